This design comes from an exercise in tuning for small area on the open sky130 flow, not from production work.
Where RTL was checked, it was by simulation tests only, not by an equivalence proof against the original.
Order is by start time. A run may have started before the one above it ended, and the first run may already hold edits.
Not every run is shown, and edits may drop behaviour that the tests do not exercise.
Only the layout flow was run in run 1; the RTL was not checked for function there.
The flow treats the clock pin as an ideal source, which a real chip does not have.
Power and IR drop assume default switching activity.

**design/flow/design.v**
```verilog
`timescale 1ns / 1ps
module UDP_Packet_Sender(
									clk,rst,
									SRC_PORT,
									DST_PORT,
									DST_MAC,
									Dst_IP,Local_IP,
									StartUDPSend,
									UserDaPacketLen,
									UserDaFifoRd,
									UserDaFifoDout,
									Mac_tx_data,
									Mac_tx_mod,
									Mac_tx_sop,
									Mac_tx_eop,
									Mac_tx_wren,
									Mac_tx_rdy);
input								clk,rst;
input				[15:0]		SRC_PORT,DST_PORT;
input				[47:0]		DST_MAC;
input				[31:0]		Dst_IP,Local_IP;
input								StartUDPSend; 
input				[15:0]		UserDaPacketLen; 
output reg						UserDaFifoRd; 
input				[31:0]		UserDaFifoDout; 
output reg		[31:0]		Mac_tx_data; 
output reg		[1:0]			Mac_tx_mod; 
output reg						Mac_tx_sop; 
output reg						Mac_tx_eop; 
output reg						Mac_tx_wren; 
input								Mac_tx_rdy; 
localparam				INIT				  =	0;
localparam				SP0				  =	1;
localparam				SP1				  =	2;
localparam				SP2				  =	3;
localparam				SP3				  =	4;
localparam				SP4				  =	5;
localparam				SP5				  =	6;
localparam				SP6				  =	7;
localparam				SP7				  =	8;
localparam				SP8				  =	9;
localparam				SP9				  =	10;
localparam				SP10				  =	11;
localparam				SP11				  =	12;
localparam				SPn				  =	13;
localparam [15:0]   UDP_CHECKSUM        = 16'h0000;
reg		[3:0]	 state,next_state;
reg		[15:0]	 ByteCnt;
wire    [15:0]  ip_total_length;
wire    [15:0]  udp_length;
wire    [31:0]  ip_word_0;
wire    [31:0]  ip_word_1;
wire    [31:0]  ip_word_2;
wire    [31:0]  ip_word_3;
wire    [31:0]  ip_word_4;
wire    [31:0]  udp_word_0;
wire    [31:0]  udp_word_1;
reg     [16:0]  ip_header_sum_0;
reg     [16:0]  ip_header_sum_1;
reg     [16:0]  ip_header_sum_2;
reg     [16:0]  ip_header_sum_3;
reg     [16:0]  ip_header_sum_4;
reg     [17:0]  ip_header_sum_a;
reg     [17:0]  ip_header_sum_b;
reg     [18:0]  ip_header_sum_c;
reg     [19:0]  ip_header_sum_d;
reg     [19:0]  ip_header_sum_e;
wire    [15:0]  ip_header_carry_sum;
wire    [15:0]  ip_header_checksum;
wire    [31:0]  packet_word_0;
wire    [31:0]  packet_word_1;
wire    [31:0]  packet_word_2;
wire    [31:0]  packet_word_3;
wire    [31:0]  packet_word_4;
wire    [31:0]  packet_word_5;
wire    [31:0]  packet_word_6;
wire    [31:0]  packet_word_7;
wire    [31:0]  packet_word_8;
wire    [31:0]  packet_word_9;
wire    [31:0]  packet_word_10;
wire	  [47:0]	 Dst_MAC,Src_MAC;
reg	  [1:0]	 UserFifoDaRdyNum;
reg	  [15:0]	 LastByteLen;	
reg				 FifoRdStoped;
reg		[15:0]	IP_IDENTIFICATION;
assign udp_length           = UserDaPacketLen + 16'd8;
assign ip_total_length      = udp_length + 16'd20; 
assign ip_header_carry_sum  = (ip_header_sum_e[15:0]) + ({{12{1'b0}}, ip_header_sum_e[19:16]});
assign ip_header_checksum   = ~ip_header_carry_sum;
assign		Dst_MAC=DST_MAC;
assign		Src_MAC=48'h5c_63_bf_41_6c_6a;
assign ip_word_0    = {4'h4, 4'h5, 8'h0, ip_total_length};
assign ip_word_1    = {IP_IDENTIFICATION, 3'h2, 13'h0};
assign ip_word_2    = {8'h80, 8'h11, ip_header_checksum};
assign ip_word_3    = Local_IP;
assign ip_word_4    = Dst_IP;
assign udp_word_0   = {SRC_PORT, DST_PORT};
assign udp_word_1   = {udp_length, UDP_CHECKSUM};
assign packet_word_0    = {16'h0000,Dst_MAC[47:32]};
assign packet_word_1    = Dst_MAC[31:0];
assign packet_word_2    = Src_MAC[47:16];
assign packet_word_3    = {Src_MAC[15:0],16'h0800};
assign packet_word_4    = ip_word_0;
assign packet_word_5    = ip_word_1;
assign packet_word_6    = ip_word_2;
assign packet_word_7    = ip_word_3;
assign packet_word_8    = ip_word_4;
assign packet_word_9    = udp_word_0;
assign packet_word_10   = udp_word_1;
always @ (posedge clk or posedge rst)
begin
    if(rst) begin
        ip_header_sum_0 <= 0;
        ip_header_sum_1 <= 0;
        ip_header_sum_2 <= 0;
        ip_header_sum_3 <= 0;
        ip_header_sum_4 <= 0;
        ip_header_sum_a <= 0;
        ip_header_sum_b <= 0;
        ip_header_sum_c <= 0;
        ip_header_sum_d <= 0;
    end
    else begin
        ip_header_sum_0 <= ip_word_0[31:16] + ip_word_0[15:0];
        ip_header_sum_1 <= ip_word_1[31:16] + ip_word_1[15:0];
        ip_header_sum_2 <= ip_word_2[31:16] + 17'h0;
        ip_header_sum_3 <= ip_word_3[31:16] + ip_word_3[15:0];
        ip_header_sum_4 <= ip_word_4[31:16] + ip_word_4[15:0];
        ip_header_sum_a <= ip_header_sum_0 + ip_header_sum_1;
        ip_header_sum_b <= ip_header_sum_3 + ip_header_sum_4;
        ip_header_sum_c <= ip_header_sum_a + ip_header_sum_b;
        ip_header_sum_d <= ip_header_sum_2 + ip_header_sum_c;
		  ip_header_sum_e<=(ip_header_sum_d[15:0]) + ip_header_sum_d[19:16];
    end
end
always@(*)begin
	next_state=state;
	case(state)
		INIT:
			if(StartUDPSend && Mac_tx_rdy) 
				next_state=SP1;
		SP1:
			if(Mac_tx_rdy)
				next_state=SP2;
		SP2:
			if(Mac_tx_rdy)
				next_state=SP3;
		SP3:
			if(Mac_tx_rdy)
				next_state=SP4;
		SP4:
			if(Mac_tx_rdy)
				next_state=SP5;
		SP5:
			if(Mac_tx_rdy)
				next_state=SP6;
		SP6:
			if(Mac_tx_rdy)
				next_state=SP7;
		SP7:if(Mac_tx_rdy)
				next_state=SP8;
		SP8:if(Mac_tx_rdy)
				next_state=SP9;
		SP9:
			if(Mac_tx_rdy)
				next_state=SP10;
		SP10:
			if(Mac_tx_rdy && UserFifoDaRdyNum==2'b00)
				next_state=INIT;
			else if(Mac_tx_rdy)
				next_state=SPn;
		SPn:
			if(Mac_tx_rdy && UserFifoDaRdyNum==2'b01)
				next_state=INIT;
	endcase
end
always@(posedge clk or posedge rst)
	if(rst)
		state<=INIT;
	else 
		state<=next_state;
always@(posedge clk or posedge rst)
	if(rst)begin
		UserDaFifoRd<=1'b0;
		Mac_tx_data<=32'h0;
		Mac_tx_mod<=2'b00;
		Mac_tx_sop<=1'b0;
		Mac_tx_eop<=1'b0;
		Mac_tx_wren<=1'b0;
		FifoRdStoped<=1'b0;
		UserFifoDaRdyNum<=2'b00;
		IP_IDENTIFICATION<=16'h0;
	end
	else case(state)
		INIT:
			if(StartUDPSend && Mac_tx_rdy)begin
				Mac_tx_data<=packet_word_0;
				IP_IDENTIFICATION<=IP_IDENTIFICATION+1'b1;
				ByteCnt<=UserDaPacketLen; 
				Mac_tx_mod<=2'b00;
				Mac_tx_sop<=1'b1;
				Mac_tx_eop<=1'b0;
				Mac_tx_wren<=1'b1;
				LastByteLen<=16'h0;
			end
			else begin
				Mac_tx_data<=32'h0;
				Mac_tx_mod<=2'b00;
				Mac_tx_sop<=1'b0;
				Mac_tx_eop<=1'b0;
				Mac_tx_wren<=1'b0;
			end
		SP1:
			if( Mac_tx_rdy)begin
				Mac_tx_data<=packet_word_1;
				Mac_tx_mod<=2'b00;
				Mac_tx_sop<=1'b0;
				Mac_tx_eop<=1'b0;
				Mac_tx_wren<=1'b1;
			end
			else begin
				Mac_tx_data<=32'h0;
				Mac_tx_mod<=2'b00;
				Mac_tx_sop<=1'b0;
				Mac_tx_eop<=1'b0;
				Mac_tx_wren<=1'b0;
			end
		SP2:
			if( Mac_tx_rdy)begin
				Mac_tx_data<=packet_word_2;
				Mac_tx_mod<=2'b00;
				Mac_tx_sop<=1'b0;
				Mac_tx_eop<=1'b0;
				Mac_tx_wren<=1'b1;
			end
			else begin
				Mac_tx_data<=32'h0;
				Mac_tx_mod<=2'b00;
				Mac_tx_sop<=1'b0;
				Mac_tx_eop<=1'b0;
				Mac_tx_wren<=1'b0;
			end
		SP3:
			if( Mac_tx_rdy)begin
				Mac_tx_data<=packet_word_3;
				Mac_tx_mod<=2'b00;
				Mac_tx_sop<=1'b0;
				Mac_tx_eop<=1'b0;
				Mac_tx_wren<=1'b1;
			end
			else begin
				Mac_tx_data<=32'h0;
				Mac_tx_mod<=2'b00;
				Mac_tx_sop<=1'b0;
				Mac_tx_eop<=1'b0;
				Mac_tx_wren<=1'b0;
			end
		SP4:
			if( Mac_tx_rdy)begin
				Mac_tx_data<=packet_word_4;
				Mac_tx_mod<=2'b00;
				Mac_tx_sop<=1'b0;
				Mac_tx_eop<=1'b0;
				Mac_tx_wren<=1'b1;
			end
			else begin
				Mac_tx_data<=32'h0;
				Mac_tx_mod<=2'b00;
				Mac_tx_sop<=1'b0;
				Mac_tx_eop<=1'b0;
				Mac_tx_wren<=1'b0;
			end
		SP5:
			if( Mac_tx_rdy)begin
				Mac_tx_data<=packet_word_5;
				Mac_tx_mod<=2'b00;
				Mac_tx_sop<=1'b0;
				Mac_tx_eop<=1'b0;
				Mac_tx_wren<=1'b1;
			end
			else begin
				Mac_tx_data<=32'h0;
				Mac_tx_mod<=2'b00;
				Mac_tx_sop<=1'b0;
				Mac_tx_eop<=1'b0;
				Mac_tx_wren<=1'b0;
			end
		SP6:
			if( Mac_tx_rdy)begin
				Mac_tx_data<=packet_word_6;
				Mac_tx_mod<=2'b00;
				Mac_tx_sop<=1'b0;
				Mac_tx_eop<=1'b0;
				Mac_tx_wren<=1'b1;
			end
			else begin
				Mac_tx_data<=32'h0;
				Mac_tx_mod<=2'b00;
				Mac_tx_sop<=1'b0;
				Mac_tx_eop<=1'b0;
				Mac_tx_wren<=1'b0;
			end
		SP7:
			if( Mac_tx_rdy)begin
				Mac_tx_data<=packet_word_7;
				Mac_tx_mod<=2'b00;
				Mac_tx_sop<=1'b0;
				Mac_tx_eop<=1'b0;
				Mac_tx_wren<=1'b1;
			end
			else begin
				Mac_tx_data<=32'h0;
				Mac_tx_mod<=2'b00;
				Mac_tx_sop<=1'b0;
				Mac_tx_eop<=1'b0;
				Mac_tx_wren<=1'b0;
			end
		SP8:
			if( Mac_tx_rdy)begin
				Mac_tx_data<=packet_word_8;
				Mac_tx_mod<=2'b00;
				Mac_tx_sop<=1'b0;
				Mac_tx_eop<=1'b0;
				Mac_tx_wren<=1'b1;
			end
			else begin
				Mac_tx_data<=32'h0;
				Mac_tx_mod<=2'b00;
				Mac_tx_sop<=1'b0;
				Mac_tx_eop<=1'b0;
				Mac_tx_wren<=1'b0;
			end
		SP9:begin
			if( Mac_tx_rdy)begin
				Mac_tx_data<=packet_word_9;
				Mac_tx_mod<=2'b00;
				Mac_tx_sop<=1'b0;
				Mac_tx_eop<=1'b0;
				Mac_tx_wren<=1'b1;
			end
			else begin
				Mac_tx_data<=32'h0;
				Mac_tx_mod<=2'b00;
				Mac_tx_sop<=1'b0;
				Mac_tx_eop<=1'b0;
				Mac_tx_wren<=1'b0;
			end
			if(Mac_tx_rdy && ByteCnt>16'h0)begin
				UserDaFifoRd<=1'b1;
				UserFifoDaRdyNum<=2'b01;
			end
			else 
				UserFifoDaRdyNum<=2'b00;
			if(ByteCnt>16'h3 && Mac_tx_rdy)
				ByteCnt<=ByteCnt-16'h4;
			else if(Mac_tx_rdy)
				ByteCnt<=16'h0;
			if(Mac_tx_rdy && ByteCnt>16'h0)
				LastByteLen<=ByteCnt;
		end
		SP10:begin
			if( Mac_tx_rdy && UserFifoDaRdyNum==2'b00)begin
				Mac_tx_data<=packet_word_10;
				Mac_tx_mod<=2'b00;
				Mac_tx_sop<=1'b0;
				Mac_tx_eop<=1'b1;
				Mac_tx_wren<=1'b1;
			end
			else if(Mac_tx_rdy)begin
				Mac_tx_data<=packet_word_10;
				Mac_tx_mod<=2'b00;
				Mac_tx_sop<=1'b0;
				Mac_tx_eop<=1'b0;
				Mac_tx_wren<=1'b1;
			end
			else begin
				Mac_tx_data<=32'h0;
				Mac_tx_mod<=2'b00;
				Mac_tx_sop<=1'b0;
				Mac_tx_eop<=1'b0;
				Mac_tx_wren<=1'b0;
			end
			if(Mac_tx_rdy && ByteCnt>16'h0)begin
				UserDaFifoRd<=1'b1;
				UserFifoDaRdyNum<=2'b10;
			end
			else begin
				UserDaFifoRd<=1'b0;
				UserFifoDaRdyNum<=2'b01;
			end
			if(ByteCnt>16'h3 && Mac_tx_rdy)
				ByteCnt<=ByteCnt-16'h4;
			else if(Mac_tx_rdy)
				ByteCnt<=16'h0;
			if(Mac_tx_rdy && ByteCnt>16'h0)
				LastByteLen<=ByteCnt;
		end
		SPn:begin
			if(Mac_tx_rdy && UserFifoDaRdyNum==2'b01)begin
				Mac_tx_data<=FifoRdStoped ? Mac_tx_data : UserDaFifoDout;
				Mac_tx_sop<=1'b0;
				Mac_tx_eop<=1'b1;
				Mac_tx_wren<=1'b1;
				if(LastByteLen==16'h3)
					Mac_tx_mod<=2'b01;
				else if(LastByteLen==16'h2)
					Mac_tx_mod<=2'b10;
				else if(LastByteLen==16'h1)
					Mac_tx_mod<=2'b11;
				else
					Mac_tx_mod<=2'b00;
			end
			else if(Mac_tx_rdy)begin
				Mac_tx_data<= FifoRdStoped ? Mac_tx_data : UserDaFifoDout;
				Mac_tx_mod<=2'b00;
				Mac_tx_sop<=1'b0;
				Mac_tx_eop<=1'b0;
				Mac_tx_wren<=1'b1;
			end
			else if(FifoRdStoped==1'b0) begin
				Mac_tx_data<=UserDaFifoDout;
				Mac_tx_mod<=2'b00;
				Mac_tx_sop<=1'b0;
				Mac_tx_eop<=1'b0;
				Mac_tx_wren<=1'b0;
			end
			if(Mac_tx_rdy && ByteCnt>16'h0)begin
				UserDaFifoRd<=1'b1;
				FifoRdStoped<=1'b0;
				UserFifoDaRdyNum<=2'b10;
			end
			else if(Mac_tx_rdy)begin
				UserDaFifoRd<=1'b0;
				FifoRdStoped<=1'b0;
				UserFifoDaRdyNum<=UserFifoDaRdyNum-1'b1;
			end
			else begin
				UserDaFifoRd<=1'b0;
				FifoRdStoped<=1'b1;
			end
			if(ByteCnt>16'h3 && Mac_tx_rdy)
				ByteCnt<=ByteCnt-16'h4;
			else if(Mac_tx_rdy)
				ByteCnt<=16'h0;
			if(Mac_tx_rdy && ByteCnt>16'h0)
				LastByteLen<=ByteCnt;
		end
	endcase
endmodule	
```
**design/flow/run.sh**
```bash
#!/bin/bash
# synth_recipe.tcl (not shown) runs the flow's synth.tcl, then flattens the netlist and writes it again
# the make line also repeats each setting of config.mk as NAME=value (left out here)
make -C /OpenROAD-flow-scripts/flow DESIGN_CONFIG=/design/flow/config.mk WORK_HOME=/design/flow/orfs CLKGATE_MAP_FILE= SYNTH_SCRIPT=/design/flow/synth_recipe.tcl finish
```
**design/flow/config.mk**
```make
export PLATFORM = sky130hd
export DESIGN_NAME = UDP_Packet_Sender
export DESIGN_NICKNAME = UDP_Packet_Sender
export VERILOG_FILES = /design/flow/design.v
export SDC_FILE = /design/flow/constraint.sdc
export NUM_CORES = 4
export LEC_CHECK = 0
export CAP_MARGIN = 20
export CORE_MARGIN = 2
export CORE_UTILIZATION = 40
export PLACE_DENSITY = 0.6
export SLEW_MARGIN = 20
```
**design/flow/constraint.sdc**
```tcl
create_clock -name core_clock -period 6.0 [get_ports {clk}]
set_input_delay 1.2000 -clock core_clock [delete_from_list [all_inputs] [get_ports {clk}]]
set_output_delay 1.2000 -clock core_clock [all_outputs]
set_load 0.01 [all_outputs]
```
==> impl_metrics.ini, run 1 <==
[global_route]
grt_pass1_wl_um = 83100
grt_pass1_vias = 13300
grt_max_degree = 149
grt_use_total_pct = 28.5
antenna_found_initial = 2
grt-ovfl-total = 0

[worst_setup_path]
timing.rr.end = Mac_tx_data[12]$_DFFE_PP0P_
end_kind = flop
rrSetupSlack_ns = 2.34
crit_fanout = 29
crit_required_ns = 6.44
rr_worst_depth = 10
r2r-start = state[3]$_DFFE_PP0P_
cp.arrival_ns = 4.10
crit_type = flop to flop
critPathLaunchType = flop

[yosys]
post_synth.cell_area_avg_um2 = 9.88
ys_async_sr_fraction_pct = 80.7
yosysUniqueCellTypes = 86
synth-edff-count = 49
yosysWarnings = 1
synth_nets = 1859
synth_seq_cells = 254
synth-seq-area-share_pct = 43.2
ys.flop_type = dfrtp_1
syn_area_mm2 = 0.0153
synth_cells = 1548

[pwr]
switching_share_pct = 41.2
power-per-cell-area_mw_per_mm2 = 433
switching_power_mw = 3.41
p_leak_nw = 7.92
internal-power_mw = 4.86
ir_drop_uv = 259
combPwrFrac_pct = 46.6
clkPwrFrac_pct = 20.7
seqPwrFrac_pct = 32.8

[clock_network]
cts_resized = 0
cts.reportedPaths.clkPinSlew_ns = 0.06
clock_path_buffers = 3
clkLatencyLatePin_ns = 0.56
cts.sinks = 254
cts_buffers = 29
clock_tree.root_cell = clkbuf_16
htreeDepth = 1
cts_setup_buffers = 0
tritoncts = done
cts_hold_buf = 0

[min_path]
whs_path_depth = 1
hold_start = ip_header_sum_c[18]$_DFF_PP0_
min_to = ip_header_sum_d[18]$_DFF_PP0_
holdCritPathClass = flop to flop

[routing]
wirelength_um = 56200
drt_iter0_markers = 1338
vias_per_cell = 5.71
wl_per_cell_um = 24.3
vias = 13200
firstDrtPassIters = 8
drc_errors = 0
ant_nets = 0

[finish]
drive_above_1_share_pct = 5.56
final_util_pct = 50.7
fillers = 3542
finalNonFillerCells = 2311
antenna_cells = 0
nets = 2090
design_area_mm2 = 0.0191
multiInputGateArea_mm2 = 0.00818
syn_to_final_growth_pct = 24.8
ff_latch_area_mm2 = 0.00660

[sta]
worstMarginPinSlew_ns = 1.01
fin_tns_setup_ns = 0
period_share_pct = 61.1
maxSlewViolCount = 0
period_minus_slack_ns = 3.66
max_freq_mhz = 273
hold_viol = 0
max_slew_margin_pct = 32.8
rsz0062_at_grt = false
hold_ws_ns = 0.455
setup_viol = 0
fin_skew_ns = 0.00997

[place]
dp_hpwl_um = 44600
io_buffers = 233
gp_congestion = 0.966
placedCellCount = 2258
dpl_cell_area_mm2 = 0.0182

[run]
maxCapViolCount = 0

[floorplan]
die_y_um = 200
fp.dieW_um = 200
rows = 71
io_pins = 234
start_util_pct = 40.6
core_area_mm2 = 0.0377
dieArea_mm2 = 0.0398

[outcome]
status = no timing/DRC/antenna violations
worst max-delay path by stage:
stage / startpoint / endpoint / slack [ns] / cells after the start
finish: state[3]$_DFFE_PP0P_ / Mac_tx_data[12]$_DFFE_PP0P_ / 2.34 / 10
global route: state[3]$_DFFE_PP0P_ / Mac_tx_data[13]$_DFFE_PP0P_ / 2.06 / 10
CTS: state[3]$_DFFE_PP0P_ / Mac_tx_data[12]$_DFFE_PP0P_ / 2.43 / 10
detailed placement: UserDaPacketLen[3] / ip_header_sum_0[14]$_DFF_PP0_ / 1.84 / 12
global placement: UserDaPacketLen[3] / ip_header_sum_0[12]$_DFF_PP0_ / 1.94 / 12
floorplan: rst / ip_header_sum_e[0]$_DFFE_PN_ / 0.79 / 1
layer usage:
layer	vias up	GRT usage (%)	wire length [um]
li1	6081	-	-
met3	124	4.66	4030
met2	563	46.0	25700
met4	2	13.8	2980
met1	6419	37.2	23400
met5	-	0	11
power by group through the flow:
stage,combinational [mW],sequential (mW),clock (mW)
after floorplan,2.39,2.64,0
after global placement,3.75,2.72,0
after detailed placement,3.78,2.73,0
after CTS,3.80,2.71,1.74
after global routing,4.18,2.76,1.81
final,3.85,2.71,1.71
registers in the layout (all words and copies together) (netlist names), 2 cells and up:
register and flops:
ip_header_sum_b 18, ip_header_sum_0 17, ByteCnt 16, ip_header_sum_4 17, ip_header_sum_1 17, ip_header_sum_e 17, ip_header_sum_a 18, IP_IDENTIFICATION 16
Mac_tx_data 32, Mac_tx_mod 2, UserFifoDaRdyNum 2, state 4, LastByteLen 16, ip_header_sum_c 19, ip_header_sum_d 20, ip_header_sum_3 17
area by class of cell:
class                           count  share of cell area (%)
Clock buffer                       39                    4.10
Clock inverter                     13                   0.596
Inverter                           72                    1.44
Multi-Input combinational cell   1169                    42.9
Sequential cell                   254                    34.6
Tap cell                          511                    3.35
Timing Repair Buffer              253                    13.1
logic make-up (layout without fill, tap and decap cells):
logic type | count (synthesis) | in the layout | synth area share, %
AOI/OAI and AO/OA | 427 | 427 | 18.2
and+or+nand+nor | 440 | 440 | 14.4
other | 1 | 1 | 0.0245
DFF | 254 | 254 | 43.2
adders and majority gates | 115 | 115 | 9.70
muxes | 18 | 18 | 1.37
xor gates and xnor gates | 168 | 168 | 9.72
buffers and inverters | 125 | 377 | 3.40
cells in the mapped netlist, types with 12 or more instances:
cell type,n,share of area [%]
nor2b_1,16,0.65
a21o_1,15,0.74
and2_1,18,0.74
buf_2,13,0.43
nand4_1,14,0.57
a22o_1,17,0.97
nand3_1,49,1.6
mux2i_1,12,0.79
and3_1,26,1.1
xor2_1,48,2.7
nor2_1,103,2.5
clkbuf_1,30,0.74
o22ai_1,15,0.61
nand2_1,122,3.0
nor3_1,22,0.72
o21bai_1,12,0.59
nand2b_1,22,0.90
ha_1,109,8.9
inv_1,72,1.8
a21oi_1,110,3.6
dfrtp_1,205,34
o21a_1,12,0.59
a31oi_1,16,0.65
edfxtp_1,49,9.6
xnor2_1,118,6.8
a22oi_1,30,1.5
o21ai_0,99,3.2
a221oi_1,14,0.80
cells in the final DEF, fill, tap and decap left out, types with 6 or more instances in the layout:
cell               n
nand3_1           49
clkinv_2           6
a31oi_1           16
xor2_1            48
a21oi_1          110
o21ai_0           98
nor2b_1           15
nand2b_1          22
nand4_1           14
dfrtp_1          204
and2_1            18
and3_1            26
buf_4             19
a21boi_0           6
o22ai_1           15
mux2i_1           12
nor3_1            21
a22oi_1           30
ha_1             109
nor2_1           103
clkbuf_1           8
a21o_1            15
a211oi_1           6
a222oi_1          11
a22o_1            17
a221oi_1          14
o21bai_1          12
inv_1             71
fa_1               6
nand2_1          122
nor4_1             7
o211ai_1          11
clkdlybuf4s50_1  233
o21a_1            12
xnor2_1          118
clkbuf_16         29
and4_1             6
edfxtp_1          49
worst max-delay path: stages (launching register included):
cell	delay (ns)
dfrtp_1	0.43
inv_1	0.12
ha_1	0.67
inv_1	0.21
o21ai_0	0.69
o21ai_2	0.08
buf_4	0.28
a21oi_1	0.48
nand3_1	0.19
a221oi_1	0.32
nor2_1	0.08
stage by stage:
stage	setup slack, ns	total power, mW
CTS	2.43	8.25
global route	2.06	8.75
global placement	1.94	6.48
finish	2.34	8.27
detailed placement	1.84	6.51
floorplan	0.787	5.02
==> run 2: changes to the inputs <==
==> design/flow/design.v (replaced) <==
`timescale 1ns / 1ps
module UDP_Packet_Sender(
    clk,rst,
    SRC_PORT,
    DST_PORT,
    DST_MAC,
    Dst_IP,Local_IP,
    StartUDPSend,
    UserDaPacketLen,
    UserDaFifoRd,
    UserDaFifoDout,
    Mac_tx_data,
    Mac_tx_mod,
    Mac_tx_sop,
    Mac_tx_eop,
    Mac_tx_wren,
    Mac_tx_rdy);
input               clk,rst;
input       [15:0]  SRC_PORT,DST_PORT;
input       [47:0]  DST_MAC;
input       [31:0]  Dst_IP,Local_IP;
input               StartUDPSend;
input       [15:0]  UserDaPacketLen;
output reg          UserDaFifoRd;
input       [31:0]  UserDaFifoDout;
output      [31:0]  Mac_tx_data;
output      [1:0]   Mac_tx_mod;
output              Mac_tx_sop;
output              Mac_tx_eop;
output reg          Mac_tx_wren;
input               Mac_tx_rdy;
localparam [3:0] INIT  = 4'd0;
localparam [3:0] SP1   = 4'd1;
localparam [3:0] SP2   = 4'd2;
localparam [3:0] SP3   = 4'd3;
localparam [3:0] SP4   = 4'd4;
localparam [3:0] SP5   = 4'd5;
localparam [3:0] SP6   = 4'd6;
localparam [3:0] SP7   = 4'd7;
localparam [3:0] SP8   = 4'd8;
localparam [3:0] SP9   = 4'd9;
localparam [3:0] SP10A = 4'd10;   
localparam [3:0] SP10B = 4'd11;   
localparam [3:0] SPN2  = 4'd12;   
localparam [3:0] SPN1  = 4'd13;   
localparam [15:0] CKS_K = 16'h0512;
reg  [3:0]  state;
reg  [15:0] IP_IDENTIFICATION;
reg  [15:0] acc;
reg         acc_c;
reg  [31:0] dreg;
reg         FifoRdStoped;
wire rdy  = Mac_tx_rdy;
wire go   = (state == INIT) & StartUDPSend & rdy;
wire pay  = (state == SP9) | (state == SP10A) | (state == SP10B) | (state == SPN2) | (state == SPN1);
wire inspn = (state == SPN2) | (state == SPN1);
wire more = ~acc[15];            
wire [15:0] udp_length      = UserDaPacketLen + 16'd8;
wire [15:0] ip_total_length = UserDaPacketLen + 16'd28;
reg  [15:0] add_a, add_x;
reg         add_ci;
always @(*) begin
    add_a  = acc;
    add_x  = 16'h0;
    add_ci = acc_c;
    case (state)
        INIT: begin add_a = CKS_K; add_x = ip_total_length; add_ci = 1'b0; end
        SP1:  if (rdy) add_x = IP_IDENTIFICATION;
        SP2:  if (rdy) add_x = Local_IP[31:16];
        SP3:  if (rdy) add_x = Local_IP[15:0];
        SP4:  if (rdy) add_x = Dst_IP[31:16];
        SP5:  if (rdy) add_x = Dst_IP[15:0];
        SP6:  ;
        SP7, SP8: begin
            add_a  = 16'hffff;
            add_x  = {2'b00, UserDaPacketLen[15:2]};
            add_ci = |UserDaPacketLen[1:0];
        end
        default: begin
            add_x  = (pay & rdy) ? 16'hffff : 16'h0;
            add_ci = 1'b0;
        end
    endcase
end
always @(posedge clk)
    {acc_c, acc} <= {1'b0, add_a} + {1'b0, add_x} + {16'h0, add_ci};
reg [3:0] next_state;
always @(*) begin
    next_state = state;
    case (state)
        INIT:  if (go) next_state = SP1;
        SP1:   if (rdy) next_state = SP2;
        SP2:   if (rdy) next_state = SP3;
        SP3:   if (rdy) next_state = SP4;
        SP4:   if (rdy) next_state = SP5;
        SP5:   if (rdy) next_state = SP6;
        SP6:   if (rdy) next_state = SP7;
        SP7:   if (rdy) next_state = SP8;
        SP8:   if (rdy) next_state = SP9;
        SP9:   if (rdy) next_state = more ? SP10B : SP10A;
        SP10A: next_state = rdy ? INIT : SP10B;
        SP10B: if (rdy) next_state = more ? SPN2 : SPN1;
        SPN2:  if (rdy) next_state = more ? SPN2 : SPN1;
        SPN1:  if (rdy) next_state = INIT;
        default: next_state = INIT;
    endcase
end
always @(posedge clk or posedge rst)
    if (rst) begin
        state             <= INIT;
        Mac_tx_wren       <= 1'b0;
        UserDaFifoRd      <= 1'b0;
        IP_IDENTIFICATION <= 16'h0;
    end else begin
        state             <= next_state;
        Mac_tx_wren       <= go | (rdy & (state != INIT));
        UserDaFifoRd      <= pay & rdy & more;
        IP_IDENTIFICATION <= IP_IDENTIFICATION + {15'h0, go};
    end
always @(posedge clk)
    FifoRdStoped <= inspn & ~rdy;
reg [31:0] next_word;
always @(*) begin
    case (state)
        INIT:    next_word = {16'h0000, DST_MAC[47:32]};
        SP1:     next_word = DST_MAC[31:0];
        SP2:     next_word = 48'h5c_63_bf_41_6c_6a >> 16;
        SP3:     next_word = {16'h6c6a, 16'h0800};
        SP4:     next_word = {4'h4, 4'h5, 8'h0, ip_total_length};
        SP5:     next_word = {IP_IDENTIFICATION, 3'h2, 13'h0};
        SP6:     next_word = {8'h80, 8'h11, 16'h0000};
        SP7:     next_word = Local_IP;
        SP8:     next_word = Dst_IP;
        SP9:     next_word = {SRC_PORT, DST_PORT};
        SP10A, SP10B: next_word = {udp_length, 16'h0000};
        default: next_word = UserDaFifoDout;
    endcase
end
always @(posedge clk)
    if (!FifoRdStoped)
        dreg <= next_word;
assign Mac_tx_data = {dreg[31:16], (state == SP7) ? ~acc : dreg[15:0]};
assign Mac_tx_sop  = (state == SP1);
assign Mac_tx_eop  = (state == INIT);
assign Mac_tx_mod  = (state == INIT) ? {UserDaPacketLen[1] ^ UserDaPacketLen[0], UserDaPacketLen[0]} : 2'b00;
endmodule
==> impl_metrics.ini, run 2 <==
[outcome]
status = no timing/DRC/antenna violations

[clock_network]
cts_setup_buffers = 0
cts_hold_buf = 0
clock_tree.root_cell = clkbuf_16
cts_resized = 0
clock_path_buffers = 2
cts_buffers = 9
tritoncts = done
cts.sinks = 72
htreeDepth = 3
clkLatencyLatePin_ns = 0.35
cts.reportedPaths.clkPinSlew_ns = 0.06

[sta]
hold_ws_ns = 0.525
max_freq_mhz = 214
max_slew_margin_pct = 22.6
rsz0062_at_grt = false
setup_viol = 0
fin_skew_ns = 0.0111
worstMarginPinSlew_ns = 1.16
maxSlewViolCount = 0
fin_tns_setup_ns = 0
setup_slack_ns = 1.33
hold_viol = 0
period_share_pct = 77.9
period_minus_slack_ns = 4.67

[place]
pre_cts_slack_ns = 1.20
io_buffers = 233
dp_hpwl_um = 23300
gp_congestion = 0.987
placedCellCount = 1222

[finish]
largest_reg_flops = 32
finalNonFillerCells = 1238
layout_commonest_cell = clkdlybuf4s50_1
final_cell_mix = 233 x clkdlybuf4s50_1, 94 x nand2_1, 79 x nor2_1, 56 x a21oi_1, 54 x a22oi_1
drive_above_1_share_pct = 5.58
syn_to_final_growth_pct = 39.4
nets = 1237
top_register = dreg
antenna_cells = 0

[global_route]
antenna_found_initial = 0
grt_pass1_vias = 7866
grt_max_degree = 52
grt_use_total_pct = 34.8
grt_pass1_wl_um = 46900
grt-ovfl-total = 0

[routing]
wl_met3_um = 3190
vias = 7891
ant_nets = 0
wl_met2_um = 14300
drt_iter0_markers = 822
drc_errors = 0
wl_per_cell_um = 25.0
m1WireLength_um = 12200
firstDrtPassIters = 7
wirelength_um = 31000
vias_per_cell = 6.37
maxUsedRoutingLayer = met4

[yosys]
yosys.area.top_type = edfxtp_1
yosys.cell_count.top_type = nand2_1
ys_async_sr_fraction_pct = 30.6
synth-edff-count = 32
yosysUniqueCellTypes = 67
synth_seq_cells = 72
synthTopCellsByCount = 95 x nand2_1, 79 x nor2_1, 56 x a21oi_1, 54 x a22oi_1, 41 x o21ai_0
synth_nets = 1054
ys.flop_type = edfxtp_1
synth-seq-area-share_pct = 28.3
synth_cells = 834
syn_area_mm2 = 0.00661
post_synth.cell_area_avg_um2 = 7.92
synth_top_area_share_pct = 14.5
ys_top_cells_by_area = edfxtp_1 15%, dfrtp_1 8.3%, a22oi_1 6.1%
yosysWarnings = 1

[worst_setup_path]
path_buf_inv = 3
cp.depth = 16
crit_chain = inv_2 > nor2_4 > nand3_1 > buf_4 > nand2_2 > a221oi_1 > or2_1 > fa_1 > inv_1 > fa_1 > a21o_1 > a221oi_2 > o31ai_1 > nor2b_1 > o22ai_1 > xnor2_1
rrSetupSlack_ns = 1.33
cpMostUsedCell = fa_1
cp.arrival_ns = 4.91
crit_type = flop to flop
crit_path_start = state[2]$_DFFE_PP0P_
crit_path_end = acc[14]$_DFF_P_
cpMaxStageDelayCell = dfrtp_1
r2r-start = state[2]$_DFFE_PP0P_
slowest_delay_ns = 0.74
critPathLaunchType = flop
rr_worst_depth = 16
crit_required_ns = 6.23
end_kind = flop
timing.rr.end = acc[14]$_DFF_P_
crit_fanout = 33
crit_family = simple AND/OR/NAND/NOR gates

[pwr]
seqPwrFrac_pct = 19.9
power-per-cell-area_mw_per_mm2 = 510
combPwrFrac_pct = 69.3
ir_drop_uv = 250
clkPwrFrac_pct = 10.9
switching_share_pct = 48.1
switching_power_mw = 2.26
p_total_mw = 4.70
p_leak_nw = 3.54
internal-power_mw = 2.44

[floorplan]
fp.dieW_um = 133
die_y_um = 133
dieArea_mm2 = 0.0176
io_pins = 234
start_util_pct = 41.3
rows = 46
core_area_mm2 = 0.0160

[min_path]
holdCritPathClass = flop to flop

[run]
maxCapViolCount = 0
## run 2: changes by cell type after synthesis, sizes merged, moves of 18 or more
| cell | before | now |
|---|---|---|
| xnor2 | 120 | 32 |
| a22oi | 30 | 54 |
| xor2 | 48 | 18 |
| inv | 72 | 18 |
| dfrtp | 205 | 22 |
| nor2 | 103 | 83 |
| nand3 | 50 | 22 |
| dfxtp | 0 | 18 |
| buf | 23 | 54 |
| a21oi | 112 | 57 |
| nand2 | 124 | 96 |
| ha | 109 | 22 |
| o21ai | 103 | 65 |
## run 2: worst min path at each step
| stage | depth (start not counted) | end | start |
|---|---|---|---|
| 5_1_grt | 1 | IP_IDENTIFICATION[4]$_DFF_PP0_ | IP_IDENTIFICATION[4]$_DFF_PP0_ |
| 3_5_place_dp | 1 | IP_IDENTIFICATION[15]$_DFF_PP0_ | IP_IDENTIFICATION[15]$_DFF_PP0_ |
| 4_1_cts | 1 | IP_IDENTIFICATION[4]$_DFF_PP0_ | IP_IDENTIFICATION[4]$_DFF_PP0_ |
| 3_3_place_gp | 1 | IP_IDENTIFICATION[15]$_DFF_PP0_ | IP_IDENTIFICATION[15]$_DFF_PP0_ |
| 2_1_floorplan | 1 | IP_IDENTIFICATION[15]$_DFF_PP0_ | IP_IDENTIFICATION[15]$_DFF_PP0_ |
| 6_report | 1 | IP_IDENTIFICATION[15]$_DFF_PP0_ | IP_IDENTIFICATION[15]$_DFF_PP0_ |
## run 2: cell type report
cell class,instances,area (um^2)
Clock buffer,12,236
Clock inverter,4,22.5
Fill cell,1546,6790
Inverter,18,67.6
Multi-Input combinational cell,661,4240
Sequential cell,72,1870
Tap cell,216,270
Timing Repair Buffer,255,2500
## run 2: cell families after synthesis
family          count (synthesis)  synth area share (%)
compound gates                315                  32.9
simple gates                  263                  18.3
buf+inv                       101                  7.65
flops                          72                  28.3
xor+xnor                       50                  6.63
fa+ha+maj                      25                  4.93
mux                             8                  1.23
## run 2: routing by layer
metal	track usage (%)	vias up
met3	7.59	89
li1	-	3502
met5	0	-
met1	44.9	3743
met4	15.1	0
met2	56.3	557
## run 2: per-stage QoR
step,util [%],instance area (um^2)
finish,57.6,9210
global placement,55.9,8950
floorplan,-,6610
detailed placement,55.9,8950
global route,57.6,9210
CTS,57.6,9210
## run 2: power by group through the flow
stage | clock [mW] | sequential, mW | combinational [mW]
2_1_floorplan | 0 | 0.849 | 2.23
3_3_place_gp | 0 | 0.931 | 3.12
3_5_place_dp | 0 | 0.938 | 3.19
4_1_cts | 0.513 | 0.929 | 3.20
5_1_grt | 0.538 | 0.953 | 3.51
6_report | 0.511 | 0.933 | 3.26
==> run 3: changes to the inputs <==
--- a/design/flow/design.v
+++ b/design/flow/design.v
@@ -82,8 +82,11 @@
         end
     endcase
 end
+wire [15:0] add_sum;
+wire        add_co;
+assign {add_co, add_sum} = {1'b0, add_a} + {1'b0, add_x} + {16'h0, add_ci};
 always @(posedge clk)
-    {acc_c, acc} <= {1'b0, add_a} + {1'b0, add_x} + {16'h0, add_ci};
+    {acc_c, acc} <= {add_co, add_sum};
 reg [3:0] next_state;
 always @(*) begin
     next_state = state;
@@ -128,7 +131,7 @@
         SP3:     next_word = {16'h6c6a, 16'h0800};
         SP4:     next_word = {4'h4, 4'h5, 8'h0, ip_total_length};
         SP5:     next_word = {IP_IDENTIFICATION, 3'h2, 13'h0};
-        SP6:     next_word = {8'h80, 8'h11, 16'h0000};
+        SP6:     next_word = {8'h80, 8'h11, ~add_sum};
         SP7:     next_word = Local_IP;
         SP8:     next_word = Dst_IP;
         SP9:     next_word = {SRC_PORT, DST_PORT};
@@ -137,9 +140,8 @@
     endcase
 end
 always @(posedge clk)
-    if (!FifoRdStoped)
-        dreg <= next_word;
-assign Mac_tx_data = {dreg[31:16], (state == SP7) ? ~acc : dreg[15:0]};
+    dreg <= (next_word & {32{~FifoRdStoped}}) | (dreg & {32{FifoRdStoped}});
+assign Mac_tx_data = dreg;
 assign Mac_tx_sop  = (state == SP1);
 assign Mac_tx_eop  = (state == INIT);
 assign Mac_tx_mod  = (state == INIT) ? {UserDaPacketLen[1] ^ UserDaPacketLen[0], UserDaPacketLen[0]} : 2'b00;
==> impl_metrics.ini, run 3 <==
[yosys]
synth_cells = 776
synthAdderAreaFrac_pct = 5.05
ys_top_cells_by_area = edfxtp_1 15%, dfrtp_1 8.8%, a22oi_1 7.0%
yosysUniqueCellTypes = 64
synth_top_family_by_area = compound AO/OA/AOI/OAI gates
post_synth.cell_area_avg_um2 = 8.05
yosys.area.top_type = edfxtp_1
synth_nets = 996
synth-compound-area-share_pct = 31.1
synthMuxAreaShare_pct = 0.801
synth-xor-area-share_pct = 6.73
synth-edff-count = 32
yosys.cell_count.top_type = nand2_1
ys.flop_type = edfxtp_1
syn_area_mm2 = 0.00625
synthSimpleGateAreaFrac_pct = 20.7
synth-seq-area-share_pct = 30.0
synth_top_area_share_pct = 15.4
synthTopCellsByCount = 83 x nand2_1, 78 x nor2_1, 63 x a21oi_1, 58 x a22oi_1, 36 x nand3_1
yosysWarnings = 1
ys_async_sr_fraction_pct = 30.6
synth_seq_cells = 72

[floorplan]
io_pins = 234
core_area_mm2 = 0.0153
fp.dieW_um = 129
dieArea_mm2 = 0.0166
die_y_um = 129
rows = 45
start_util_pct = 41.0

[routing]
drt_iter0_markers = 977
vias_per_cell = 6.32
firstDrtPassIters = 8
wirelength_um = 29600
vias = 7548
drc_errors = 0
wl_per_cell_um = 24.8
ant_nets = 0

[pwr]
combPwrFrac_pct = 72.9
p_total_mw = 5.34
switching_share_pct = 50.1
seqPwrFrac_pct = 17.5
internal-power_mw = 2.66
ir_drop_uv = 550
p_leak_nw = 3.45
clkPwrFrac_pct = 9.5
power-per-cell-area_mw_per_mm2 = 592
switching_power_mw = 2.68

[clock_network]
cts.sinks = 72
cts_buffers = 9
clock_tree.root_cell = clkbuf_16
tritoncts = done
clkLatencyLatePin_ns = 0.35
cts_resized = 0
htreeDepth = 3
cts_hold_buf = 0
clock_path_buffers = 2
cts_setup_buffers = 0
cts.reportedPaths.clkPinSlew_ns = 0.06

[finish]
finalNonFillerCells = 1194
multiInputGateArea_mm2 = 0.00405
antenna_cells = 0
fillers = 1421
syn_to_final_growth_pct = 44.3
ff_latch_area_mm2 = 0.00187
nets = 1198
drive_above_1_share_pct = 5.09
layout_commonest_cell = clkdlybuf4s50_1
design_area_mm2 = 0.00902
final_util_pct = 59.1
final_cell_mix = 233 x clkdlybuf4s50_1, 83 x nand2_1, 78 x nor2_1, 63 x a21oi_1, 58 x a22oi_1

[sta]
rsz0062_at_grt = false
setup_viol = 0
period_share_pct = 85.5
max_slew_margin_pct = 31.0
fin_skew_ns = 0.00741
maxSlewViolCount = 0
hold_ws_ns = 0.531
fin_tns_setup_ns = 0
period_minus_slack_ns = 5.13
hold_viol = 0
max_freq_mhz = 195
setup_slack_ns = 0.868
worstMarginPinSlew_ns = 1.03

[outcome]
status = no timing/DRC/antenna violations

[global_route]
grt_pass1_wl_um = 44500
grt-ovfl-total = 0
antenna_found_initial = 0
grt_max_degree = 36
grt_pass1_vias = 7457
grt_use_total_pct = 35.8

[place]
pre_cts_slack_ns = 0.671
placedCellCount = 1178
dpl_cell_area_mm2 = 0.00875
gp_congestion = 0.955
io_buffers = 233
dp_hpwl_um = 22300

[min_path]
holdCritPathClass = flop to flop

[run]
maxCapViolCount = 0

[worst_setup_path]
crit_family = compound AO/OA/AOI/OAI gates
cpMaxStageDelayCell = a21boi_0
path_buf_inv = 2
cp.arrival_ns = 5.21
end_kind = flop
crit_required_ns = 6.08
crit_type = primary input to flop
crit_chain = clkdlybuf4s50_1 > inv_1 > ha_1 > a21boi_0 > xnor2_1 > a222oi_1 > nor2_1 > ha_1 > o21a_1 > o21a_1 > o21ai_0 > a21oi_1 > o2111ai_1 > o211ai_1
crit_fanout = 7
critPathLaunchType = primary input
slowest_delay_ns = 0.63
-- run 3: final timing paths --
check,start,to,slack (ns),cells past startpoint
max,UserDaPacketLen[4],flop,0.87,14
min,IP_IDENTIFICATION[13]$_DFF_PP0_,IP_IDENTIFICATION[13]$_DFF_PP0_,0.53,1
max reg2reg,state[1]$_DFFE_PP0P_,flop,1.01,15
min reg2reg,IP_IDENTIFICATION[13]$_DFF_PP0_,IP_IDENTIFICATION[13]$_DFF_PP0_,0.53,1
max in group asynchronous,rst,IP_IDENTIFICATION[2]$_DFF_PP0_,4.01,2
min in group asynchronous,rst,Mac_tx_wren$_DFF_PP0_,1.39,2
-- run 3: cell families (layout without fill, tap and decap cells) --
group / count (synthesis) / count (layout)
xor+xnor: 48 / 48
buf+inv: 80 / 287
simple gates: 268 / 268
fa+ha+maj: 24 / 24
mux: 5 / 5
flops: 72 / 72
compound gates: 279 / 279
-- run 3: power groups by stage --
stage | sequential (mW) | clock (mW) | combinational (mW)
6_report | 0.936 | 0.509 | 3.89
2_1_floorplan | 0.939 | 0 | 2.51
5_1_grt | 0.956 | 0.528 | 4.24
3_5_place_dp | 0.945 | 0 | 3.80
4_1_cts | 0.936 | 0.509 | 3.82
3_3_place_gp | 0.935 | 0 | 3.74
-- run 3: worst reg2reg max path: stages, from the launching register on --
cell,delay (ns)
dfrtp_1,0.88
buf_4,0.34
nor4b_4,0.68
a22oi_1,0.19
nand3_1,0.16
a221oi_1,0.09
or2_2,0.33
fa_1,0.43
inv_1,0.09
fa_1,0.21
a21oi_1,0.14
o211ai_1,0.20
o21ai_0,0.24
a21oi_1,0.49
o21a_1,0.17
o211ai_1,0.10
-- run 3: per-layer routing --
layer	share of wire, %	vias up	global-route usage, %
li1	-	3365	-
met1	40	3571	46.1
met2	46	527	58.5
met3	9.4	85	6.24
met4	4.4	0	16.8
met5	0	-	0
-- run 3: area by class of cell --
| class | count | share of cell area (%) |
|---|---|---|
| Clock buffer | 10 | 2.54 |
| Clock inverter | 6 | 0.402 |
| Inverter | 16 | 0.666 |
| Multi-Input combinational cell | 624 | 44.9 |
| Sequential cell | 72 | 20.8 |
| Tap cell | 211 | 2.93 |
| Timing Repair Buffer | 255 | 27.8 |
==> run 4: changes to the inputs <==
==> design/flow/flow/run.sh (new file) <==
#!/bin/bash
set -euo pipefail
export BUFFER_PORTS_ARGS="-buffer_cell sky130_fd_sc_hd__buf_1"
bash standard.sh > standard_make.log 2>&1
==> design/flow/standard.sh (new file) <==
#!/bin/bash
# synth_recipe.tcl (not shown) runs the flow's synth.tcl, then flattens the netlist and writes it again
# the make line also repeats each setting of config.mk as NAME=value (left out here)
make -C /OpenROAD-flow-scripts/flow DESIGN_CONFIG=/design/flow/config.mk WORK_HOME=/design/flow/orfs CLKGATE_MAP_FILE= SYNTH_SCRIPT=/design/flow/synth_recipe.tcl "${@:-finish}"
removed: design/flow/run.sh
==> impl_metrics.ini, run 4 <==
[outcome]
status = no timing/DRC/antenna violations

[clock_network]
cts_resized = 0
cts.reportedPaths.clkPinSlew_ns = 0.06
clock_tree.root_cell = clkbuf_16
tritoncts = done
htreeDepth = 3
cts.sinks = 72
cts_buffers = 9
cts_hold_buf = 0
clock_path_buffers = 2
clkLatencyLatePin_ns = 0.36
cts_setup_buffers = 0

[yosys]
ys_top_cells_by_area = edfxtp_1 15%, dfrtp_1 8.8%, a22oi_1 7.0%
synth-edff-count = 32
ys_async_sr_fraction_pct = 30.6
post_synth.cell_area_avg_um2 = 8.05
yosys.cell_count.top_type = nand2_1
yosysUniqueCellTypes = 64
synth_cells = 776
synth_seq_cells = 72
syn_area_mm2 = 0.00625
synth_top_area_share_pct = 15.4
synthTopCellsByCount = 83 x nand2_1, 78 x nor2_1, 63 x a21oi_1, 58 x a22oi_1, 36 x nand3_1
yosys.area.top_type = edfxtp_1
synth_nets = 996
yosysWarnings = 1
synth-seq-area-share_pct = 30.0
ys.flop_type = edfxtp_1

[place]
dp_hpwl_um = 20500
placedCellCount = 1176
gp_congestion = 0.975
io_buffers = 233
pre_cts_slack_ns = 1.15
dpl_cell_area_mm2 = 0.00727

[floorplan]
io_pins = 234
die_y_um = 129
rows = 45
dieArea_mm2 = 0.0166
fp.dieW_um = 129
start_util_pct = 41.0
core_area_mm2 = 0.0153

[finish]
syn_to_final_growth_pct = 21.2
finalNonFillerCells = 1192
design_area_mm2 = 0.00757
final_util_pct = 49.6
nets = 1196
final_cell_mix = 233 x buf_1, 83 x nand2_1, 78 x nor2_1, 63 x a21oi_1, 58 x a22oi_1
layout_commonest_cell = buf_1
drive_above_1_share_pct = 4.99
antenna_cells = 0

[pwr]
power-per-cell-area_mw_per_mm2 = 672
p_total_mw = 5.09
p_leak_nw = 2.83
ir_drop_uv = 276

[routing]
ant_nets = 0
vias = 7355
wirelength_um = 27400
vias_per_cell = 6.17
firstDrtPassIters = 8
drc_errors = 0
drt_iter0_markers = 827
wl_per_cell_um = 23.0

[worst_setup_path]
critPathLaunchType = flop
crit_fanout = 38
rr_worst_depth = 12
cp.arrival_ns = 4.88
crit_type = flop to flop
crit_required_ns = 6.09
end_kind = flop

[sta]
worstMarginPinSlew_ns = 0.971
fin_skew_ns = 0.00973
setup_slack_ns = 1.20
period_minus_slack_ns = 4.80
period_share_pct = 79.9
maxSlewViolCount = 0
max_slew_margin_pct = 35.2
hold_viol = 0
max_freq_mhz = 209
fin_tns_setup_ns = 0
setup_viol = 0
hold_ws_ns = 0.533
rsz0062_at_grt = false

[global_route]
grt_pass1_wl_um = 39800
grt_pass1_vias = 6891
grt_max_degree = 39
antenna_found_initial = 0
grt-ovfl-total = 0
grt_use_total_pct = 32.2

[min_path]
whs_path_depth = 1
holdCritPathClass = flop to flop

[run]
maxCapViolCount = 0
[run 4: cell counts after synthesis]
No cell type changed its count.
[run 4: where the power goes]
group / internal [mW] / total [mW] / leakage (nW) / switching [mW]
Combinational: 1.34 / 3.59 / 1.88 / 2.26
Sequential: 0.817 / 0.930 / 0.804 / 0.112
Clock: 0.335 / 0.569 / 0.145 / 0.235
[run 4: area by class of cell]
type                       instances  area [um^2]
fill                            1568         7680
tap                              211          264
timing repair buffer             253         1020
inverter                          16         60.1
sequential                        72         1870
clock inverter                     6         67.6
clock buffer                      10          239
multi-input combinational        624         4050
[run 4: kinds of logic (layout without fill, tap and decap cells)]
group	Yosys count	after routing	share of synthesized area [%]
multiplexers	5	5	0.801
AO/OA/AOI/OAI	279	279	31.1
buffers and inverters	80	285	5.65
flip-flops	72	72	30.0
AND/OR/NAND/NOR	268	268	20.7
XOR/XNOR	48	48	6.73
adder cells (fa/ha/maj)	24	24	5.05
[run 4: path summary, 6_finish.rpt]
check / startpoint / endpoint / slack [ns]
worst max-delay path: state[2]$_DFFE_PP0P_ / flop / 1.20
worst min-delay path: IP_IDENTIFICATION[15]$_DFF_PP0_ / IP_IDENTIFICATION[15]$_DFF_PP0_ / 0.53
worst max register to register: state[2]$_DFFE_PP0P_ / flop / 1.20
worst min register to register: IP_IDENTIFICATION[15]$_DFF_PP0_ / IP_IDENTIFICATION[15]$_DFF_PP0_ / 0.53
max in group asynchronous: rst / IP_IDENTIFICATION[5]$_DFF_PP0_ / 4.37
min in group asynchronous: rst / state[3]$_DFFE_PP0P_ / 1.04
[run 4: worst max-delay path, stage by stage (launching register included)]
cell	delay [ns]
dfrtp_1	0.66
nor2_1	0.66
nand2_2	0.35
inv_2	0.72
a222oi_1	0.19
nor2_1	0.15
ha_1	0.29
a211oi_1	0.44
o211ai_1	0.19
o21ai_0	0.22
a21oi_1	0.26
a32oi_1	0.25
o31ai_1	0.10
[run 4: per-layer routing]
metal	up-vias	part of all wire, %	GRT usage (%)
met2	469	45	52.5
met4	0	4.1	13.2
met3	67	9.7	6.86
met5	-	0	0
li1	3352	-	-
met1	3467	41	41.6
==> run 5: changes to the inputs <==
==> design/flow/design.v (replaced) <==
`timescale 1ns / 1ps
module UDP_Packet_Sender(
    clk,rst,
    SRC_PORT,
    DST_PORT,
    DST_MAC,
    Dst_IP,Local_IP,
    StartUDPSend,
    UserDaPacketLen,
    UserDaFifoRd,
    UserDaFifoDout,
    Mac_tx_data,
    Mac_tx_mod,
    Mac_tx_sop,
    Mac_tx_eop,
    Mac_tx_wren,
    Mac_tx_rdy);
input               clk,rst;
input       [15:0]  SRC_PORT,DST_PORT;
input       [47:0]  DST_MAC;
input       [31:0]  Dst_IP,Local_IP;
input               StartUDPSend;
input       [15:0]  UserDaPacketLen;
output              UserDaFifoRd;
input       [31:0]  UserDaFifoDout;
output      [31:0]  Mac_tx_data;
output      [1:0]   Mac_tx_mod;
output              Mac_tx_sop;
output              Mac_tx_eop;
output              Mac_tx_wren;
input               Mac_tx_rdy;
localparam [3:0] INIT  = 4'd0;
localparam [3:0] SP1   = 4'd1;
localparam [3:0] SP2   = 4'd2;
localparam [3:0] SP3   = 4'd3;
localparam [3:0] SP4   = 4'd4;
localparam [3:0] SP5   = 4'd5;
localparam [3:0] SP6   = 4'd6;
localparam [3:0] SP7   = 4'd7;
localparam [3:0] SP8   = 4'd8;
localparam [3:0] SP9   = 4'd9;
localparam [3:0] SP10A = 4'd10;   
localparam [3:0] SP10B = 4'd11;   
localparam [3:0] SPN2  = 4'd12;   
localparam [3:0] SPN1  = 4'd13;   
localparam [3:0] DONE  = 4'd14;   
localparam [15:0] CKS_K = 16'h0512;
reg  [3:0]  state;
reg         rdy_q;               
reg  [15:0] IP_IDENTIFICATION;
reg  [15:0] acc;
reg         acc_c;
reg  [31:0] dreg;
wire rdy   = Mac_tx_rdy;
wire s_idle = (state == INIT) | (state == DONE);
wire s_1    = (state == SP1);
wire s_2    = (state == SP2);
wire s_3    = (state == SP3);
wire s_4    = (state == SP4);
wire s_5    = (state == SP5);
wire s_6    = (state == SP6);
wire s_7    = (state == SP7);
wire s_8    = (state == SP8);
wire s_9    = (state == SP9);
wire s_10   = (state == SP10A) | (state == SP10B);
wire s_n    = (state == SPN2) | (state == SPN1);
wire s_ck   = s_1 | s_2 | s_3 | s_4 | s_5 | s_6;    
wire s_ld   = s_7 | s_8;                           
wire s_pay  = s_9 | s_10 | s_n;                    
wire go     = s_idle & StartUDPSend & rdy;
genvar gi;
wire        len_k = ~s_10;
wire [15:0] len_sum;
wire [16:0] l_c;
assign len_sum[1:0] = UserDaPacketLen[1:0];
assign len_sum[2]   = UserDaPacketLen[2] ^ len_k;
assign l_c[3]       = UserDaPacketLen[2] & len_k;
assign len_sum[3]   = ~(UserDaPacketLen[3] ^ l_c[3]);
assign l_c[4]       = UserDaPacketLen[3] | l_c[3];
assign len_sum[4]   = UserDaPacketLen[4] ^ len_k ^ l_c[4];
assign l_c[5]       = (UserDaPacketLen[4] & len_k) | (l_c[4] & (UserDaPacketLen[4] ^ len_k));
generate
    for (gi = 5; gi < 16; gi = gi + 1) begin : g_len
        assign len_sum[gi] = UserDaPacketLen[gi] ^ l_c[gi];
        assign l_c[gi+1]   = UserDaPacketLen[gi] & l_c[gi];
    end
endgenerate
wire [15:0] udp_length      = len_sum;
wire [15:0] ip_total_length = len_sum;
wire len_wrap = (&UserDaPacketLen[15:5]) & (|UserDaPacketLen[4:2]);    
wire s_dec  = rdy_q & (s_10 | s_n);             
wire [15:0] add_a =
      ({16{s_ck | s_pay}} & acc)
    | ({16{s_idle}}       & 16'h052d)
    | ({16{s_ld}}         & 16'hffff);         
wire [15:0] add_x =
      ({16{s_idle | s_ld}} & UserDaPacketLen)
    | ({16{s_1 & rdy_q}}   & IP_IDENTIFICATION)
    | ({16{s_2 & rdy_q}}   & Local_IP[31:16])
    | ({16{s_3 & rdy_q}}   & Local_IP[15:0])
    | ({16{s_4 & rdy_q}}   & Dst_IP[31:16])
    | ({16{s_5 & rdy_q}}   & Dst_IP[15:0])
    | {{14{s_pay}}, {2{s_pay & ~s_dec}}};
wire        add_ci = (s_ck & acc_c) | (s_pay & ~s_dec) | (s_idle & ~len_wrap);
wire [15:0] add_sum;
wire [15:0] a_g = add_a & add_x;
wire [15:0] a_p = add_a ^ add_x;
wire [16:0] a_c;
wire [3:0]  b_g, b_p;
assign a_c[0] = add_ci;
generate
    for (gi = 0; gi < 4; gi = gi + 1) begin : g_blk
        assign b_g[gi] = a_g[4*gi+3] | (a_p[4*gi+3] & a_g[4*gi+2]) | (a_p[4*gi+3] & a_p[4*gi+2] & a_g[4*gi+1])
                       | (a_p[4*gi+3] & a_p[4*gi+2] & a_p[4*gi+1] & a_g[4*gi]);
        assign b_p[gi] = &a_p[4*gi+3:4*gi];
        assign a_c[4*gi+4] = b_g[gi] | (b_p[gi] & a_c[4*gi]);
        assign a_c[4*gi+1] = a_g[4*gi]   | (a_p[4*gi]   & a_c[4*gi]);
        assign a_c[4*gi+2] = a_g[4*gi+1] | (a_p[4*gi+1] & a_c[4*gi+1]);
        assign a_c[4*gi+3] = a_g[4*gi+2] | (a_p[4*gi+2] & a_c[4*gi+2]);
    end
endgenerate
assign add_sum = a_p ^ a_c[15:0];
wire acc_c_next = a_c[16] ^ s_ld ^ (s_pay & ~acc_c);
wire more       = ~acc_c & (~s_dec | (|acc[15:2]));    
always @(posedge clk)
    {acc_c, acc} <= {acc_c_next, add_sum};
wire [15:0] id_inc;
wire [16:0] i_c;
assign i_c[0] = go;
generate
    for (gi = 0; gi < 16; gi = gi + 1) begin : g_id
        assign id_inc[gi] = IP_IDENTIFICATION[gi] ^ i_c[gi];
        assign i_c[gi+1]  = IP_IDENTIFICATION[gi] & i_c[gi];
    end
endgenerate
reg [3:0] next_state;
always @(*) begin
    next_state = state;
    case (state)
        INIT, DONE: next_state = go ? SP1 : INIT;
        SP1:   if (rdy) next_state = SP2;
        SP2:   if (rdy) next_state = SP3;
        SP3:   if (rdy) next_state = SP4;
        SP4:   if (rdy) next_state = SP5;
        SP5:   if (rdy) next_state = SP6;
        SP6:   if (rdy) next_state = SP7;
        SP7:   if (rdy) next_state = SP8;
        SP8:   if (rdy) next_state = SP9;
        SP9:   if (rdy) next_state = more ? SP10B : SP10A;
        SP10A: next_state = rdy ? DONE : SP10B;
        SP10B: if (rdy) next_state = more ? SPN2 : SPN1;
        SPN2:  if (rdy) next_state = more ? SPN2 : SPN1;
        SPN1:  if (rdy) next_state = DONE;
        default: next_state = INIT;
    endcase
end
always @(posedge clk or posedge rst)
    if (rst) begin
        state             <= INIT;
        IP_IDENTIFICATION <= 16'h0;
    end else begin
        state             <= next_state;
        IP_IDENTIFICATION <= id_inc;
    end
always @(posedge clk)
    rdy_q <= rdy;
wire s_dl = s_n & rdy_q;
wire s_dh = s_n & ~rdy_q;
wire [31:0] next_word =
      ({32{s_idle}} & {16'h0000, DST_MAC[47:32]})
    | ({32{s_1}}    & DST_MAC[31:0])
    | ({32{s_2}}    & (48'h5c_63_bf_41_6c_6a >> 16))
    | ({32{s_3}}    & {16'h6c6a, 16'h0800})
    | ({32{s_4}}    & {4'h4, 4'h5, 8'h0, ip_total_length})
    | ({32{s_5}}    & {IP_IDENTIFICATION, 3'h2, 13'h0})
    | ({32{s_6}}    & {8'h80, 8'h11, 16'h0000})
    | ({32{s_7}}    & Local_IP)
    | ({32{s_8}}    & Dst_IP)
    | ({32{s_9}}    & {SRC_PORT, DST_PORT})
    | ({32{s_10}}   & {udp_length, 16'h0000})
    | ({32{s_dl}}   & UserDaFifoDout)
    | ({32{s_dh}}   & dreg);
always @(posedge clk)
    dreg <= next_word;
assign Mac_tx_data  = {dreg[31:16], s_7 ? ~acc : dreg[15:0]};
assign Mac_tx_wren  = (state == DONE) | (rdy_q & (state != INIT));
assign UserDaFifoRd = rdy_q & ((state == SP10B) | (state == SPN2));
assign Mac_tx_sop   = s_1;
assign Mac_tx_eop   = (state == DONE);
assign Mac_tx_mod   = (state == DONE) ? {UserDaPacketLen[1] ^ UserDaPacketLen[0], UserDaPacketLen[0]} : 2'b00;
endmodule
==> design/flow/flow/run.sh (replaced) <==
#!/bin/bash
# The standard layout (standard.sh), with three changes to how it is made:
#  * synthesis maps logic with an area-oriented ABC script (synth_area.tcl,
#    abc_area.script); everything else in it is the standard synthesis;
#  * every port is still buffered, with the smallest buffer (buf_1);
#  * CTS builds the clock tree from clkbuf_4 without dummy loads.
set -euo pipefail
F=$PWD/flow
export FLOW_ABC_SCRIPT=$F/abc_area.script
export BUFFER_PORTS_ARGS="-buffer_cell sky130_fd_sc_hd__buf_1"
export CTS_ARGS="-sink_clustering_enable -repair_clock_nets -dont_use_dummy_load -buf_list sky130_fd_sc_hd__clkbuf_8"
bash standard.sh SYNTH_SCRIPT=$F/synth_area.tcl finish > standard_make.log 2>&1
==> design/flow/flow/abc_area.script (new file) <==
strash
&get -n
&fraig -x
&put
scorr
dc2
strash
&get -n
&dch -f
&nf -R 1000
&put
==> design/flow/flow/synth_area.tcl (new file) <==
proc synth {args} { yosys synth -nofsm -noshare {*}$args }
# Same as the standard synthesis, except that the technology mapping
# (abc) uses an area-oriented script instead of ORFS's speed script.
proc abc {args} {
  set i [lsearch -exact $args -script]
  if {$i >= 0} { set args [lreplace $args [expr {$i + 1}] [expr {$i + 1}] $::env(FLOW_ABC_SCRIPT)] }
  yosys abc {*}$args
}
source $::env(SCRIPTS_DIR)/synth.tcl
# left out here: clear keep_hierarchy, flatten, clean up, hide names made inside functions, write 1_2_yosys.v
==> impl_metrics.ini, run 5 <==
[worst_setup_path]
cp.arrival_ns = 5.68
crit_required_ns = 6.24
crit_type = flop to flop
r2r-start = state[1]$_DFFE_PP0P_
crit_fanout = 13
slowest_delay_ns = 0.60
crit_path_start = state[1]$_DFFE_PP0P_
crit_family = adder cells
crit_chain = buf_4 > and2_0 > clkinv_1 > o21ai_0 > nand2_1 > a222oi_1 > nand3_1 > ha_1 > a21o_1 > a21oi_1 > nor2b_1 > o21ai_0 > nand2b_1 > a21oi_1 > o21ai_0 > nand3_1 > o211ai_1 > fa_1 > fa_1 > fa_1 > xor2_1
rr_worst_depth = 21
critPathLaunchType = flop
timing.rr.end = acc[15]$_DFF_P_
end_kind = flop
cpMaxStageDelayCell = dfrtp_1
rrSetupSlack_ns = 0.56
path_buf_inv = 2

[global_route]
grt-ovfl-total = 0
grt_max_degree = 35
grt_use_total_pct = 31.9
antenna_found_initial = 0
grt_pass1_vias = 5935
grt_pass1_wl_um = 32300

[sta]
rsz0062_at_grt = false
hold_ws_ns = 0.483
fin_skew_ns = 0.0171
setup_viol = 0
period_minus_slack_ns = 5.44
fin_tns_setup_ns = 0
worstMarginPinSlew_ns = 0.911
period_share_pct = 90.7
max_slew_margin_pct = 39.0
hold_viol = 0
max_freq_mhz = 184
maxSlewViolCount = 0

[pwr]
ir_drop_uv = 218
p_leak_nw = 2.64
power-per-cell-area_mw_per_mm2 = 555

[yosys]
yosys.area.top_type = dfxtp_1
yosys.cell_count.top_type = nand2_1
syn_area_mm2 = 0.00501
synthTopCellsByCount = 75 x nand2_1, 65 x a222oi_1, 50 x dfxtp_1, 49 x nand3_1, 44 x ha_1
synth_cells = 551
yosysUniqueCellTypes = 37
synth_top_area_share_pct = 20.0
ys_async_sr_fraction_pct = 28.6
synth-edff-count = 0
synth_nets = 804
post_synth.cell_area_avg_um2 = 9.09
yosysWarnings = 1
synth-seq-area-share_pct = 30.0
ys.flop_type = dfxtp_1
ys_top_cells_by_area = dfxtp_1 20%, a222oi_1 13%, ha_1 11%
synth_seq_cells = 70

[clock_network]
tritoncts = done
cts.reportedPaths.clkPinSlew_ns = 0.07
clock_tree.root_cell = clkbuf_8
clock_path_buffers = 2
cts.sinks = 70
htreeDepth = 3
clkLatencyLatePin_ns = 0.37
cts_buffers = 9

[finish]
antenna_cells = 0
final_cell_mix = 233 x buf_1, 75 x nand2_1, 65 x a222oi_1, 50 x dfxtp_1, 49 x nand3_1
drive_above_1_share_pct = 4.99
final_util_pct = 52.3
top_register = dreg
largest_reg_flops = 32
nets = 1057
syn_to_final_growth_pct = 26.3
layout_commonest_cell = buf_1
fillers = 1215

[floorplan]
rows = 40
fp.dieW_um = 116
core_area_mm2 = 0.0121
die_y_um = 116
start_util_pct = 41.4
io_pins = 234
dieArea_mm2 = 0.0134

[min_path]
whs_path_depth = 2
holdCritPathClass = flop to flop
hold_start = dreg[12]$_DFF_P_
min_to = dreg[12]$_DFF_P_

[routing]
drt_iter0_markers = 1032
wl_per_cell_um = 22.3
vias_per_cell = 6.38
drc_errors = 0
firstDrtPassIters = 9
ant_nets = 0
vias = 6192
wirelength_um = 21600

[outcome]
status = no timing/DRC/antenna violations

[place]
io_buffers = 233
gp_congestion = 1.03
dp_hpwl_um = 16200

[run]
maxCapViolCount = 0
[run 5: cell count changes after synthesis, sizes merged, moves of 31 or more]
cell / previous run / this run
a21oi: 63 / 21
a222oi: 18 / 65
a22oi: 58 / 23
clkbuf: 31 / 0
dfxtp: 18 / 50
edfxtp: 32 / 0
nor2: 79 / 12
[run 5: worst register-to-register path, stage by stage, from the launching register on]
cell,delay [ns]
dfrtp_1,0.60
buf_4,0.23
and2_0,0.28
clkinv_1,0.20
o21ai_0,0.18
nand2_1,0.20
a222oi_1,0.26
nand3_1,0.18
ha_1,0.33
a21o_1,0.16
a21oi_1,0.14
nor2b_1,0.06
o21ai_0,0.17
nand2b_1,0.12
a21oi_1,0.17
o21ai_0,0.17
nand3_1,0.13
o211ai_1,0.16
fa_1,0.49
fa_1,0.47
fa_1,0.45
xor2_1,0.17
[run 5: repair_timing]
action | 4_1_cts | 5_1_grt
hold buffers | 0 | 0
hold endpoints to repair | 0 | 0
endpoints found under the setup margin | 0 | 1
buffers inserted | 0 | 0
gates resized for setup | 0 | 1
[run 5: how the worst max path moves through the flow]
stage,depth (start not counted),end
after global routing,21,acc[15]$_DFF_P_
after detailed placement,21,acc[15]$_DFF_P_
after global placement,23,acc[15]$_DFF_P_
after floorplan,20,acc[15]$_DFF_P_
final,21,acc[15]$_DFF_P_
after CTS,21,acc[15]$_DFF_P_
[run 5: routing by layer]
layer  up-vias  track usage, %  share of wire, %
li1       2764               -                 -
met1      2919            42.8                40
met2       462            51.8                47
met3        47            7.95                12
met4         0            7.78               1.8
met5         -               0                 0
[run 5: power by group]
group | switching, mW | internal, mW
sequential | 0.164 | 0.697
clock | 0.170 | 0.134
combinational | 1.40 | 0.951
[run 5: kinds of logic after synthesis]
group | count (synthesis) | share of synthesized area, %
multiplexers | 1 | 0.225
XOR/XNOR | 8 | 1.40
adder cells (fa/ha/maj) | 57 | 16.2
buffers and inverters | 38 | 4.05
flip-flops | 70 | 30.0
AND/OR/NAND/NOR | 184 | 17.2
AO/OA/AOI/OAI | 193 | 31.0
[run 5: final cells by class]
type	count	area [um^2]	area share (%)
Timing Repair Buffer	258	1060	16.8
Inverter	22	82.6	1.30
Tap cell	168	210	3.32
Multi-Input combinational cell	443	3350	52.9
Clock buffer	9	124	1.96
Sequential cell	70	1500	23.7
[run 5: through the flow]
step | total power [mW] | setup WS (ns) | instance area (um^2) | std cells
2_1_floorplan | 2.45 | 0.157 | 5020 | 551
3_3_place_gp | 3.12 | 0.705 | 6200 | 961
3_5_place_dp | 3.18 | 0.601 | 6200 | 961
4_1_cts | 3.50 | 0.553 | 6330 | 970
5_1_grt | 3.86 | 0.0460 | 6330 | 970
6_report | 3.52 | 0.559 | 6330 | 970
==> run 6: changes to the inputs <==
--- a/design/flow/flow/run.sh
+++ b/design/flow/flow/run.sh
@@ -8,5 +8,5 @@
 F=$PWD/flow
 export FLOW_ABC_SCRIPT=$F/abc_area.script
 export BUFFER_PORTS_ARGS="-buffer_cell sky130_fd_sc_hd__buf_1"
-export CTS_ARGS="-sink_clustering_enable -repair_clock_nets -dont_use_dummy_load -buf_list sky130_fd_sc_hd__clkbuf_8"
+export CTS_ARGS="-sink_clustering_enable -repair_clock_nets -dont_use_dummy_load -buf_list sky130_fd_sc_hd__clkbuf_4 -sink_clustering_size 8"
 bash standard.sh SYNTH_SCRIPT=$F/synth_area.tcl finish > standard_make.log 2>&1
==> impl_metrics.ini, run 6 <==
[yosys]
yosysUniqueCellTypes = 37
synth_top_area_share_pct = 20.0
synthTopCellsByCount = 75 x nand2_1, 65 x a222oi_1, 50 x dfxtp_1, 49 x nand3_1, 44 x ha_1
yosysWarnings = 1
synth-xor-area-share_pct = 1.40
synth-compound-area-share_pct = 31.0
ys_async_sr_fraction_pct = 28.6
synth-seq-area-share_pct = 30.0
synthAdderAreaFrac_pct = 16.2
yosys.cell_count.top_type = nand2_1
synth_seq_cells = 70
synthMuxAreaShare_pct = 0.225
synth_nets = 804
syn_area_mm2 = 0.00501
synth_top_family_by_area = compound AO/OA/AOI/OAI gates
post_synth.cell_area_avg_um2 = 9.09
ys_top_cells_by_area = dfxtp_1 20%, a222oi_1 13%, ha_1 11%
synthSimpleGateAreaFrac_pct = 17.2
synth-edff-count = 0
synth_cells = 551
yosys.area.top_type = dfxtp_1
ys.flop_type = dfxtp_1

[sta]
period_minus_slack_ns = 5.44
hold_ws_ns = 0.485
setup_viol = 0
fin_skew_ns = 0.0252
period_share_pct = 90.6
worstMarginPinSlew_ns = 0.888
hold_viol = 0
fin_tns_setup_ns = 0
max_freq_mhz = 184
setup_slack_ns = 0.562
rsz0062_at_grt = false
maxSlewViolCount = 0
max_slew_margin_pct = 40.5

[routing]
wl_met3_um = 2590
m1WireLength_um = 8480
wl_per_cell_um = 22.3
drc_errors = 0
vias_per_cell = 6.44
wl_met2_um = 10100
ant_nets = 0
wirelength_um = 21700
vias = 6258
firstDrtPassIters = 10
maxUsedRoutingLayer = met4
drt_iter0_markers = 1060

[worst_setup_path]
path_buf_inv = 2
rrSetupSlack_ns = 0.56
crit_required_ns = 6.34
r2r-start = state[1]$_DFFE_PP0P_
critPathLaunchType = flop
slowest_delay_ns = 0.61
rr_worst_depth = 21
end_kind = flop
crit_chain = buf_4 > and2_0 > clkinv_1 > o21ai_0 > nand2_1 > a222oi_1 > nand3_1 > ha_1 > a21o_1 > a21oi_1 > nor2b_1 > o21ai_0 > nand2b_1 > a21oi_1 > o21ai_0 > nand3_1 > o211ai_1 > fa_1 > fa_1 > fa_1 > xor2_1
crit_type = flop to flop
crit_fanout = 13
cpMaxStageDelayCell = dfrtp_1
crit_family = adder cells
cp.arrival_ns = 5.78
timing.rr.end = acc[15]$_DFF_P_

[floorplan]
start_util_pct = 41.4
fp.dieW_um = 116
core_area_mm2 = 0.0121
dieArea_mm2 = 0.0134
io_pins = 234
rows = 40
die_y_um = 116

[clock_network]
cts_buffers = 9
cts.sinks = 70
htreeDepth = 3
cts_setup_buffers = 0
clkLatencyLatePin_ns = 0.47
clock_path_buffers = 2
cts_hold_buf = 0
tritoncts = done
cts_resized = 0
cts.reportedPaths.clkPinSlew_ns = 0.10
clock_tree.root_cell = clkbuf_4

[place]
pre_cts_slack_ns = 0.601
placedCellCount = 961
gp_congestion = 1.03
io_buffers = 233
dp_hpwl_um = 16200
dpl_cell_area_mm2 = 0.00620

[global_route]
grt-ovfl-total = 0
grt_pass1_vias = 5962
grt_pass1_wl_um = 32200
grt_max_degree = 35
grt_use_total_pct = 31.7
antenna_found_initial = 1

[finish]
finalNonFillerCells = 971
final_util_pct = 51.8
ff_latch_area_mm2 = 0.00150
design_area_mm2 = 0.00628
top_register = dreg
layout_commonest_cell = buf_1
largest_reg_flops = 32
syn_to_final_growth_pct = 25.2
multiInputGateArea_mm2 = 0.00335
drive_above_1_share_pct = 4.99
fillers = 1230
final_cell_mix = 233 x buf_1, 75 x nand2_1, 65 x a222oi_1, 50 x dfxtp_1, 49 x nand3_1
nets = 1057

[min_path]
min_to = dreg[12]$_DFF_P_
holdCritPathClass = flop to flop
whs_path_depth = 2
hold_start = dreg[12]$_DFF_P_

[run]
maxCapViolCount = 0

[pwr]
p_total_mw = 3.45
power-per-cell-area_mw_per_mm2 = 549
p_leak_nw = 2.62
ir_drop_uv = 220

[outcome]
status = no timing/DRC/antenna violations
-- run 6: report_power, final --
group / internal (mW) / leakage [nW] / switching, mW / total (mW)
Sequential: 0.695 / 0.687 / 0.163 / 0.858
Combinational: 0.951 / 1.89 / 1.40 / 2.35
Clock: 0.0694 / 0.0414 / 0.165 / 0.234
-- run 6: final cells by class --
class	instances	share of cell area, %
multi-input combinational	443	53.3
sequential	70	23.9
timing repair buffer	258	16.9
tap	168	3.35
inverter	22	1.32
clock buffer	9	1.08
antenna	1	0.0399
-- run 6: cells by family (layout without fill, tap and decap cells) --
logic type                 after synthesis  in the layout
DFF                                     70             70
xor gates and xnor gates                 8              8
buffers and inverters                   38            289
other                                    0              1
and+or+nand+nor                        184            184
AOI/OAI and AO/OA                      193            193
muxes                                    1              1
adders and majority gates               57             57
-- run 6: worst reg2reg max path, delay by kind of cell (launching register included) --
family / cells / cell delay, ns
xor+xnor: 1 / 0.17
simple gates: 6 / 0.97
compound gates: 8 / 1.41
buf+inv: 2 / 0.43
fa+ha+maj: 4 / 1.74
flops: 1 / 0.61
-- run 6: worst max path at each step --
stage | slack [ns] | cells after the start | startpoint | end
after global routing | 0.03 | 21 | state[1]$_DFFE_PP0P_ | acc[15]$_DFF_P_
after detailed placement | 0.60 | 21 | state[3]$_DFFE_PP0P_ | acc[15]$_DFF_P_
final | 0.56 | 21 | state[1]$_DFFE_PP0P_ | acc[15]$_DFF_P_
after floorplan | 0.16 | 20 | state[2]$_DFFE_PP0P_ | acc[15]$_DFF_P_
after CTS | 0.54 | 21 | state[3]$_DFFE_PP0P_ | acc[15]$_DFF_P_
after global placement | 0.70 | 23 | state[3]$_DFFE_PP0P_ | acc[15]$_DFF_P_
-- run 6: routing by layer --
| metal | track usage [%] | vias up |
|---|---|---|
| li1 | - | 2769 |
| met1 | 42.1 | 2964 |
| met2 | 51.2 | 471 |
| met3 | 8.58 | 54 |
| met4 | 8.89 | 0 |
| met5 | 0 | - |
==> run 7: changes to the inputs <==
==> design/flow/flow/run.sh (replaced) <==
#!/bin/bash
# The standard layout (standard.sh), with three changes to how it is made:
#  * synthesis maps logic with an area-oriented ABC script (synth_area.tcl,
#    abc_area.script); everything else in it is the standard synthesis;
#  * every port is still buffered, with the smallest buffer (buf_1);
#  * CTS builds the clock tree from clkbuf_8 without dummy loads.
set -euo pipefail
F=$PWD/flow
export FLOW_ABC_SCRIPT=$F/abc_area.script
export BUFFER_PORTS_ARGS="-buffer_cell sky130_fd_sc_hd__buf_1"
export CTS_ARGS="-sink_clustering_enable -repair_clock_nets -dont_use_dummy_load -buf_list sky130_fd_sc_hd__clkbuf_8"
bash standard.sh SYNTH_SCRIPT=$F/synth_area.tcl finish > standard_make.log 2>&1
==> impl_metrics.ini, run 7 <==
[run]
maxCapViolCount = 0

[yosys]
synth_nets = 804
ys_top_cells_by_area = dfxtp_1 20%, a222oi_1 13%, ha_1 11%
yosysWarnings = 1
yosys.cell_count.top_type = nand2_1
syn_area_mm2 = 0.00501
synth_top_area_share_pct = 20.0
synthTopCellsByCount = 75 x nand2_1, 65 x a222oi_1, 50 x dfxtp_1, 49 x nand3_1, 44 x ha_1
synth-seq-area-share_pct = 30.0
synth_seq_cells = 70
ys_async_sr_fraction_pct = 28.6
synth_cells = 551
synth-edff-count = 0
yosysUniqueCellTypes = 37
ys.flop_type = dfxtp_1
post_synth.cell_area_avg_um2 = 9.09
yosys.area.top_type = dfxtp_1

[floorplan]
die_y_um = 116
fp.dieW_um = 116
start_util_pct = 41.4
io_pins = 234
core_area_mm2 = 0.0121
rows = 40
dieArea_mm2 = 0.0134

[clock_network]
cts_hold_buf = 0
cts.sinks = 70
clkLatencyLatePin_ns = 0.37
cts.reportedPaths.clkPinSlew_ns = 0.07
cts_setup_buffers = 0
htreeDepth = 3
clock_path_buffers = 2
tritoncts = done
cts_buffers = 9
clock_tree.root_cell = clkbuf_8

[finish]
final_cell_mix = 233 x buf_1, 75 x nand2_1, 65 x a222oi_1, 50 x dfxtp_1, 49 x nand3_1
nets = 1057
top_register = dreg
drive_above_1_share_pct = 4.99
antenna_cells = 0
layout_commonest_cell = buf_1
final_util_pct = 52.3
largest_reg_flops = 32
syn_to_final_growth_pct = 26.3

[min_path]
holdCritPathClass = flop to flop

[sta]
worstMarginPinSlew_ns = 0.911
rsz0062_at_grt = false
fin_tns_setup_ns = 0
fin_skew_ns = 0.0171
hold_viol = 0
max_slew_margin_pct = 39.0
maxSlewViolCount = 0
setup_viol = 0
period_share_pct = 90.7
period_minus_slack_ns = 5.44
max_freq_mhz = 184

[worst_setup_path]
crit_fanout = 13
critPathLaunchType = flop
crit_type = flop to flop
cp.arrival_ns = 5.68
end_kind = flop
crit_chain = buf_4 > and2_0 > clkinv_1 > o21ai_0 > nand2_1 > a222oi_1 > nand3_1 > ha_1 > a21o_1 > a21oi_1 > nor2b_1 > o21ai_0 > nand2b_1 > a21oi_1 > o21ai_0 > nand3_1 > o211ai_1 > fa_1 > fa_1 > fa_1 > xor2_1
slowest_delay_ns = 0.60
cpMaxStageDelayCell = dfrtp_1
rrSetupSlack_ns = 0.56
crit_required_ns = 6.24

[place]
gp_congestion = 1.03
io_buffers = 233
dp_hpwl_um = 16200

[global_route]
grt-ovfl-total = 0
grt_pass1_wl_um = 32300
grt_max_degree = 35
grt_use_total_pct = 31.9
grt_pass1_vias = 5935
antenna_found_initial = 0

[routing]
wirelength_um = 21600
drc_errors = 0
vias = 6192
ant_nets = 0
drt_iter0_markers = 1032
wl_per_cell_um = 22.3
firstDrtPassIters = 9
vias_per_cell = 6.38

[outcome]
status = no timing/DRC/antenna violations

[pwr]
power-per-cell-area_mw_per_mm2 = 555
p_leak_nw = 2.64
ir_drop_uv = 218
[run 7: cell counts after synthesis]
No cell type changed its count.
[run 7: final cells by class]
type / count / area [um^2]
fillers: 1215 / 5780
multi-input cells: 443 / 3350
flip-flops and latches: 70 / 1500
repair buffers: 258 / 1060
well taps: 168 / 210
clock buffers: 9 / 124
inverters: 22 / 82.6
[run 7: worst paths after layout]
check,start,to,cells after the start
max in group asynchronous,rst,state[3]$_DFFE_PP0P_,2
min in group asynchronous,rst,IP_IDENTIFICATION[0]$_DFF_PP0_,2
setup / recovery,state[1]$_DFFE_PP0P_,acc[15]$_DFF_P_,21
hold / removal,dreg[12]$_DFF_P_,dreg[12]$_DFF_P_,2
setup reg to reg,state[1]$_DFFE_PP0P_,acc[15]$_DFF_P_,21
hold reg to reg,dreg[12]$_DFF_P_,dreg[12]$_DFF_P_,2
[run 7: cells by family after synthesis]
family / share of synthesized area [%]
AOI/OAI and AO/OA: 31.0
and+or+nand+nor: 17.2
muxes: 0.225
xor gates and xnor gates: 1.40
adders and majority gates: 16.2
buffers and inverters: 4.05
DFF: 30.0
[run 7: through the flow]
| stage | power (mW) | setup WS (ns) | area (um^2) | cells | hold WS, ns |
|---|---|---|---|---|---|
| after detailed placement | 3.18 | 0.601 | 6200 | 961 | 0.460 |
| after global placement | 3.12 | 0.705 | 6200 | 961 | 0.453 |
| after global routing | 3.86 | 0.0460 | 6330 | 970 | 0.506 |
| final | 3.52 | 0.559 | 6330 | 970 | 0.483 |
| after CTS | 3.50 | 0.553 | 6330 | 970 | 0.476 |
| after floorplan | 2.45 | 0.157 | 5020 | 551 | 0.439 |
[run 7: critical path: cells and delay by family, from the launching register on]
family	cells	cell delay (ns)
AOI/OAI and AO/OA	8	1.41
xor gates and xnor gates	1	0.17
adders and majority gates	4	1.74
buffers and inverters	2	0.43
DFF	1	0.60
and+or+nand+nor	6	0.96
[run 7: what timing repair did]
action,in CTS,in global routing
setup endpoints to repair,0,1
gates resized for setup,0,1
hold endpoints to repair,0,0
[run 7: power by group]
group	switching [mW]	internal (mW)
sequential	0.164	0.697
combinational	1.40	0.951
clock	0.170	0.134
[run 7: metal layers]
layer	wire, um	part of all wire [%]	global-route usage (%)	vias up
met5	0	0	0	-
met4	393	1.8	7.78	0
met2	10100	47	51.8	462
li1	-	-	-	2764
met1	8560	40	42.8	2919
met3	2540	12	7.95	47
==> run 8: changes to the inputs <==
==> design/flow/flow/run.sh (replaced) <==
#!/bin/bash
# The standard layout (standard.sh), with three changes to how it is made:
#  * synthesis maps logic with an area-oriented ABC script (synth_area.tcl,
#    abc_area.script); everything else in it is the standard synthesis;
#  * every port is still buffered, with the smallest buffer (buf_1);
#  * CTS builds the clock tree from clkbuf_4 (clusters of at most 8 sinks) without dummy loads.
set -euo pipefail
F=$PWD/flow
export FLOW_ABC_SCRIPT=$F/abc_area.script
export BUFFER_PORTS_ARGS="-buffer_cell sky130_fd_sc_hd__buf_1"
export CTS_ARGS="-sink_clustering_enable -repair_clock_nets -dont_use_dummy_load -buf_list sky130_fd_sc_hd__clkbuf_4 -sink_clustering_size 8"
bash standard.sh SYNTH_SCRIPT=$F/synth_area.tcl finish > standard_make.log 2>&1
==> impl_metrics.ini, run 8 <==
[clock_network]
clkLatencyLatePin_ns = 0.47
cts.sinks = 70
clock_path_buffers = 2
cts_setup_buffers = 0
htreeDepth = 3
cts.reportedPaths.clkPinSlew_ns = 0.10
tritoncts = done
clock_tree.root_cell = clkbuf_4
cts_buffers = 9

[worst_setup_path]
crit_required_ns = 6.34
crit_type = flop to flop
timing.rr.end = acc[15]$_DFF_P_
cp.arrival_ns = 5.78
critPathLaunchType = flop
crit_fanout = 13
rr_worst_depth = 21
end_kind = flop
r2r-start = state[1]$_DFFE_PP0P_
rrSetupSlack_ns = 0.56

[global_route]
grt_pass1_wl_um = 32200
grt-ovfl-total = 0
grt_max_degree = 35
grt_pass1_vias = 5962
use_met2_pct = 51.2
busiest_layer = met2
grt_use_total_pct = 31.7
met3_usage_pct = 8.58
grt_util_met1_pct = 42.1
antenna_found_initial = 1

[pwr]
power-per-cell-area_mw_per_mm2 = 549
ir_drop_uv = 220
p_leak_nw = 2.62

[routing]
drc_errors = 0
wl_per_cell_um = 22.3
vias = 6258
ant_nets = 0
drt_iter0_markers = 1060
vias_per_cell = 6.44
firstDrtPassIters = 10
wirelength_um = 21700

[place]
dp_hpwl_um = 16200
gp_congestion = 1.03
io_buffers = 233

[yosys]
synth_top_area_share_pct = 20.0
yosysWarnings = 1
yosys.area.top_type = dfxtp_1
post_synth.cell_area_avg_um2 = 9.09
synthTopCellsByCount = 75 x nand2_1, 65 x a222oi_1, 50 x dfxtp_1, 49 x nand3_1, 44 x ha_1
ys_async_sr_fraction_pct = 28.6
synth_seq_cells = 70
synth-edff-count = 0
yosysUniqueCellTypes = 37
ys.flop_type = dfxtp_1
synth_nets = 804
synth_cells = 551
synth-seq-area-share_pct = 30.0
syn_area_mm2 = 0.00501
yosys.cell_count.top_type = nand2_1
ys_top_cells_by_area = dfxtp_1 20%, a222oi_1 13%, ha_1 11%

[floorplan]
fp.dieW_um = 116
die_y_um = 116
dieArea_mm2 = 0.0134
io_pins = 234
core_area_mm2 = 0.0121
rows = 40
start_util_pct = 41.4

[sta]
setup_viol = 0
rsz0062_at_grt = false
fin_tns_setup_ns = 0
period_share_pct = 90.6
maxSlewViolCount = 0
worstMarginPinSlew_ns = 0.888
hold_viol = 0
max_slew_margin_pct = 40.5
fin_skew_ns = 0.0252
max_freq_mhz = 184
period_minus_slack_ns = 5.44

[min_path]
hold_start = dreg[12]$_DFF_P_
holdCritPathClass = flop to flop
whs_path_depth = 2
min_to = dreg[12]$_DFF_P_

[finish]
drive_above_1_share_pct = 4.99
top_register = dreg
final_cell_mix = 233 x buf_1, 75 x nand2_1, 65 x a222oi_1, 50 x dfxtp_1, 49 x nand3_1
fillers = 1230
syn_to_final_growth_pct = 25.2
nets = 1057
largest_reg_flops = 32
layout_commonest_cell = buf_1
final_util_pct = 51.8

[run]
maxCapViolCount = 0

[outcome]
status = no timing/DRC/antenna violations
run 8: changes by cell type in the layout (fill, tap and decap cells not counted), sizes merged:
cell	delta
diode	+1
run 8: area by class of cell:
class                      instances  area (um^2)  area share (%)
clock buffer                       9         67.6            1.08
multi-input combinational        443         3350            53.3
antenna                            1         2.50          0.0399
sequential                        70         1500            23.9
tap                              168          210            3.35
inverter                          22         82.6            1.32
timing repair buffer             258         1060            16.9
run 8: worst max-delay path by stage:
| stage | slack, ns | startpoint | cells after the start | to |
|---|---|---|---|---|
| 2_1_floorplan | 0.16 | state[2]$_DFFE_PP0P_ | 20 | acc[15]$_DFF_P_ |
| 3_3_place_gp | 0.70 | state[3]$_DFFE_PP0P_ | 23 | acc[15]$_DFF_P_ |
| 3_5_place_dp | 0.60 | state[3]$_DFFE_PP0P_ | 21 | acc[15]$_DFF_P_ |
| 4_1_cts | 0.54 | state[3]$_DFFE_PP0P_ | 21 | acc[15]$_DFF_P_ |
| 5_1_grt | 0.03 | state[1]$_DFFE_PP0P_ | 21 | acc[15]$_DFF_P_ |
| 6_report | 0.56 | state[1]$_DFFE_PP0P_ | 21 | acc[15]$_DFF_P_ |
run 8: per-stage QoR:
stage	std cells	cell area [um^2]	power, mW	hold WS (ns)	worst slack [ns]
floorplan	551	5020	2.45	0.439	0.157
global placement	961	6200	3.12	0.453	0.705
detailed placement	961	6200	3.18	0.460	0.601
CTS	970	6270	3.42	0.485	0.537
global route	971	6280	3.79	0.516	0.0286
finish	971	6280	3.45	0.485	0.562
run 8: cells by family (layout without fill, tap and decap cells):
kind of cell    count (synthesis)  count (layout)  share of synthesized area [%]
compound gates                193             193                           31.0
xor+xnor                        8               8                           1.40
fa+ha+maj                      57              57                           16.2
buf+inv                        38             289                           4.05
flops                          70              70                           30.0
mux                             1               1                          0.225
other cells                     0               1                              0
simple gates                  184             184                           17.2
run 8: what timing repair did:
action / CTS / global route
setup endpoints to repair: 0 / 1
resized for setup: 0 / 1
hold endpoints to repair: 0 / 0
hold buffers: 0 / 0
run 8: report_power, final:
part	total, mW	switching (mW)	internal (mW)
clock network	0.234	0.165	0.0694
registers	0.858	0.163	0.695
logic	2.35	1.40	0.951
total	3.45	1.73	1.72
run 8: metal layers:
layer	vias up	share of wire (%)
li1	2769	-
met1	2964	39
met2	471	47
met3	54	12
met4	0	2.2
met5	-	0
run 8: worst max-delay path: stages (launching register included):
cell and delay [ns]:
dfrtp_1 0.61, buf_4 0.23, and2_0 0.27, clkinv_1 0.20, o21ai_0 0.18, nand2_1 0.20
a222oi_1 0.26, nand3_1 0.19, ha_1 0.33, a21o_1 0.16, a21oi_1 0.14, nor2b_1 0.06
o21ai_0 0.17, nand2b_1 0.12, a21oi_1 0.17, o21ai_0 0.17, nand3_1 0.13, o211ai_1 0.16
fa_1 0.50, fa_1 0.46, fa_1 0.45, xor2_1 0.17
==> run 9: changes to the inputs <==
==> design/flow/flow/run.sh (replaced) <==
#!/bin/bash
# The standard layout (standard.sh), with these changes to how it is made:
#  * synthesis maps logic with an area-oriented ABC script (synth_area.tcl,
#    abc_area.script); everything else in it is the standard synthesis;
#  * every port is still buffered, with the smallest buffer (buf_1);
#  * CTS builds the clock tree from clkbuf_4 without dummy loads; after CTS,
#    leaf buffers driving more than 8 clock pins become clkbuf_8
#    (clk_resize.tcl), then the standard flow continues to the end.
set -euo pipefail
F=$PWD/flow
export FLOW_ABC_SCRIPT=$F/abc_area.script
export BUFFER_PORTS_ARGS="-buffer_cell sky130_fd_sc_hd__buf_1"
export CTS_ARGS="-sink_clustering_enable -repair_clock_nets -dont_use_dummy_load -buf_list sky130_fd_sc_hd__clkbuf_4"
bash standard.sh SYNTH_SCRIPT=$F/synth_area.tcl cts > standard_make_cts.log 2>&1
R=$PWD/orfs/results/sky130hd/UDP_Packet_Sender/base
LIB_FILE=$FLOW_HOME/platforms/sky130hd/lib/sky130_fd_sc_hd__tt_025C_1v80.lib ODB_IN=$R/4_cts.odb SDC_IN=$R/4_cts.sdc \
  openroad -no_init -exit $F/clk_resize.tcl > clk_resize.log 2>&1
bash standard.sh SYNTH_SCRIPT=$F/synth_area.tcl finish > standard_make.log 2>&1
==> design/flow/flow/clk_resize.tcl (new file) <==
# After CTS: a clkbuf_4 that drives more than 8 flip-flop clock pins is
# swapped for a clkbuf_8 (same tree, stronger leaf), then placement is legalized.
read_liberty $::env(LIB_FILE)
read_db $::env(ODB_IN)
read_sdc $::env(SDC_IN)
set n 0
foreach inst [[ord::get_db_block] getInsts] {
  if {[[$inst getMaster] getName] ne "sky130_fd_sc_hd__clkbuf_4"} { continue }
  foreach it [$inst getITerms] {
    if {![$it isOutputSignal]} { continue }
    set sinks [expr {[llength [[$it getNet] getITerms]] - 1}]
    if {$sinks > 8} {
      replace_cell [get_cells [$inst getName]] sky130_fd_sc_hd__clkbuf_8
      incr n
    }
  }
}
puts "clk_resize: $n leaf buffers upsized"
detailed_placement
check_placement -verbose
write_db $::env(ODB_IN)
--- a/design/flow/config.mk
+++ b/design/flow/config.mk
@@ -7,6 +7,6 @@
 export LEC_CHECK = 0
 export CAP_MARGIN = 20
 export CORE_MARGIN = 2
-export CORE_UTILIZATION = 40
-export PLACE_DENSITY = 0.6
+export CORE_UTILIZATION = 60
+export PLACE_DENSITY = 0.8
 export SLEW_MARGIN = 20
==> impl_metrics.ini, run 9 <==
[floorplan]
core_area_mm2 = 0.00818
start_util_pct = 61.3
fp.dieW_um = 95.4
io_pins = 234
die_y_um = 95.4
dieArea_mm2 = 0.00910
rows = 33

[sta]
fin_skew_ns = 0.0337
worstMarginPinSlew_ns = 1.15
hold_ws_ns = 0.479
setup_viol = 0
rsz0062_at_grt = false
period_share_pct = 92.5
maxSlewViolCount = 0
fin_tns_setup_ns = 0
hold_viol = 0
period_minus_slack_ns = 5.55
max_freq_mhz = 180
max_slew_margin_pct = 22.7

[pwr]
p_leak_nw = 2.60
power-per-cell-area_mw_per_mm2 = 566
switching_power_mw = 1.75
combPwrFrac_pct = 67.5
internal-power_mw = 1.75
switching_share_pct = 50.1
seqPwrFrac_pct = 24.7
clkPwrFrac_pct = 7.8
ir_drop_uv = 342

[min_path]
holdCritPathClass = flop to flop

[finish]
syn_to_final_growth_pct = 23.3
nets = 1051
ff_latch_area_mm2 = 0.00150
antenna_cells = 0
largest_reg_flops = 32
multiInputGateArea_mm2 = 0.00335
layout_commonest_cell = buf_1
fillers = 648
top_register = dreg
final_cell_mix = 233 x buf_1, 75 x nand2_1, 65 x a222oi_1, 50 x dfxtp_1, 48 x nand3_1
drive_above_1_share_pct = 4.27

[clock_network]
cts.sinks = 70
cts_setup_buffers = 0
clock_tree.root_cell = clkbuf_4
htreeDepth = 3
clkLatencyLatePin_ns = 0.45
cts_hold_buf = 0
cts_resized = 0
cts_buffers = 9
clock_path_buffers = 2
cts.reportedPaths.clkPinSlew_ns = 0.10
tritoncts = done

[yosys]
synth_nets = 804
synth_cells = 551
yosys.area.top_type = dfxtp_1
ys.flop_type = dfxtp_1
yosysWarnings = 1
synth_seq_cells = 70
synth-seq-area-share_pct = 30.0
ys_async_sr_fraction_pct = 28.6
post_synth.cell_area_avg_um2 = 9.09
ys_top_cells_by_area = dfxtp_1 20%, a222oi_1 13%, ha_1 11%
synthTopCellsByCount = 75 x nand2_1, 65 x a222oi_1, 50 x dfxtp_1, 49 x nand3_1, 44 x ha_1
yosys.cell_count.top_type = nand2_1
synth-edff-count = 0
yosysUniqueCellTypes = 37
synth_top_area_share_pct = 20.0
syn_area_mm2 = 0.00501

[routing]
maxUsedRoutingLayer = met4
drt_iter0_markers = 1242
wl_per_cell_um = 23.1
ant_nets = 0
vias = 6510
wl_met2_um = 9480
wirelength_um = 20800
m1WireLength_um = 7270
vias_per_cell = 7.23
wl_met3_um = 3250
firstDrtPassIters = 10
drc_errors = 0

[worst_setup_path]
cp.arrival_ns = 5.88
crit_type = flop to flop
crit_required_ns = 6.33
end_kind = flop
critPathLaunchType = flop
crit_fanout = 18

[run]
maxCapViolCount = 0

[place]
dp_hpwl_um = 15200
io_buffers = 233
gp_congestion = 1.07

[global_route]
grt_use_total_pct = 44.8
grt-ovfl-total = 0
antenna_found_initial = 0
grt_pass1_vias = 5953
grt_max_degree = 35
grt_pass1_wl_um = 30300

[outcome]
status = no timing/DRC/antenna violations
[run 9: cell count changes in the layout (fill, tap and decap cells not counted)]
cell and delta:
diode_2 -1, nand3_1 -1, nor3_2 +1, clkbuf_4 -5, buf_4 -6, clkbuf_8 +5, nand3_2 +1, nor3_4 -1
dfrtp_2 -1, dfrtp_1 +1
[run 9: final timing paths]
check / start / end / slack (ns) / depth (start not counted)
worst min register to register: dreg[12]$_DFF_P_ / dreg[12]$_DFF_P_ / 0.48 / 2
worst min-delay path: dreg[12]$_DFF_P_ / dreg[12]$_DFF_P_ / 0.48 / 2
max in group asynchronous: rst / IP_IDENTIFICATION[8]$_DFF_PP0_ / 4.79 / 2
worst max register to register: state[1]$_DFFE_PP0P_ / acc[15]$_DFF_P_ / 0.45 / 19
worst max-delay path: state[1]$_DFFE_PP0P_ / acc[15]$_DFF_P_ / 0.45 / 19
min in group asynchronous: rst / IP_IDENTIFICATION[15]$_DFF_PP0_ / 0.78 / 2
[run 9: area by class of cell]
| type | count | area share (%) |
|---|---|---|
| clock buffers | 9 | 1.60 |
| inverters | 22 | 1.34 |
| flip-flops and latches | 70 | 24.3 |
| repair buffers | 252 | 16.5 |
| multi-input cells | 443 | 54.2 |
| well taps | 105 | 2.13 |
[run 9: layer usage]
metal / vias up / GRT usage, %
met5: - / 0
met4: 0 / 19.4
met3: 113 / 9.25
met2: 651 / 71.7
met1: 2988 / 58.8
li1: 2758 / -
[run 9: power groups by stage]
stage	clock network (mW)	logic [mW]	registers, mW
after floorplan	0	1.64	0.805
after global placement	0	2.15	0.855
after detailed placement	0	2.28	0.862
after CTS	0.231	2.30	0.853
after global routing	0.290	2.60	0.880
final	0.273	2.36	0.864
[run 9: logic make-up (layout without fill, tap and decap cells)]
| family | Yosys count | count (layout) | share of synthesized area, % |
|---|---|---|---|
| AO/OA/AOI/OAI | 193 | 193 | 31.0 |
| XOR/XNOR | 8 | 8 | 1.40 |
| adder cells (fa/ha/maj) | 57 | 57 | 16.2 |
| buffers and inverters | 38 | 283 | 4.05 |
| flip-flops | 70 | 70 | 30.0 |
| multiplexers | 1 | 1 | 0.225 |
| AND/OR/NAND/NOR | 184 | 184 | 17.2 |
[run 9: critical path, cell delays in order, from the launching register on]
cell and delay [ns]:
dfrtp_1 0.61, nor2b_1 0.30, nand3_1 0.22, nand3_1 0.45, a222oi_1 0.49, nand3_1 0.20, ha_1 0.33, a21o_1 0.16
a21oi_1 0.15, nor2b_1 0.06, o21ai_0 0.15, nand2b_1 0.12, a21oi_1 0.16, o21ai_0 0.17, nand3_1 0.13, o211ai_1 0.17
fa_1 0.48, fa_1 0.46, fa_1 0.45, xor2_1 0.16
[run 9: per-stage QoR]
| stage | power, mW | instance area, um^2 | utilization (%) | setup WS (ns) | std cells |
|---|---|---|---|---|---|
| global route | 3.77 | 6180 | 75.6 | 0.158 | 901 |
| CTS | 3.38 | 6140 | 75.1 | 0.507 | 901 |
| finish | 3.50 | 6180 | 75.6 | 0.450 | 901 |
| floorplan | 2.45 | 5020 | - | 0.157 | 551 |
| global placement | 3.01 | 6070 | 74.3 | 0.713 | 892 |
| detailed placement | 3.14 | 6070 | 74.3 | 0.570 | 892 |
==> run 10: changes to the inputs <==
==> design/flow/flow/abc_area.script (replaced) <==
strash
&get -n
&fraig -x
&put
scorr
dc2
strash
&get -n
&dch -f
&nf -R 1000 -C 32
&put
--- a/design/flow/config.mk
+++ b/design/flow/config.mk
@@ -5,8 +5,8 @@
 export SDC_FILE = /design/flow/constraint.sdc
 export NUM_CORES = 4
 export LEC_CHECK = 0
-export CAP_MARGIN = 20
+export CAP_MARGIN = 0
 export CORE_MARGIN = 2
 export CORE_UTILIZATION = 60
 export PLACE_DENSITY = 0.8
-export SLEW_MARGIN = 20
+export SLEW_MARGIN = 0
==> impl_metrics.ini, run 10 <==
[floorplan]
io_pins = 234
dieArea_mm2 = 0.00904
fp.dieW_um = 95.1
core_area_mm2 = 0.00813
start_util_pct = 61.2
rows = 33
die_y_um = 95.1

[clock_network]
cts.reportedPaths.clkPinSlew_ns = 0.09
cts.sinks = 70
cts_buffers = 9
cts_hold_buf = 0
cts_setup_buffers = 0
clkLatencyLatePin_ns = 0.44
clock_tree.root_cell = clkbuf_4
clock_path_buffers = 2
htreeDepth = 3
tritoncts = done
cts_resized = 0

[yosys]
ys_async_sr_fraction_pct = 28.6
yosys.area.top_type = dfxtp_1
syn_area_mm2 = 0.00497
synth_top_area_share_pct = 20.1
ys.flop_type = dfxtp_1
yosysWarnings = 1
yosys.cell_count.top_type = nand2_1
ys_top_cells_by_area = dfxtp_1 20%, a222oi_1 14%, ha_1 11%
synthTopCellsByCount = 74 x nand2_1, 69 x a222oi_1, 50 x dfxtp_1, 47 x nand3_1, 44 x ha_1
synth_nets = 797
synth_seq_cells = 70
post_synth.cell_area_avg_um2 = 9.14
synth-seq-area-share_pct = 30.2
yosysUniqueCellTypes = 34
synth-edff-count = 0
synth_cells = 544

[place]
dpl_cell_area_mm2 = 0.00605
io_buffers = 233
gp_congestion = 1.07
dp_hpwl_um = 15600
placedCellCount = 886

[worst_setup_path]
cp.arrival_ns = 5.99
crit_fanout = 16
end_kind = flop
cpMaxStageDelayCell = dfrtp_1
crit_family = adder cells
critPathLaunchType = flop
path_buf_inv = 1
crit_type = flop to flop
crit_chain = nor2_1 > and2_0 > nand2_1 > o21ai_0 > nor3_1 > nand2_1 > buf_4 > a21o_1 > ha_1 > a21o_1 > a21oi_1 > nor2b_1 > o21ai_0 > nand2b_1 > a21oi_1 > o21ai_0 > nand3_1 > o211ai_1 > fa_1 > fa_1 > fa_1 > xor2_1
slowest_delay_ns = 0.55
crit_required_ns = 6.31

[min_path]
holdCritPathClass = flop to flop

[sta]
worstMarginPinSlew_ns = 1.16
setup_viol = 0
hold_viol = 0
max_slew_margin_pct = 22.0
fin_tns_setup_ns = 0
period_share_pct = 94.6
max_freq_mhz = 176
rsz0062_at_grt = false
fin_skew_ns = 0.0411
period_minus_slack_ns = 5.67
maxSlewViolCount = 0

[routing]
drt_iter0_markers = 1423
vias_per_cell = 7.24
wl_per_cell_um = 24.0
ant_nets = 0
firstDrtPassIters = 17
wirelength_um = 21500
drc_errors = 0
vias = 6477

[global_route]
grt_max_degree = 35
grt_pass1_wl_um = 31200
antenna_found_initial = 0
grt_use_total_pct = 46.1
grt_pass1_vias = 6050
grt-ovfl-total = 0

[pwr]
power-per-cell-area_mw_per_mm2 = 572
ir_drop_uv = 317
p_total_mw = 3.51
p_leak_nw = 2.58

[finish]
design_area_mm2 = 0.00614
finalNonFillerCells = 895
final_cell_mix = 233 x buf_1, 74 x nand2_1, 69 x a222oi_1, 50 x dfxtp_1, 47 x nand3_1
drive_above_1_share_pct = 4.30
syn_to_final_growth_pct = 23.4
largest_reg_flops = 32
antenna_cells = 0
layout_commonest_cell = buf_1
nets = 1045
top_register = dreg

[outcome]
status = no timing/DRC/antenna violations

[run]
maxCapViolCount = 0
[run 10: cell count changes after synthesis, sizes merged, moves of 2 or more]
cell	before	now
a21boi	2	0
a21oi	21	15
a221o	6	2
a221oi	28	33
a222oi	65	69
a22o	4	2
a22oi	23	20
clkinv	22	19
nand3	49	47
nor2	12	14
nor3	11	13
o21ai	24	29
[run 10: cell type report]
class                      instances  area (um^2)
fill                             642         2000
timing repair buffer             253         1020
sequential                        70         1500
clock buffer                       9         92.6
tap                              105          131
multi-input combinational        439         3320
inverter                          19         71.3
[run 10: metrics by stage]
stage	util [%]	hold slack, ns	setup slack [ns]
floorplan	-	0.448	0.134
global placement	74.3	0.468	0.755
detailed placement	74.3	0.473	0.531
CTS	75.2	0.497	0.537
global route	75.5	0.527	0.0257
finish	75.5	0.495	0.326
[run 10: kinds of logic after synthesis]
family,Yosys count,synth area share [%]
DFF,70,30.2
AOI/OAI and AO/OA,190,31.0
xor gates and xnor gates,8,1.41
adders and majority gates,57,16.3
buffers and inverters,35,3.85
and+or+nand+nor,184,17.3
[run 10: report_power, final]
part           leakage, nW  internal (mW)  switching (mW)  total (mW)
clock               0.0518         0.0978           0.170       0.268
sequential           0.688          0.698           0.176       0.874
combinational         1.84          0.935            1.43        2.37
[run 10: final timing paths]
| path | startpoint | to | slack, ns | depth (start not counted) |
|---|---|---|---|---|
| max reg2reg | state[2]$_DFFE_PP0P_ | acc[15]$_DFF_P_ | 0.33 | 22 |
| min | dreg[23]$_DFF_P_ | dreg[23]$_DFF_P_ | 0.50 | 2 |
| min reg2reg | dreg[23]$_DFF_P_ | dreg[23]$_DFF_P_ | 0.50 | 2 |
| max | state[2]$_DFFE_PP0P_ | acc[15]$_DFF_P_ | 0.33 | 22 |
| min in group asynchronous | rst | IP_IDENTIFICATION[14]$_DFF_PP0_ | 0.79 | 2 |
| max in group asynchronous | rst | IP_IDENTIFICATION[7]$_DFF_PP0_ | 4.76 | 2 |
[run 10: tightest hold or removal path: cells and delay by family (launching register included)]
kind            cells  cell delay, ns
simple gates        1            0.07
flops               1            0.33
compound gates      1            0.07
[run 10: per-layer routing]
| layer | vias up | GRT usage (%) | wire (um) |
|---|---|---|---|
| met5 | - | 0 | 0 |
| met4 | 0 | 20.5 | 1010 |
| met3 | 136 | 14.0 | 3490 |
| met2 | 678 | 70.1 | 9500 |
| met1 | 2921 | 60.8 | 7460 |
| li1 | 2742 | - | - |

afterwards: timing with drivers on the ports:
Ports are ideal in the flow. The routed layouts listed here were re-timed in OpenROAD. Step 1 sets driving cells, clkbuf_16 on the clock port and buf_2 on the other inputs (assumed; they add their load-dependent delay and slew). Step 2 adds t to the input delays and takes it off the output delays; t is the mean of the earliest and latest rising clock arrival at the registers after step 1. Input paths then give back, and output paths get back, about the clock's delay inside the block. Slacks: ideal ports / drivers / drivers and shift; pairs: ideal ports / drivers.
run | t, ns | setup WS [ns] | hold WS [ns] | worst setup path after step 2
run 1 | 0.618 | 2.336 / 2.336 / 1.781 | 0.455 / 0.455 / 0.455 | input to register
run 2 | 0.391 | 1.327 / 1.327 / 1.036 | 0.525 / 0.525 / 0.525 | input to register
run 3 | 0.391 | 0.868 / 0.854 / 0.463 | 0.531 / 0.531 / 0.531 | input to register
run 4 | 0.393 | 1.204 / 1.204 / 1.054 | 0.533 / 0.533 / 0.533 | input to register
run 5 | 0.397 | 0.559 / 0.559 / 0.559 | 0.483 / 0.483 / 0.483 | register to register
run 6 | 0.493 | 0.562 / 0.562 / 0.562 | 0.485 / 0.485 / 0.485 | register to register
run 7 | 0.397 | 0.559 / 0.559 / 0.559 | 0.483 / 0.483 / 0.483 | register to register
run 8 | 0.493 | 0.562 / 0.562 / 0.562 | 0.485 / 0.485 / 0.485 | register to register
run 9 | 0.461 | 0.450 / 0.450 / 0.450 | 0.479 / 0.479 / 0.479 | register to register
run 10 | 0.455 | 0.326 / 0.326 / 0.326 | 0.495 / 0.495 / 0.495 | register to register
After both steps setup and hold are still met in every run listed. For run 1, which loses most, drivers alone change the setup slack by 0.000 ns; drivers and shift together by -0.555 ns.
